Background: an optimization exercise with open tools, aiming at small area. Do not read the settings as production practice.
RTL that was checked went through simulation tests only; none was proved equivalent to the original.
Order is by start time. A run may have started before the one above it ended, and the first run may already hold edits.
Not every run is shown, and edits may drop behaviour that the tests do not exercise.
Function not checked in run 5: the RTL went through the layout flow alone.
Power figures rest on the tool's default switching activity, not on a simulated workload.

`design/flow/config.mk`:
```
export PLATFORM = sky130hd
export DESIGN_NAME = top_level_pong
export DESIGN_NICKNAME = top_level_pong
export VERILOG_FILES = /design/flow/design.v
export SDC_FILE = /design/flow/constraint.sdc
export NUM_CORES = 4
export LEC_CHECK = 0
export CAP_MARGIN = 20
export CORE_MARGIN = 2
export CORE_UTILIZATION = 40
export SLEW_MARGIN = 20
```
`design/flow/constraint.sdc`:
```
create_clock -name core_clock -period 10.0 [get_ports {clk}]
set_input_delay 2.0000 -clock core_clock [delete_from_list [all_inputs] [get_ports {clk}]]
set_output_delay 2.0000 -clock core_clock [all_outputs]
set_load 0.01 [all_outputs]
```
`design/flow/design.v`:
```
module top_level_pong(
    input logic clk,
    input logic reset,
    input logic btnU,
    input logic btnL,
    input logic btnR,
    input logic btnD,
    input logic pong_en,
    input logic RsRx,
    output logic [3:0] vgaRed,
    output logic [3:0] vgaGreen,
    output logic [3:0] vgaBlue,
    output logic Vsync,
    output logic Hsync
);
logic [1:0] pc;
logic pz;
logic [9:0] h, v;
always_ff @(posedge clk) begin
    if (reset) begin
        pc <= 2'd0;
        pz <= 1'b0;
    end else begin
        pc <= pc + 2'd1;
        pz <= (pc == 2'd3);
    end
end
logic h_end, v_end;
assign h_end = h[9] & h[8] & (&h[4:0]);
assign v_end = v[9] & v[3] & v[2];
always_ff @(posedge clk) begin
    if (reset) begin
        h <= 10'd0;
        v <= 10'd0;
    end else if (pz) begin
        if (h_end) begin
            h <= 10'd0;
            v <= v_end ? 10'd0 : v + 10'd1;
        end else begin
            h <= h + 10'd1;
        end
    end
end
assign Hsync = ~(h >= 10'd656 && h <= 10'd751);
assign Vsync = ~(v[9:1] == 9'd245);
localparam logic [16:0] U_V1 = 17'd115365;
localparam logic [16:0] U_V2 = 17'd22196;
logic        busy;
logic [16:0] un;
logic        drdy;
assign drdy = ~busy & un[5];
always_ff @(posedge clk) begin
    if (reset | ~busy)
        un <= {16'd0, RsRx};
    else
        un <= {un[15:0], ~(un[16] ^ un[10])};
    if (reset)
        busy <= 1'b0;
    else if (busy)
        busy <= ~((un == U_V1 && RsRx) || un == U_V2);
    else
        busy <= un[0] & ~RsRx;
end
localparam logic [14:0] T = 15'd17894;
logic run, stp;
logic [14:0] bc, lc, rc;
logic [5:0] bx;
logic [4:0] by;
logic dx, dy;
logic [4:0] hl, hr;
logic bstep, lstep, rstep, lval, rval;
assign lval = btnU ^ btnL;
assign rval = btnR ^ btnD;
assign bstep = run & (bc == T);
assign lstep = run & lval & (lc == T);
assign rstep = run & rval & (rc == T);
always_ff @(posedge clk) begin
    bc <= (run & ~(bc == T)) ? {bc[13:0], ~(bc[14] ^ bc[13])} : 15'd0;
    lc <= (run & lval & ~(lc == T)) ? {lc[13:0], ~(lc[14] ^ lc[13])} : 15'd0;
    rc <= (run & rval & ~(rc == T)) ? {rc[13:0], ~(rc[14] ^ rc[13])} : 15'd0;
end
logic gox, goy;
assign gox = dx ? (bx != 6'd39) : (bx == 6'd0);    
assign goy = dy ? (by == 5'd0) : (by != 5'd29);    
always_ff @(posedge clk) begin
    if (reset | ~run) begin
        bx <= 6'd19;
        by <= 5'd14;
        dx <= 1'b0;
        dy <= 1'b0;
    end else if (bstep) begin
        bx <= gox ? bx + 6'd1 : bx - 6'd1;
        by <= goy ? by + 5'd1 : by - 5'd1;
        dx <= gox;
        dy <= ~goy;
    end
end
always_ff @(posedge clk) begin
    if (reset) begin
        hl <= 5'd0;
        hr <= 5'd0;
    end else begin
        if (lstep) begin
            if (btnL && hl != 5'd23) hl <= hl + 5'd1;
            if (btnU && hl != 5'd0)  hl <= hl - 5'd1;
        end
        if (rstep) begin
            if (btnD && hr != 5'd23) hr <= hr + 5'd1;
            if (btnR && hr != 5'd0)  hr <= hr - 5'd1;
        end
    end
end
logic miss_l, miss_r, miss;
assign miss_l = (hl < 5'd2) || (by < 5'd2) || ({1'b0, hl} > by + 6'd2) || ({1'b0, by} > hl + 6'd8);
assign miss_r = (hr < 5'd2) || (by < 5'd2) || ({1'b0, hr} > by + 6'd2) || ({1'b0, by} > hr + 6'd8);
assign miss = (bx == 6'd0 && miss_l) || (bx == 6'd39 && miss_r);
always_ff @(posedge clk) begin
    if (reset) begin
        run <= 1'b0;
        stp <= 1'b0;
    end else begin
        run <= run ? ~miss : (~stp & drdy);
        stp <= run & miss;
    end
end
logic [5:0] col;
logic [4:0] row;
logic valid, on_b, on_l, on_r;
logic [5:0] dl, dr;
assign col = h[9:4];
assign row = v[8:4];    
assign valid = (h < 10'd640) && (v < 10'd480);
assign dl = {1'b0, row} - {1'b0, hl};
assign dr = {1'b0, row} - {1'b0, hr};
assign on_b = (col == bx) && (row == by);
assign on_l = (col == 6'd0) && (dl <= 6'd6);
assign on_r = (col == 6'd39) && (dr <= 6'd6);
logic pix;
always_ff @(posedge clk)
    pix <= valid & ~(on_b | on_l | on_r);
assign vgaRed = {4{pix}};
assign vgaBlue = {4{pix}};
assign vgaGreen = 4'h0;
endmodule
```
`design/flow/run.sh`:
```
#!/bin/bash
# synth_recipe.tcl (not shown) runs the flow's synth.tcl, then flattens the netlist and writes it again
# the make line also repeats each setting of config.mk as NAME=value (left out here)
make -C /OpenROAD-flow-scripts/flow DESIGN_CONFIG=/design/flow/config.mk WORK_HOME=/design/flow/orfs CLKGATE_MAP_FILE= SYNTH_SCRIPT=/design/flow/synth_recipe.tcl finish
```
==> metrics.md, run 1 <==
| Metric | Value |
|---|---|
| Vias in the first global route | about 4300 |
| Crit path capture type | register |
| CP peak stage delay | ~0.47 ns |
| Gr usage total | 15.8% |
| Max cap viols | 0 |
| CP top delay family | buffers and inverters |
| Port Buffers | 16 |
| First-pass GRT wire length | 20300 um |
| Worst-Margin Slew | just under 0.8 ns |
| Reg2Reg Setup Slack | approximately 7.0 ns |
| Met3 WL | around 370 um |
| Setup Crit Path Kind | in2reg |
| Worst Hold Class | reg2reg |
| Std-Cell Core Area | about 14000 sq um |
| Clock root buffer | clkbuf_16 |
| Final Slew Violations | 0 |
| Hold Crit Depth | 1 |
| Clock slew at reported path FFs | around 0.070 ns |
| Prevailing post-synth register cell | dfxtp_1 |
| Cts hold-fix bufs | 0 |
| Resized Gates After CTS | 0 |
| Min-Delay Endpoint | pc[0] |
| Seq/Total Area, Yosys | approximately 38% |
| DP HPWL | around 8400 um |
| CP most frequent cell | o21ai_0 |
| DR WL/cell | approximately 14 um |
| Detailed Route WL | between 10000 and 15000 um |
| Average cell area after synthesis | around 9.2 sq um |
| Top-area cell type share of the netlist area | about two fifths |
| Inserted Diodes | 0 |
| GPL Wtd Cong | roughly 0.84 |
| Register Area | about 2200 sq um |
| Setup violations, final | 0 |
| Clock latency on the worst-skew pair | around 0.35 ns |
| Largest net degree at the start of global routing | 24 |
| Max frequency | between 200 and 300 MHz |
| Area Overhead vs Synth | 9.62% |
| Metal-1 WL | around 5400 um |
| Ranking of synthesized cells by area | dfxtp_1 38%, ha_1 12%, and2_1 5.6% |
| Synth Register Bits | ~110 |
| Top layer in use | met4 |
| Die Height | between 100 and 150 um |
| Fraction of registers with async set/reset | 0% |
| Relative slew slack | about half |
| Critical Path Source | btnR |
| Total grt overflow | 0 |
| Die Width | about 120 um |
| Reg2Reg Depth | 10 |
| Min Tclk post-route | slightly below 4 ns |
| CTS buffer count | 9 |
| Die ar. | ~16000 sq um |
| Wire length on met2 | ~5600 um |
| Worst r2r src | by[1] |
| CTS Sinks | 112 |
| Critical path buffers and inverters | 2 |
| Initial core utilization | between 40 and 50% |
| Via density per instance | between 5 and 6 |
| Post-CTS Setup Inserts | 0 |
| Vias | 4237 |
| Final Hold Fails | 0 |
| Final Skew | between 0.008 and 0.009 ns |
| Max Buffers Root-to-Sink | 2 |
| RR Endpoint | by[4] |
| Post-synthesis cell count | roughly 630 |
| Drt first-iter violations | 185 |
| Layout fillers | between 1000 and 1500 |
| Setup TNS | 0 ns |
| First-pass DRT Iterations | 4 |
| Outcome | finished clean |
| Initial antenna violation count | 0 |
| CP required | 10.24 ns |
| Boundary Pins | 22 |
| Netlist cell types | 55 |
| CP Max Fanout | 4 |
| Synthesized cell area | ~5800 sq um |
| Synth warnings | 1 |
| Unrepaired setup endpoints after global routing | false |
| CTS tree | built |
| Cell Rows | 44 |
| Multi-input logic area | between 3000 and 4000 sq um |
| CP Data Arrival Time | around 4.1 ns |
| Post-synth EDFFs | 0 |
| Cell at the slowest stage of the critical path | clkdlybuf4s50_1 |
| Cell taking the most area after synthesis | dfxtp_1 |
| Hold Crit Start | pc[0] |
| NumNets Final | 700 |
| CP Cell Sequence | clkdlybuf4s50_1 -> o21ai_0 -> inv_1 -> ha_1 -> nor2b_1 -> o21ai_0 -> and3_1 -> nor3_2 -> xnor2_1 -> nor2_1 |
| CP Launch Type | primary input |
| Antenna-violating nets left | 0 |
| Fin crit share | roughly 39% |
| DRC viols | 0 |
| CTS H-tree lvls | 3 |
| Layout cell share with drive strength beyond 1 | under 10% |
-- worst max path at each step --
stage                        to  slack, ns  depth (start not counted)
after floorplan           hr[4]       6.53                          9
after global placement    hr[4]       5.87                         10
after detailed placement  hr[4]       5.73                         10
after CTS                 hr[4]       6.11                         10
after global routing      hr[4]       5.87                         10
final                     hr[4]       6.11                         10
-- per-layer routing --
layer  track usage, %  vias to the layer above
met5                0                        -
met4             5.82                        0
met3             4.42                       18
met2             27.4                       48
met1             18.7                     2015
li1                 -                     2156
-- cells in the mapped netlist, types with 2 or more instances --
master and instances:
nand3_1 18, clkbuf_1 14, and3_1 17, nor3_1 11
o211ai_1 8, a21o_1 13, nand2b_1 2, ha_1 55
a21oi_1 30, buf_1 2, o31ai_1 3, inv_1 39
and4b_1 2, or3_1 6, nand3b_1 2, and2_1 52
xor2_1 27, buf_2 5, nand4_1 9, o21ai_0 17
a31oi_1 2, nor4_1 8, xnor2_1 23, dfxtp_1 112
mux2i_1 7, nor2b_1 11, buf_4 12, nor4bb_1 6
nor3b_1 3, fa_1 6, o21bai_1 5, nor2_1 48
nand4b_1 5, a211oi_1 6, nand2_1 24, a211o_1 2
or2_2 3
-- registers in the layout, indices dropped and copies added, names as in the netlist, 2 cells and up --
register,flops
lc,15
bc,15
un,17
pc,2
bx,6
hr,5
rc,15
h,10
hl,5
v,10
by,5
-- area by class of cell --
class	count	area share (%)
multi-input cells	451	51.1
flip-flops and latches	112	35.1
clock buffers	12	4.02
well taps	184	3.61
repair buffers	18	2.74
inverters	39	2.29
clock inverters	4	1.16
-- worst reg2reg max path: cells and delay by family (launching register included) --
family,cells,cell delay [ns]
DFF,1,0.48
adders and majority gates,1,0.33
AOI/OAI and AO/OA,3,0.57
and+or+nand+nor,5,1.38
xor gates and xnor gates,1,0.15
-- cell families after synthesis --
kind of cell | count (synthesis) | synth area share, %
xor gates and xnor gates | 50 | 7.52
muxes | 8 | 1.44
other | 1 | 0.0644
adders and majority gates | 61 | 13.9
AOI/OAI and AO/OA | 94 | 10.3
DFF | 112 | 38.5
buffers and inverters | 73 | 5.71
and+or+nand+nor | 234 | 22.6
-- per-stage QoR --
stage | instance area (sq um) | setup slack, ns | utilization [%] | instances | hold slack, ns
floorplan | 5840 | 6.53 | - | 636 | 0.399
global placement | 6060 | 5.87 | 42.1 | 804 | 0.407
detailed placement | 6060 | 5.73 | 42.1 | 804 | 0.414
CTS | 6390 | 6.11 | 44.4 | 820 | 0.424
global route | 6390 | 5.87 | 44.4 | 820 | 0.444
finish | 6390 | 6.11 | 44.4 | 820 | 0.419
-- cell usage in the layout, fill, tap and decap left out, types with 11 or more instances in the layout --
cell type	synthesis	final
a21o_1	13	13
nand2_1	24	24
nand3_1	18	18
xor2_1	27	27
and3_1	17	17
dfxtp_1	112	112
clkdlybuf4s50_1	0	16
inv_1	39	39
a21oi_1	30	30
and2_1	52	52
nor2_1	48	48
nor3_1	11	11
ha_1	55	55
xnor2_1	23	23
o21ai_0	17	17
nor2b_1	11	11
Power of run 1 is not shown: the default activity estimate is doubtful for this run.
==> inputs of run 2 (changes only) <==
==> design/flow/design.v (replaced) <==
module top_level_pong(
    input logic clk,
    input logic reset,
    input logic btnU,
    input logic btnL,
    input logic btnR,
    input logic btnD,
    input logic pong_en,
    input logic RsRx,
    output logic [3:0] vgaRed,
    output logic [3:0] vgaGreen,
    output logic [3:0] vgaBlue,
    output logic Vsync,
    output logic Hsync
);
logic [6:0] s;
logic [5:0] col, row;
logic [3:0] vl;
logic s_end, h_end, v_end;
assign s_end = &s[3:0];                             
assign h_end = s_end & col[5] & col[4] & col[0];    
assign v_end = row[5] & vl[3] & vl[2];              
always_ff @(posedge clk) begin
    if (reset)
        s <= 7'd0;
    else if (s_end)
        s <= 7'd1;
    else
        s <= {s[5:0], ~(s[6] ^ s[0])};
    col <= (reset | h_end) ? 6'd0 : col + {5'd0, s_end};
    {row, vl} <= (reset | (h_end & v_end)) ? 10'd0 : {row, vl} + {9'd0, h_end};
end
assign Hsync = ~(col[5] & ~col[4] & col[3] & (col[2:0] != 3'd0) & (col[2:0] != 3'd7));
assign Vsync = ~(row[4] & row[3] & row[2] & row[1] & ~row[0] & vl[3] & ~vl[2] & vl[1]);
localparam logic [16:0] U_V1 = 17'd115365;
localparam logic [16:0] U_V2 = 17'd22196;
localparam logic [16:0] UP = 17'h0AAAA;
logic        busy;
logic [16:0] us, un, un_next;
logic        drdy;
assign un = us ^ UP;
assign drdy = ~busy & un[5];
assign un_next = (reset | ~busy) ? {16'd0, RsRx} : {un[15:0], ~(un[16] ^ un[10])};
always_ff @(posedge clk) begin
    us <= un_next ^ UP;
    if (reset)
        busy <= 1'b0;
    else if (busy)
        busy <= ~((un == U_V1 && RsRx) || un == U_V2);
    else
        busy <= un[0] & ~RsRx;
end
localparam logic [14:0] T = 15'd13410;
localparam logic [14:0] CP = 15'h2AAA;
logic run, stp;
logic [14:0] bcs, lcs, rcs, bc, lc, rc;
logic ben, len, ren, bt, lt, rt, bstep, lstep, rstep;
assign bc = bcs ^ CP;
assign lc = lcs ^ CP;
assign rc = rcs ^ CP;
assign ben = run;
assign len = run & (btnU ^ btnL);
assign ren = run & (btnR ^ btnD);
assign bt = (bc == T);
assign lt = (lc == T);
assign rt = (rc == T);
assign bstep = ben & bt;
assign lstep = len & lt;
assign rstep = ren & rt;
always_ff @(posedge clk) begin
    bcs <= ((ben & ~bt) ? {bc[13:0], ~(bc[14] ^ bc[7])} : 15'd0) ^ CP;
    lcs <= ((len & ~lt) ? {lc[13:0], ~(lc[14] ^ lc[7])} : 15'd0) ^ CP;
    rcs <= ((ren & ~rt) ? {rc[13:0], ~(rc[14] ^ rc[7])} : 15'd0) ^ CP;
end
logic [5:0] bx;
logic [4:0] by;
logic [4:1] byh;
logic dx, dy;
logic bx0, bx39, gox, goy;
assign by = {byh, ~bx[0]};
assign bx0 = (bx == 6'd0);
assign bx39 = bx[5] & bx[2] & bx[1] & bx[0];
assign gox = dx ? ~bx39 : bx0;                                       
assign goy = dy ? (by == 5'd0) : ~(by[4] & by[3] & by[2] & by[0]);   
logic [5:0] tx;
logic [4:0] ty;
assign tx[0] = bstep;
assign ty[0] = bstep;
for (genvar i = 1; i < 6; i++) assign tx[i] = tx[i-1] & ~(bx[i-1] ^ gox);
for (genvar i = 1; i < 5; i++) assign ty[i] = ty[i-1] & ~(by[i-1] ^ goy);
always_ff @(posedge clk) begin
    if (reset | ~run) begin
        bx <= 6'd19;
        byh <= 4'd7;
        dx <= 1'b0;
        dy <= 1'b0;
    end else begin
        bx <= bx ^ tx;
        byh <= byh ^ ty[4:1];
        if (bstep) begin
            dx <= gox;
            dy <= ~goy;
        end
    end
end
logic [4:0] hl, hr, tl, tr;
assign tl[0] = lstep & (btnL ? ~(hl[4] & hl[2] & hl[1] & hl[0]) : (hl != 5'd0));
assign tr[0] = rstep & (btnD ? ~(hr[4] & hr[2] & hr[1] & hr[0]) : (hr != 5'd0));
for (genvar i = 1; i < 5; i++) assign tl[i] = tl[i-1] & (hl[i-1] ^ btnU);
for (genvar i = 1; i < 5; i++) assign tr[i] = tr[i-1] & (hr[i-1] ^ btnR);
always_ff @(posedge clk) begin
    hl <= reset ? 5'd0 : hl ^ tl;
    hr <= reset ? 5'd0 : hr ^ tr;
end
logic [4:0] hb;
logic [5:0] d;
logic hit, dok, miss;
assign hb = bx[5] ? hr : hl;
assign d = {1'b0, by} - {1'b0, hb};
assign dok = d[5] ? (&d[4:1]) : (~d[4] & (~d[3] | (d[2:0] == 3'd0)));
assign hit = (hb[4:1] != 4'd0) & (by[4:1] != 4'd0) & dok;
assign miss = (bx0 | bx39) & ~hit;
always_ff @(posedge clk) begin
    if (reset) begin
        run <= 1'b0;
        stp <= 1'b0;
    end else begin
        run <= run ? ~miss : (~stp & drdy);
        stp <= run & miss;
    end
end
logic valid, on_b, on_p;
logic [4:0] hp;
logic [5:0] dp;
assign valid = ~(col[5] & (col[4] | col[3])) & ~(row[5] | (row[4] & row[3] & row[2] & row[1]));
assign hp = col[5] ? hr : hl;
assign dp = {1'b0, row[4:0]} - {1'b0, hp};
assign on_b = (col == bx) && (row[4:0] == by);
assign on_p = ((col == 6'd0) | (col[5] & col[2] & col[1] & col[0])) & ~dp[5] & ~dp[4] & ~dp[3] & ~(&dp[2:0]);
logic pix;
always_ff @(posedge clk)
    pix <= valid & ~(on_b | on_p);
assign vgaRed = {4{pix}};
assign vgaBlue = {4{pix}};
assign vgaGreen = 4'h0;
endmodule
==> design/flow/flow/run.sh (new file) <==
#!/bin/bash
# Standard ORFS layout with three option changes: CTS without dummy loads
# and with clkbuf_8 buffers, buf_1 as the port buffer, and power recovery
# (downsizing of non-critical cells) after global routing.
set -euo pipefail
bash standard.sh \
  'CTS_ARGS=-sink_clustering_enable -repair_clock_nets -dont_use_dummy_load -buf_list sky130_fd_sc_hd__clkbuf_8' \
  'BUFFER_PORTS_ARGS=-buffer_cell sky130_fd_sc_hd__buf_1' \
  'RECOVER_POWER=100' \
  finish > orfs_flow.log 2>&1
==> design/flow/standard.sh (new file) <==
#!/bin/bash
# synth_recipe.tcl (not shown) runs the flow's synth.tcl, then flattens the netlist and writes it again
# the make line also repeats each setting of config.mk as NAME=value (left out here)
make -C /OpenROAD-flow-scripts/flow DESIGN_CONFIG=/design/flow/config.mk WORK_HOME=/design/flow/orfs CLKGATE_MAP_FILE= SYNTH_SCRIPT=/design/flow/synth_recipe.tcl "${@:-finish}"
--- a/design/flow/config.mk
+++ b/design/flow/config.mk
@@ -8,4 +8,5 @@
 export CAP_MARGIN = 20
 export CORE_MARGIN = 2
-export CORE_UTILIZATION = 40
+export CORE_UTILIZATION = 70
+export PLACE_DENSITY = 0.8
 export SLEW_MARGIN = 20
removed: design/flow/run.sh
==> metrics.md, run 2 <==
| Metric | Value |
|---|---|
| Clock root buffer | clkbuf_8 |
| Critical Path Source | row[1] |
| Port Buffers | 16 |
| Via density per instance | roughly 5.8 |
| Netlist cell types | 59 |
| Worst-Margin Slew | 1.29 ns |
| Detailed Route WL | 8890 um |
| Synth warnings | 1 |
| Setup Crit Path Kind | reg2out |
| Average cell area after synthesis | between 9 and 10 sq um |
| CTS tree | built |
| Antenna-violating nets left | 0 |
| Gr usage total | between 20% and 30% |
| Fin crit share | 37.8% |
| Final Slew Violations | 0 |
| CP required | 8.00 ns |
| Area Overhead vs Synth | 1.70% |
| Max FFs per register | 17 |
| GPL Wtd Cong | about 0.85 |
| Die ar. | around 8000 sq um |
| Reg with most FFs | us |
| Largest net degree at the start of global routing | 22 |
| Die Width | 88.6 um |
| Peak supply drop | 0.120 mV |
| Most common cell after layout, fill and taps aside | dfxtp_1 |
| Seq/Total Area, Yosys | between 40% and 50% |
| Pwr/cell area | 130 nW/um^2 |
| Max frequency | 265 MHz |
| Cell Rows | 30 |
| Std-Cell Core Area | 6870 sq um |
| Boundary Pins | 22 |
| Max Buffers Root-to-Sink | 2 |
| Post-synth EDFFs | 0 |
| Most numerous cell in the Yosys netlist | dfxtp_1 |
| CP Max Fanout | 7 |
| Drt first-iter violations | 161 |
| Final Hold Fails | 0 |
| Relative slew slack | 13.3% |
| CTS Sinks | ~110 |
| Fraction of registers with async set/reset | 0% |
| Initial antenna violation count | 0 |
| DRC viols | 0 |
| Post-route setup slack | 6.22 ns |
| Unrepaired setup endpoints after global routing | false |
| First-pass DRT Iterations | 4 |
| CTS buffer count | 9 |
| Worst Hold Class | reg2reg |
| CP Launch Type | register |
| Hold Crit Depth | 1 |
| Clock slew at reported path FFs | 0.08 ns |
| Outcome | finished clean |
| Setup TNS | 0 ns |
| Setup violations, final | 0 |
| Ranking of synthesized cells by area | dfxtp_1 44%, nor2_1 5.4%, xor2_1 4.9% |
| Vias | roughly 3600 |
| Layout cell share with drive strength beyond 1 | under 10% |
| Lkg Pwr | between 0.0015 and 0.002 uW |
| Post-CTS Setup Inserts | 0 |
| Resized Gates After CTS | 0 |
| Synthesized cell area | ~5000 sq um |
| Min Tclk post-route | about 3.8 ns |
| Vias in the first global route | 3295 |
| Initial core utilization | between 70% and 80% |
| CTS H-tree lvls | 3 |
| Post-Place Worst Slack | about 6.3 ns |
| CP Data Arrival Time | between 1.5 and 2 ns |
| Worst r2r src | bx[5] |
| Crit path capture type | primary output |
| Clock latency on the worst-skew pair | between 0.3 and 0.4 ns |
| DR WL/cell | between 10 and 15 um |
| Total grt overflow | 0 |
| Die Height | between 80 and 90 um |
| NumNets Final | ~560 |
| DP HPWL | 6450 um |
| Max cap viols | 0 |
| Post-synthesis cell count | ~550 |
| Final Skew | 0.0378 ns |
| Commonest non-fill, non-tap cells in the layout | 111 x dfxtp_1, 72 x nor2_1, 54 x nand2_1 |
| Synth Register Bits | 111 |
| Cell taking the most area after synthesis | dfxtp_1 |
| Reg2Reg Depth | 8 |
| Synth cell count leaders | 111 x dfxtp_1, 72 x nor2_1, 54 x nand2_1 |
| Inserted Diodes | 0 |
| First-pass GRT wire length | 15000 um |
| Top-area cell type share of the netlist area | about 44% |
| Hold Crit Start | lcs[6] |
| Prevailing post-synth register cell | dfxtp_1 |
| Cts hold-fix bufs | 0 |
-- run 2: cell families (layout without fill, tap and decap cells) --
kind of cell,count (synthesis),count (layout),synth area share (%)
other,1,4,0.0749
adders and majority gates,16,16,4.30
DFF,111,111,44.4
AOI/OAI and AO/OA,65,65,8.50
buffers and inverters,56,37,5.12
and+or+nand+nor,241,241,26.3
muxes,14,14,2.88
xor gates and xnor gates,48,48,8.40
-- run 2: cell type report --
cell class / instances / area (sq um)
flip-flops and latches: 111 / 2220
well taps: 96 / 120
multi-input cells: 388 / 2520
clock buffers: 9 / 124
fillers: 532 / 1780
inverters: 12 / 45.0
repair buffers: 16 / 60.1
-- run 2: power breakdown --
| group | total, uW | internal, uW | switching (uW) | leakage (uW) |
|---|---|---|---|---|
| registers | 445 | 444 | 1.35 | 0.000897 |
| logic | 11.6 | 3.77 | 7.79 | 0.000815 |
| clock network | 206 | 81.0 | 125 | 0.0000647 |
| total | 662 | 528 | 134 | 0.00178 |
-- run 2: metal layers --
layer  share of wire, %  track usage [%]  vias to the layer above
li1                   -                -                     1846
met1                 47             32.2                     1718
met2                 48             40.4                       64
met3                3.8             4.66                       11
met4                1.7             9.78                        0
met5                  0                0                        -
-- run 2: critical path: stages, from the launching register on --
cell and delay (ns):
dfxtp_1 0.53, nand4_1 0.24, or4_1 0.51, buf_1 0.14
-- run 2: final timing paths --
path             to  slack (ns)
min reg2reg  lcs[7]        0.37
max reg2reg     stp        6.91
max           Vsync        6.22
min          lcs[7]        0.37
-- run 2: metrics by stage --
| step | hold slack (ns) | power (uW) | area [sq um] | utilization (%) | std cells |
|---|---|---|---|---|---|
| 6_report | 0.372 | 662 | 5090 | 74.1 | 632 |
| 2_1_floorplan | 0.353 | 465 | 5020 | - | 555 |
| 5_1_grt | 0.389 | 684 | 5090 | 74.1 | 632 |
| 3_3_place_gp | 0.356 | 466 | 4980 | 72.6 | 623 |
| 3_5_place_dp | 0.359 | 467 | 4980 | 72.6 | 623 |
| 4_1_cts | 0.375 | 669 | 5110 | 74.4 | 632 |
==> inputs of run 3 (changes only) <==
==> design/flow/flow/run.sh (replaced) <==
#!/bin/bash
# Layout flow: the standard synthesis, then the gates between the
# registers are re-mapped for area with ABC (registers, their names and
# cell types are kept; a Yosys equivalence proof guards the swap), then the
# standard ORFS layout with three option changes: CTS without dummy loads
# and with clkbuf_8 buffers, buf_1 as the port buffer, and power recovery
# (downsizing of non-critical cells) after global routing.
set -euo pipefail
cd "$(dirname "$0")/.."
R=orfs/results/sky130hd/top_level_pong/base
YOSYS=yosys
if [ -x "$FLOW_HOME/../tools/install/yosys/bin/yosys" ]; then YOSYS="$FLOW_HOME/../tools/install/yosys/bin/yosys"; fi
cp "$FLOW_HOME/platforms/sky130hd/lib/sky130_fd_sc_hd__tt_025C_1v80.lib" lib.lib

bash standard.sh synth > log_1_synth.log 2>&1

cp $R/1_2_yosys.v resyn_in.v
RESYN_IN=resyn_in.v RESYN_OUT=resyn_out.v RESYN_LIB=lib.lib RESYN_SCRIPT=flow/area.abc \
  "$YOSYS" -c flow/resyn.tcl > log_2_resyn.log 2>&1
if "$YOSYS" -s flow/equiv.ys > log_3_equiv.log 2>&1; then
  cp resyn_out.v $R/1_2_yosys.v   # make rebuilds 1_synth.odb from it
  echo "re-mapped netlist used" > log_3_equiv.result
else
  echo "equivalence not proven: standard netlist kept" > log_3_equiv.result
fi

bash standard.sh \
  'CTS_ARGS=-sink_clustering_enable -repair_clock_nets -dont_use_dummy_load -buf_list sky130_fd_sc_hd__clkbuf_8' \
  'BUFFER_PORTS_ARGS=-buffer_cell sky130_fd_sc_hd__buf_1' \
  'RECOVER_POWER=100' \
  finish > log_4_layout.log 2>&1
==> design/flow/flow/area.abc (new file) <==
strash
dch
amap
strash
dch
amap
==> design/flow/flow/equiv.ys (new file) <==
# Proves that resyn_out.v computes the same register inputs and outputs as
# resyn_in.v (registers are matched by instance name).
read_liberty -ignore_miss_func lib.lib
read_verilog resyn_in.v
rename top_level_pong gold
read_verilog resyn_out.v
rename top_level_pong gate
hierarchy -check
flatten gold gate
delete t:$scopeinfo
rename -hide w:_*
opt_clean -purge
equiv_make gold gate eq
hierarchy -top eq
equiv_simple -seq 2
equiv_induct -seq 2
equiv_status -assert
==> design/flow/flow/resyn.tcl (new file) <==
# Re-maps the combinational logic of the standard synthesis netlist for
# area. Registers (sky130_fd_sc_hd__dfxtp_1 instances) are kept as they are,
# with their names; only the gates between them are re-mapped by ABC.
# usage: yosys -c resyn.tcl  (env: RESYN_IN, RESYN_OUT, RESYN_LIB, RESYN_SCRIPT)
yosys -import
set lib $::env(RESYN_LIB)
read_liberty -ignore_miss_func $lib
read_verilog $::env(RESYN_IN)
hierarchy -top top_level_pong
setattr -mod -set keep_hierarchy 1 sky130_fd_sc_hd__dfxtp_1
flatten
delete t:\$scopeinfo
opt -purge
select top_level_pong
abc -liberty $lib -script $::env(RESYN_SCRIPT) -dont_use sky130_fd_sc_hd__lpflow_bleeder_1 -dont_use sky130_fd_sc_hd__lpflow_clkbufkapwr_1 -dont_use sky130_fd_sc_hd__lpflow_clkbufkapwr_16 -dont_use sky130_fd_sc_hd__lpflow_clkbufkapwr_2 -dont_use sky130_fd_sc_hd__lpflow_clkbufkapwr_4 -dont_use sky130_fd_sc_hd__lpflow_clkbufkapwr_8 -dont_use sky130_fd_sc_hd__lpflow_clkinvkapwr_1 -dont_use sky130_fd_sc_hd__lpflow_clkinvkapwr_16 -dont_use sky130_fd_sc_hd__lpflow_clkinvkapwr_2 -dont_use sky130_fd_sc_hd__lpflow_clkinvkapwr_4 -dont_use sky130_fd_sc_hd__lpflow_clkinvkapwr_8 -dont_use sky130_fd_sc_hd__lpflow_decapkapwr_12 -dont_use sky130_fd_sc_hd__lpflow_decapkapwr_3 -dont_use sky130_fd_sc_hd__lpflow_decapkapwr_4 -dont_use sky130_fd_sc_hd__lpflow_decapkapwr_6 -dont_use sky130_fd_sc_hd__lpflow_decapkapwr_8 -dont_use sky130_fd_sc_hd__lpflow_inputiso0n_1 -dont_use sky130_fd_sc_hd__lpflow_inputiso0p_1 -dont_use sky130_fd_sc_hd__lpflow_inputiso1n_1 -dont_use sky130_fd_sc_hd__lpflow_inputiso1p_1 -dont_use sky130_fd_sc_hd__lpflow_inputisolatch_1 -dont_use sky130_fd_sc_hd__lpflow_isobufsrc_1 -dont_use sky130_fd_sc_hd__lpflow_isobufsrc_16 -dont_use sky130_fd_sc_hd__lpflow_isobufsrc_2 -dont_use sky130_fd_sc_hd__lpflow_isobufsrc_4 -dont_use sky130_fd_sc_hd__lpflow_isobufsrc_8 -dont_use sky130_fd_sc_hd__lpflow_isobufsrckapwr_16 -dont_use sky130_fd_sc_hd__lpflow_lsbuf_lh_hl_isowell_tap_1 -dont_use sky130_fd_sc_hd__lpflow_lsbuf_lh_hl_isowell_tap_2 -dont_use sky130_fd_sc_hd__lpflow_lsbuf_lh_hl_isowell_tap_4 -dont_use sky130_fd_sc_hd__lpflow_lsbuf_lh_isowell_4 -dont_use sky130_fd_sc_hd__lpflow_lsbuf_lh_isowell_tap_1 -dont_use sky130_fd_sc_hd__lpflow_lsbuf_lh_isowell_tap_2 -dont_use sky130_fd_sc_hd__lpflow_lsbuf_lh_isowell_tap_4 -dont_use sky130_fd_sc_hd__probe_p_8 -dont_use sky130_fd_sc_hd__probec_p_8 
select -clear
setundef -zero
splitnets
opt_clean -purge
hilomap -singleton -hicell sky130_fd_sc_hd__conb_1 HI -locell sky130_fd_sc_hd__conb_1 LO
insbuf -buf sky130_fd_sc_hd__buf_4 A X
select top_level_pong
write_verilog -noattr -nohex -nodec -selected $::env(RESYN_OUT)
tee -o $::env(RESYN_OUT).stat stat -liberty $lib
==> metrics.md, run 3 <==
| Metric | Value |
|---|---|
| Largest net degree at the start of global routing | 21 |
| GPL Wtd Cong | 0.870 |
| Max Buffers Root-to-Sink | 2 |
| Worst-Margin Slew | around 0.74 ns |
| Critical Path Source | reset |
| Layout cell share with drive strength beyond 1 | under 10% |
| Synthesized cell area | about 4400 sq um |
| Gr usage total | about a quarter |
| Multi-input logic area | between 1500 and 2000 sq um |
| Setup Crit Path Kind | in2reg |
| Clock slew at reported path FFs | roughly 0.10 ns |
| Post-CTS Setup Inserts | 0 |
| First-pass GRT wire length | 15100 um |
| CP Launch Type | primary input |
| Clock root buffer | clkbuf_8 |
| Unrepaired setup endpoints after global routing | false |
| Min Tclk post-route | between 3 and 4 ns |
| Via density per instance | slightly above 6 |
| Max frequency | between 200 and 300 MHz |
| Initial core utilization | approximately three quarters |
| Antenna-violating nets left | 0 |
| Commonest non-fill, non-tap cells in the layout | 111 x dfxtp_1, 107 x nor2_1, 59 x nand2_1 |
| Final Skew | roughly 0.03 ns |
| Detailed Route WL | approximately 9000 um |
| Max FFs per register | 17 |
| Drt first-iter violations | around 290 |
| CTS Sinks | ~110 |
| CP required | 10.27 ns |
| Layout fillers | 450 |
| Reg2Reg Setup Slack | a little over 7 ns |
| GR Util met2 | about 46% |
| Worst r2r src | lcs[4] |
| Cts hold-fix bufs | 0 |
| RR Endpoint | hl[4] |
| Max cap viols | 0 |
| Most used routing layer | met2 |
| Reg2Reg Depth | 11 |
| Post-synthesis cell count | approximately 530 |
| Outcome | finished clean |
| GR met1 Demand/Resource | 32.5% |
| Crit path capture type | register |
| Pwr/cell area | ~150 nW/um^2 |
| Register Area | between 2000 and 2500 sq um |
| Clock latency on the worst-skew pair | about 0.37 ns |
| Vias in the first global route | 3521 |
| DRC viols | 0 |
| Met3 Usage GRT | between 6 and 7% |
| Area Overhead vs Synth | 4.74% |
| Std-Cell Core Area | ~6000 sq um |
| Boundary Pins | 22 |
| CP Max Fanout | 15 |
| Fin crit share | approximately two fifths |
| NumNets Final | 559 |
| Total grt overflow | 0 |
| Final Slew Violations | 0 |
| Initial antenna violation count | 0 |
| Die Width | just over 80 um |
| Port Buffers | 16 |
| CP Data Arrival Time | 4.21 ns |
| Die ar. | ~6900 sq um |
| Resized Gates After CTS | 0 |
| Setup violations, final | 0 |
| Cell Rows | 28 |
| Power, Total | approximately 670 uW |
| Average cell area after synthesis | slightly above 8 sq um |
| Lkg Pwr | 0.00145 uW |
| Most common cell after layout, fill and taps aside | dfxtp_1 |
| Relative slew slack | 49.7% |
| DP HPWL | ~6600 um |
| Inserted Diodes | 0 |
| Worst Hold Class | reg2reg |
| Worst Setup EP | busy |
| Setup TNS | 0 ns |
| Peak supply drop | roughly 0.15 mV |
| CTS H-tree lvls | 3 |
| CTS buffer count | 9 |
| Synth warnings | 1 |
| Vias | approximately 3800 |
| Die Height | 82.9 um |
| First-pass DRT Iterations | 5 |
| Reg with most FFs | us |
| Final Hold Fails | 0 |
| DR WL/cell | 14.4 um |
| CTS tree | built |
[run 3: layout make-up]
type / count / share of cell area (%)
flip-flops and latches: 111 / 48.7
multi-input cells: 361 / 41.0
inverters: 50 / 4.11
clock buffers: 9 / 2.71
well taps: 75 / 2.06
repair buffers: 18 / 1.48
[run 3: how the worst min path moves through the flow]
stage            from     end  slack [ns]  depth (start not counted)
2_1_floorplan  bcs[4]  bcs[5]        0.35                          1
3_3_place_gp   rcs[8]  rcs[9]        0.36                          1
3_5_place_dp   bcs[4]  bcs[5]        0.36                          1
4_1_cts        lcs[4]  lcs[5]        0.37                          1
5_1_grt        lcs[4]  lcs[5]        0.38                          1
6_report       lcs[2]  lcs[3]        0.38                          1
[run 3: per-layer routing]
layer / wire [um] / share of wire [%]
met4: 184 / 2.0
met5: 0 / 0
met3: 470 / 5.2
met1: 4030 / 45
met2: 4320 / 48
[run 3: through the flow]
step	setup slack [ns]	utilization [%]	hold WS (ns)	cells	cell area [sq um]
6_report	6.07	76.6	0.376	624	4560
5_1_grt	5.89	76.6	0.383	624	4560
3_3_place_gp	6.09	74.7	0.360	615	4450
3_5_place_dp	5.88	74.7	0.360	615	4450
2_1_floorplan	6.49	-	0.353	534	4370
4_1_cts	6.25	76.8	0.375	624	4570
[run 3: power breakdown]
| part | switching [uW] | internal (uW) |
|---|---|---|
| Clock | 130 | 81.3 |
| Combinational | 7.36 | 2.82 |
| Sequential | 1.18 | 444 |
| Total | 138 | 528 |
[run 3: critical path, stage by stage]
cell      delay [ns]
buf_1           0.06
clkbuf_1        0.57
clkinv_1        0.52
nand2_1         0.42
clkinv_1        0.33
a32o_1          0.29
==> inputs of run 4 (changes only) <==
==> design/flow/flow/run.sh (replaced) <==
#!/bin/bash
# Layout flow: the standard synthesis, then the gates between the
# registers are re-mapped for area with ABC (registers, their names and
# cell types are kept). Several ABC scripts are tried; the smallest result
# that a Yosys equivalence proof accepts replaces the synthesis netlist.
# Then the standard ORFS layout with three option changes: CTS without
# dummy loads and with clkbuf_8 buffers, buf_1 as the port buffer, and
# power recovery (downsizing of non-critical cells) after global routing.
set -euo pipefail
cd "$(dirname "$0")/.."
R=orfs/results/sky130hd/top_level_pong/base
YOSYS=yosys
if [ -x "$FLOW_HOME/../tools/install/yosys/bin/yosys" ]; then YOSYS="$FLOW_HOME/../tools/install/yosys/bin/yosys"; fi
cp "$FLOW_HOME/platforms/sky130hd/lib/sky130_fd_sc_hd__tt_025C_1v80.lib" lib.lib

bash standard.sh synth > log_1_synth.log 2>&1
cp $R/1_2_yosys.v resyn_in.v

for f in flow/abc_*.abc; do
  n=$(basename $f .abc)
  ( RESYN_IN=resyn_in.v RESYN_OUT=resyn_$n.v RESYN_LIB=lib.lib RESYN_SCRIPT=$f \
      timeout 900 "$YOSYS" -c flow/resyn.tcl > log_2_resyn_$n.log 2>&1 || true ) &
done
wait

best=""; best_area=""
for f in flow/abc_*.abc; do
  n=$(basename $f .abc)
  [ -f resyn_$n.v.stat ] || continue
  a=$(grep -A400 "=== top_level_pong" resyn_$n.v.stat | grep "Chip area" | awk '{print $NF}')
  if grep -q '\$lut' resyn_$n.v; then continue; fi
  [ -n "$a" ] || continue
  echo "$n $a" >> log_2_resyn_areas.txt
  if [ -z "$best" ] || awk -v a="$a" -v b="$best_area" 'BEGIN{exit !(a < b)}'; then
    best=$n; best_area=$a
  fi
done

used=standard
if [ -n "$best" ]; then
  cp resyn_$best.v resyn_out.v
  if "$YOSYS" -s flow/equiv.ys > log_3_equiv.log 2>&1; then
    cp resyn_out.v $R/1_2_yosys.v   # make rebuilds 1_synth.odb from it
    used="$best ($best_area)"
  fi
fi
echo "netlist used: $used" > log_3_equiv.result

bash standard.sh \
  'CTS_ARGS=-sink_clustering_enable -repair_clock_nets -dont_use_dummy_load -buf_list sky130_fd_sc_hd__clkbuf_8' \
  'BUFFER_PORTS_ARGS=-buffer_cell sky130_fd_sc_hd__buf_1' \
  'RECOVER_POWER=100' \
  finish > log_4_layout.log 2>&1
==> design/flow/flow/abc_c1.abc (new file) <==
strash
dch -f
amap
strash
dch -f
amap
strash
dch -f
amap
==> design/flow/flow/abc_c5.abc (new file) <==
strash
dch
amap
strash
dch
amap
==> design/flow/flow/abc_c6.abc (new file) <==
strash
dch -f
amap
strash
dch -f
amap
strash
dch -f
amap
strash
dch -f
amap
==> design/flow/flow/abc_d1.abc (new file) <==
strash
dch
amap
strash
dch
amap
strash
dch
amap
==> design/flow/flow/abc_d2.abc (new file) <==
strash
dch
amap
strash
dch
amap
strash
dch
amap
strash
dch
amap
==> design/flow/flow/abc_d3.abc (new file) <==
strash
dch
amap
strash
dch -f
amap
strash
dch
amap
==> design/flow/flow/abc_e4.abc (new file) <==
strash
&get -n
&dch
&nf -a -R 1000
&put
strash
dch
amap
strash
dch
amap
removed: design/flow/flow/area.abc
==> metrics.md, run 4 <==
| Metric | Value |
|---|---|
| Post-layout util | 76.4% |
| Commonest non-fill, non-tap cells in the layout | 111 x dfxtp_1, 105 x nor2_1, 56 x clkinv_1 |
| Clock root buffer | clkbuf_8 |
| CTS tree | built |
| Antenna-violating nets left | 0 |
| Cell Count Post-Placement | between 600 and 700 |
| Average cell area after synthesis | roughly 8 sq um |
| Setup Crit Path Kind | reg2out |
| Max Buffers Root-to-Sink | 2 |
| Post-CTS Setup Inserts | 0 |
| Via density per instance | just over 6 |
| Drt first-iter violations | ~320 |
| Final Slew Violations | 0 |
| CTS H-tree lvls | 3 |
| Most common cell after layout, fill and taps aside | dfxtp_1 |
| GPL Wtd Cong | ~0.91 |
| CP Data Arrival Time | roughly 1.7 ns |
| Max cap viols | 0 |
| Port Buffers | 16 |
| Unrepaired setup endpoints after global routing | false |
| Max frequency | between 200 and 300 MHz |
| Cts hold-fix bufs | 0 |
| Max FFs per register | 17 |
| CP Launch Type | register |
| Die Width | 82.9 um |
| Clock slew at reported path FFs | about 0.1 ns |
| Clock latency on the worst-skew pair | about 0.37 ns |
| Crit path capture type | primary output |
| Die ar. | approximately 6900 sq um |
| Vias | 3757 |
| Inserted Diodes | 0 |
| Post-Layout Inst Area | around 4600 sq um |
| DR WL/cell | 13.6 um |
| Worst Hold Class | reg2reg |
| Synthesized cell area | 4350 sq um |
| Die Height | roughly 83 um |
| DRC viols | 0 |
| Worst-Margin Slew | just under 1 ns |
| Gr usage total | between 20% and 30% |
| CP required | approximately 8.0 ns |
| Lkg Pwr | 0.00147 uW |
| Placement Cell Area | approximately 4400 sq um |
| Largest net degree at the start of global routing | 19 |
| Outcome | finished clean |
| Cell Count, Final, Fillers Out | approximately 620 |
| CP Max Fanout | 9 |
| Setup TNS | 0 ns |
| Synth warnings | 1 |
| Setup violations, final | 0 |
| CTS Sinks | between 100 and 150 |
| DP HPWL | ~6300 um |
| CP Cell Sequence | clkinv_1 -> a31oi_1 -> nand2_1 -> buf_1 |
| Area Overhead vs Synth | 4.57% |
| Reg with most FFs | us |
| Vias in the first global route | around 3400 |
| Min Tclk post-route | between 3 and 4 ns |
| Initial core utilization | 73.1% |
| Final Hold Fails | 0 |
| Initial antenna violation count | 0 |
| Final Skew | between 0.03 and 0.04 ns |
| Post-synthesis cell count | 530 |
| Peak supply drop | approximately 0.14 mV |
| Fin crit share | between 30 and 40% |
| Total grt overflow | 0 |
| Cell Rows | 28 |
| Layout cell share with drive strength beyond 1 | roughly 1.6% |
| CTS buffer count | 9 |
| Relative slew slack | about a third |
| Std-Cell Core Area | around 6000 sq um |
| CP peak stage delay | approximately 0.52 ns |
| Detailed Route WL | 8440 um |
| NumNets Final | about 560 |
| Boundary Pins | 22 |
| Resized Gates After CTS | 0 |
| Post-Place Worst Slack | around 6 ns |
| First-pass GRT wire length | about 15000 um |
| Post-route setup slack | between 6 and 7 ns |
| Pwr/cell area | 146 nW/um^2 |
| First-pass DRT Iterations | 5 |
| Cell at the slowest stage of the critical path | dfxtp_1 |
-- run 4: cell count changes in the layout (fill, tap and decap cells not counted), sizes merged, moves of 3 or more --
| cell | previous run | this run |
|---|---|---|
| nor2b | 5 | 2 |
| a32oi | 0 | 4 |
| a211oi | 25 | 19 |
| a21oi | 11 | 14 |
| nand2 | 59 | 53 |
| clkinv | 50 | 56 |
| a31oi | 9 | 12 |
-- run 4: power breakdown --
group | leakage [uW] | internal, uW | switching (uW)
logic | 0.000506 | 3.11 | 7.27
clock network | 0.0000647 | 81.1 | 126
registers | 0.000897 | 444 | 1.26
total | 0.00147 | 528 | 135
-- run 4: path summary, 6_finish.rpt --
kind                from     end  slack [ns]  cells after the start
hold reg to reg   bcs[2]  bcs[3]        0.38                      1
setup reg to reg    s[0]  row[2]        7.13                     12
hold / removal    bcs[2]  bcs[3]        0.38                      1
setup / recovery  col[5]   Hsync        6.30                      4
-- run 4: layer usage --
layer | up-vias | share of wire (%) | track usage [%]
met4 | 0 | 1.5 | 6.41
met1 | 1717 | 45 | 33.1
met3 | 16 | 6.8 | 6.96
met2 | 132 | 46 | 42.1
li1 | 1892 | - | -
met5 | - | 0 | 0
-- run 4: through the flow --
stage                     total power, uW  hold WS, ns
after CTS                             667        0.384
final                                 663        0.382
after global routing                  683        0.388
after global placement                465        0.360
after floorplan                       462        0.353
after detailed placement              465        0.366
-- run 4: area by class of cell --
class	count	area [sq um]
clock buffers	9	124
multi-input cells	354	1840
well taps	75	93.8
flip-flops and latches	111	2220
inverters	56	210
repair buffers	16	60.1
fillers	447	1400
-- run 4: critical path, delay by kind of cell (launching register included) --
family | cells | cell delay, ns
buf+inv | 2 | 0.45
simple gates | 1 | 0.09
flops | 1 | 0.52
compound gates | 1 | 0.29
==> inputs of run 5 (changes only) <==
--- a/design/flow/design.v
+++ b/design/flow/design.v
@@ -53,5 +53,5 @@
 localparam logic [14:0] T = 15'd13410;
 localparam logic [14:0] CP = 15'h2AAA;
-logic run, stp;
+logic run;
 logic [14:0] bcs, lcs, rcs, bc, lc, rc;
 logic ben, len, ren, bt, lt, rt, bstep, lstep, rstep;
@@ -122,11 +122,8 @@
 assign miss = (bx0 | bx39) & ~hit;
 always_ff @(posedge clk) begin
-    if (reset) begin
+    if (reset)
         run <= 1'b0;
-        stp <= 1'b0;
-    end else begin
-        run <= run ? ~miss : (~stp & drdy);
-        stp <= run & miss;
-    end
+    else
+        run <= run ? ~miss : (bx[4] & drdy);
 end
 logic valid, on_b, on_p;
==> metrics.md, run 5 <==
| Metric | Value |
|---|---|
| Final Slew Violations | 0 |
| Synth warnings | 1 |
| Die ar. | slightly below 7000 sq um |
| Hold Crit Start | rcs[4] |
| Min Tclk post-route | 4.31 ns |
| Die Width | roughly 83 um |
| Unrepaired setup endpoints after global routing | false |
| Max Buffers Root-to-Sink | 2 |
| Die Height | between 80 and 90 um |
| CP Launch Type | primary input |
| CTS buffer count | 9 |
| NumNets Final | roughly 570 |
| Average cell area after synthesis | approximately 8.0 sq um |
| Reg with most FFs | us |
| Crit path capture type | register |
| Final Skew | between 0.02 and 0.025 ns |
| CP Cell Sequence | clkbuf_1 -> o221ai_1 -> a311oi_1 -> clkinv_1 -> a2111oi_0 -> o21ai_0 -> a211oi_1 -> nor2_1 -> a211oi_1 |
| Lkg Pwr | 0.00146 uW |
| Vias | 3865 |
| Worst Hold Class | reg2reg |
| Via density per instance | roughly 6.1 |
| Post-synthesis cell count | around 540 |
| Internal | 523 uW |
| Relative slew slack | between 40% and 50% |
| CTS tree | built |
| GPL Wtd Cong | ~0.89 |
| Resized Gates After CTS | 0 |
| Cell at the slowest stage of the critical path | a2111oi_0 |
| Combinational power share | between 1.5 and 2% |
| Clock root buffer | clkbuf_8 |
| CP Data Arrival Time | 4.57 ns |
| Initial antenna violation count | 0 |
| Fin crit share | 43.1% |
| Cts hold-fix bufs | 0 |
| Post-CTS Setup Inserts | 0 |
| Area Overhead vs Synth | 4.64% |
| Worst-Margin Slew | 0.816 ns |
| Port Buffers | 16 |
| Synthesized cell area | between 4000 and 5000 sq um |
| Critical Path Source | btnR |
| CP required | around 10 ns |
| Most common cell after layout, fill and taps aside | nor2_1 |
| Drt first-iter violations | roughly 290 |
| CP top delay family | compound AO/OA/AOI/OAI gates |
| Initial core utilization | about 73% |
| Gr usage total | approximately 27% |
| Max FFs per register | 17 |
| Power, Total | between 600 and 700 uW |
| DR WL/cell | between 10 and 15 um |
| Boundary Pins | 22 |
| CP Max Fanout | 6 |
| Setup TNS | 0 ns |
| Detailed Route WL | around 9000 um |
| Largest net degree at the start of global routing | 22 |
| Max cap viols | 0 |
| Layout cell share with drive strength beyond 1 | around 1.6% |
| Total grt overflow | 0 |
| Sw Pwr | 136 uW |
| Cell Count Post-Placement | around 630 |
| First-pass DRT Iterations | 5 |
| Commonest non-fill, non-tap cells in the layout | 115 x nor2_1, 110 x dfxtp_1, 60 x clkinv_1 |
| Clk pwr share | between 30% and 40% |
| Outcome | finished clean |
| Vias in the first global route | about 3500 |
| DP HPWL | slightly below 7000 um |
| Inserted Diodes | 0 |
| First-pass GRT wire length | 15500 um |
| Worst r2r src | rcs[4] |
| CTS H-tree lvls | 3 |
| CP most frequent cell | a211oi_1 |
| CP peak stage delay | 0.63 ns |
| Cell Rows | 28 |
| Critical path buffers and inverters | 2 |
| Layout fillers | between 400 and 500 |
| Final Hold Fails | 0 |
| Pwr/cell area | 144 nW/um^2 |
| DRC viols | 0 |
| Clock latency on the worst-skew pair | 0.38 ns |
| Max frequency | 232 MHz |
| CTS Sinks | 110 |
| Std-Cell Core Area | 5990 sq um |
| Setup violations, final | 0 |
| Peak supply drop | between 0.1 and 0.15 mV |
| Switching share of total power | between 20% and 30% |
| Cell Count, Final, Fillers Out | around 640 |
| Setup Crit Path Kind | in2reg |
| Antenna-violating nets left | 0 |
| Clock slew at reported path FFs | approximately 0.080 ns |
| Reg power frac | between 60% and 70% |
==> run 5: power by group through the flow <==
stage	registers, uW	logic, uW	clock network, uW
finish	441	10.4	208
global route	441	11.9	224
floorplan	451	7.29	0
global placement	451	10.1	0
detailed placement	451	10.5	0
CTS	441	10.6	211
==> run 5: stage by stage <==
step | utilization (%) | setup WS [ns] | hold WS, ns | area [sq um]
after floorplan | - | 6.11 | 0.353 | 4380
after global placement | 74.3 | 5.64 | 0.360 | 4450
after detailed placement | 74.3 | 5.43 | 0.362 | 4450
after CTS | 76.3 | 5.78 | 0.385 | 4570
after global routing | 76.3 | 5.50 | 0.394 | 4570
final | 76.3 | 5.69 | 0.379 | 4570
==> run 5: layout make-up <==
cell class | count | area, sq um | share of cell area [%]
Sequential cell | 110 | 2200 | 48.2
Timing Repair Buffer | 17 | 63.8 | 1.40
Inverter | 60 | 225 | 4.93
Tap cell | 75 | 93.8 | 2.05
Multi-Input combinational cell | 365 | 1860 | 40.7
Clock buffer | 9 | 124 | 2.71
==> run 5: path summary, 6_finish.rpt <==
path | endpoint | slack [ns] | cells after the start
worst min-delay path | rcs[5] | 0.38 | 1
worst min register to register | rcs[5] | 0.38 | 1
worst max register to register | hr[4] | 6.52 | 11
worst max-delay path | hr[4] | 5.69 | 9
==> run 5: per-layer routing <==
layer  up-vias  GRT usage, %  share of wire, %
li1       1927             -                 -
met1      1777          34.2                45
met2       129          45.4                47
met3        32          5.17               5.2
met4         0          10.6               2.5
met5         -             0                 0
==> inputs of run 6 (changes only) <==
--- a/design/flow/design.v
+++ b/design/flow/design.v
@@ -53,5 +53,5 @@
 localparam logic [14:0] T = 15'd13410;
 localparam logic [14:0] CP = 15'h2AAA;
-logic run;
+logic run, stp;
 logic [14:0] bcs, lcs, rcs, bc, lc, rc;
 logic ben, len, ren, bt, lt, rt, bstep, lstep, rstep;
@@ -122,8 +122,11 @@
 assign miss = (bx0 | bx39) & ~hit;
 always_ff @(posedge clk) begin
-    if (reset)
+    if (reset) begin
         run <= 1'b0;
-    else
-        run <= run ? ~miss : (bx[4] & drdy);
+        stp <= 1'b0;
+    end else begin
+        run <= run ? ~miss : (~stp & drdy);
+        stp <= run & miss;
+    end
 end
 logic valid, on_b, on_p;
--- a/design/flow/flow/run.sh
+++ b/design/flow/flow/run.sh
@@ -19,4 +19,5 @@
 for f in flow/abc_*.abc; do
   n=$(basename $f .abc)
+  while [ "$(jobs -rp | wc -l)" -ge "${NUM_CORES:-4}" ]; do sleep 1; done
   ( RESYN_IN=resyn_in.v RESYN_OUT=resyn_$n.v RESYN_LIB=lib.lib RESYN_SCRIPT=$f \
       timeout 900 "$YOSYS" -c flow/resyn.tcl > log_2_resyn_$n.log 2>&1 || true ) &
==> design/flow/flow/abc_f10.abc (new file) <==
strash
rewrite
refactor
dch
amap
strash
dch
amap
==> design/flow/flow/abc_f11.abc (new file) <==
strash
dch
amap
strash
dch -f
amap
==> design/flow/flow/abc_f2.abc (new file) <==
strash
dch
amap
strash
dch
amap
strash
dch
amap
strash
dch
amap
==> design/flow/flow/abc_f3.abc (new file) <==
strash
dch -f
amap
strash
dch
amap
==> design/flow/flow/abc_f4.abc (new file) <==
strash
balance
dch
amap
strash
dch
amap
==> design/flow/flow/abc_f5.abc (new file) <==
strash
drw
drf
dch
amap
strash
dch
amap
==> design/flow/flow/abc_f8.abc (new file) <==
strash
&get -n
&dch
&nf -a
&put
strash
dch
amap
strash
dch
amap
==> metrics.md, run 6 <==
| Metric | Value |
|---|---|
| Max Buffers Root-to-Sink | 2 |
| Cell Rows | 28 |
| Commonest non-fill, non-tap cells in the layout | 114 x nor2_1, 111 x dfxtp_1, 60 x nand2_1 |
| Final Hold Fails | 0 |
| Port Buffers | 16 |
| Die Height | a little over 80 um |
| NumNets Final | between 500 and 600 |
| Min Tclk post-route | between 4 and 5 ns |
| Via density per instance | 6.10 |
| Outcome | finished clean |
| Final Slew Violations | 0 |
| Clock root buffer | clkbuf_8 |
| Resized Gates After CTS | 0 |
| DR WL/cell | roughly 14 um |
| Register Area | 2220 sq um |
| Cell Count, Final, Fillers Out | between 600 and 700 |
| Synth warnings | 1 |
| Hold Crit Start | lcs[10] |
| Detailed Route WL | approximately 9000 um |
| Reg with most FFs | us |
| Max frequency | ~250 MHz |
| Antenna-violating nets left | 0 |
| Final Skew | around 0.039 ns |
| Gr usage total | 27.5% |
| Vias in the first global route | 3321 |
| Cell Count Post-Placement | about 610 |
| DP HPWL | 6540 um |
| Inserted Diodes | 0 |
| CTS Sinks | approximately 110 |
| Drt first-iter violations | approximately 250 |
| Crit path capture type | register |
| CTS H-tree lvls | 3 |
| CP Max Fanout | 15 |
| Setup TNS | 0 ns |
| Relative slew slack | between 40% and 50% |
| CP Launch Type | primary input |
| CP Data Arrival Time | approximately 4.3 ns |
| Multi-input logic area | 1850 sq um |
| Layout fillers | 455 |
| Layout cell share with drive strength beyond 1 | 1.65% |
| Post-layout util | approximately three quarters |
| First-pass DRT Iterations | 5 |
| Max cap viols | 0 |
| GPL Wtd Cong | 0.863 |
| Worst r2r src | s[0] |
| Initial core utilization | 73.0% |
| RR Endpoint | row[4] |
| Synthesized cell area | roughly 4300 sq um |
| Vias | 3789 |
| Average cell area after synthesis | 8.21 sq um |
| Initial antenna violation count | 0 |
| Unrepaired setup endpoints after global routing | false |
| Boundary Pins | 22 |
| CTS buffer count | 9 |
| Most common cell after layout, fill and taps aside | nor2_1 |
| Reg2Reg Depth | 13 |
| Largest net degree at the start of global routing | 21 |
| CTS tree | built |
| Die ar. | just under 7000 sq um |
| Post-CTS Setup Inserts | 0 |
| First-pass GRT wire length | 14400 um |
| Clock latency on the worst-skew pair | ~0.38 ns |
| Std-Cell Core Area | about 6000 sq um |
| Cts hold-fix bufs | 0 |
| DRC viols | 0 |
| Post-synthesis cell count | between 500 and 600 |
| Reg2Reg Setup Slack | 7.18 ns |
| Total grt overflow | 0 |
| Setup Crit Path Kind | in2reg |
| Setup violations, final | 0 |
| Peak supply drop | roughly 0.15 mV |
| Worst Hold Class | reg2reg |
| Fin crit share | between 40% and 50% |
| Hold Crit Depth | 1 |
| Area Overhead vs Synth | 4.66% |
| Worst-Margin Slew | about 0.86 ns |
| Die Width | 82.8 um |
| Lkg Pwr | 0.00146 uW |
| Pwr/cell area | roughly 150 nW/um^2 |
| CP required | around 10 ns |
| Min-Delay Endpoint | lcs[11] |
| Clock slew at reported path FFs | roughly 0.1 ns |
| Max FFs per register | 17 |
run 6: worst max-delay path by stage:
| stage | from | to |
|---|---|---|
| 5_1_grt | reset | us[0] |
| 6_report | reset | us[0] |
| 4_1_cts | btnR | hr[4] |
| 3_5_place_dp | btnR | hr[4] |
| 3_3_place_gp | btnR | hr[4] |
| 2_1_floorplan | btnR | hr[4] |
run 6: per-stage QoR:
step / worst slack [ns] / power (uW) / cell area [sq um] / hold slack [ns]
6_report: 6.00 / 663 / 4550 / 0.369
5_1_grt: 5.75 / 680 / 4550 / 0.382
4_1_cts: 6.44 / 664 / 4550 / 0.373
3_5_place_dp: 6.09 / 465 / 4430 / 0.362
3_3_place_gp: 6.09 / 464 / 4430 / 0.355
2_1_floorplan: 6.46 / 461 / 4360 / 0.353
run 6: final cells by class:
| class | instances | area share (%) |
|---|---|---|
| Multi-Input combinational cell | 357 | 40.7 |
| Sequential cell | 111 | 48.9 |
| Clock buffer | 9 | 2.72 |
| Tap cell | 75 | 2.06 |
| Timing Repair Buffer | 17 | 1.40 |
| Inverter | 52 | 4.29 |
run 6: metal layers:
layer	GRT usage [%]	vias to the layer above	part of all wire, %	routed length, um
met5	0	-	0	0
met4	12.5	0	2.1	187
met3	5.95	22	5.2	465
met2	45.6	129	47	4230
met1	34.5	1745	46	4080
li1	-	1893	-	-
run 6: report_power, final:
| group | switching (uW) | internal [uW] |
|---|---|---|
| logic | 7.15 | 2.38 |
| clock network | 127 | 81.1 |
| registers | 1.26 | 444 |
run 6: critical path, stage by stage:
cell and delay (ns):
buf_1 0.06, clkbuf_1 0.65, clkinv_1 0.51, nand2_1 0.43, clkinv_1 0.33, a32o_1 0.29
==> inputs of run 7 (changes only) <==
--- a/design/flow/flow/run.sh
+++ b/design/flow/flow/run.sh
@@ -21,28 +21,28 @@
   while [ "$(jobs -rp | wc -l)" -ge "${NUM_CORES:-4}" ]; do sleep 1; done
   ( RESYN_IN=resyn_in.v RESYN_OUT=resyn_$n.v RESYN_LIB=lib.lib RESYN_SCRIPT=$f \
-      timeout 900 "$YOSYS" -c flow/resyn.tcl > log_2_resyn_$n.log 2>&1 || true ) &
+      timeout 600 "$YOSYS" -c flow/resyn.tcl > log_2_resyn_$n.log 2>&1 || true ) &
 done
 wait
 
-best=""; best_area=""
 for f in flow/abc_*.abc; do
   n=$(basename $f .abc)
   [ -f resyn_$n.v.stat ] || continue
-  a=$(grep -A400 "=== top_level_pong" resyn_$n.v.stat | grep "Chip area" | awk '{print $NF}')
   if grep -q '\$lut' resyn_$n.v; then continue; fi
+  a=$(grep -A400 "=== top_level_pong" resyn_$n.v.stat | grep "Chip area" | awk '{print $NF}' || true)
   [ -n "$a" ] || continue
-  echo "$n $a" >> log_2_resyn_areas.txt
-  if [ -z "$best" ] || awk -v a="$a" -v b="$best_area" 'BEGIN{exit !(a < b)}'; then
-    best=$n; best_area=$a
-  fi
+  echo "$a $n" >> log_2_resyn_areas.txt
 done
 
+# smallest first; the first one proven equivalent is used
 used=standard
-if [ -n "$best" ]; then
-  cp resyn_$best.v resyn_out.v
-  if "$YOSYS" -s flow/equiv.ys > log_3_equiv.log 2>&1; then
-    cp resyn_out.v $R/1_2_yosys.v   # make rebuilds 1_synth.odb from it
-    used="$best ($best_area)"
-  fi
+if [ -f log_2_resyn_areas.txt ]; then
+  for n in $(sort -g log_2_resyn_areas.txt | awk '{print $2}'); do
+    cp resyn_$n.v resyn_out.v
+    if "$YOSYS" -s flow/equiv.ys > log_3_equiv_$n.log 2>&1; then
+      cp resyn_out.v $R/1_2_yosys.v   # make rebuilds 1_synth.odb from it
+      used=$n
+      break
+    fi
+  done
 fi
 echo "netlist used: $used" > log_3_equiv.result
==> design/flow/flow/abc_g1.abc (new file) <==
strash
&get -n
&deepsyn -T 60
&put
dch
amap
strash
dch
amap
==> design/flow/flow/abc_h1.abc (new file) <==
strash
dch
amap
strash
&get -n
&deepsyn -T 60 -S 1
&put
dch
amap
==> design/flow/flow/abc_h2.abc (new file) <==
strash
dch
amap
strash
&get -n
&deepsyn -T 60 -S 2
&put
dch
amap
==> design/flow/flow/abc_h3.abc (new file) <==
strash
dch
amap
strash
&get -n
&deepsyn -T 60 -S 3
&put
dch
amap
==> design/flow/flow/abc_h4.abc (new file) <==
strash
dch
amap
strash
&get -n
&deepsyn -T 60 -S 4
&put
dch
amap
==> metrics.md, run 7 <==
| Metric | Value |
|---|---|
| Max FFs per register | 17 |
| Die Width | 82.3 um |
| CP Max Fanout | 16 |
| Clock slew at reported path FFs | about 0.11 ns |
| CP top delay family | buffers and inverters |
| CP Data Arrival Time | roughly 4.2 ns |
| Initial antenna violation count | 0 |
| Wire length on met2 | between 3000 and 4000 um |
| Unrepaired setup endpoints after global routing | false |
| Hold Crit Depth | 1 |
| DR WL/cell | roughly 13 um |
| Area Overhead vs Synth | 4.72% |
| Max cap viols | 0 |
| CTS tree | built |
| Layout fillers | between 400 and 500 |
| Peak supply drop | 0.140 mV |
| Setup violations, final | 0 |
| Lkg Pwr | 0.00149 uW |
| Min Tclk post-route | 3.98 ns |
| Pwr/cell area | approximately 150 nW/um^2 |
| Switching share of total power | 20.2% |
| Final Skew | about 0.034 ns |
| Setup Crit Path Kind | in2reg |
| Die Height | between 80 and 90 um |
| Cell Rows | 28 |
| Top layer in use | met4 |
| Outcome | finished clean |
| Synth warnings | 1 |
| CTS H-tree lvls | 3 |
| Final Slew Violations | 0 |
| Vias in the first global route | 3203 |
| First-pass GRT wire length | around 14000 um |
| Initial core utilization | 72.5% |
| Metal-1 WL | approximately 4000 um |
| Inserted Diodes | 0 |
| Die ar. | a little under 7000 sq um |
| Max frequency | 251 MHz |
| Port Buffers | 16 |
| Sw Pwr | between 100 and 150 uW |
| Setup TNS | 0 ns |
| Largest net degree at the start of global routing | 22 |
| Power, Total | roughly 660 uW |
| Resized Gates After CTS | 0 |
| CP Launch Type | primary input |
| Final Hold Fails | 0 |
| Total grt overflow | 0 |
| Fin crit share | slightly below 40% |
| DRC viols | 0 |
| WP depth | 8 |
| Commonest non-fill, non-tap cells in the layout | 111 x nor2_1, 111 x dfxtp_1, 57 x clkinv_1 |
| Detailed Route WL | 8240 um |
| Boundary Pins | 22 |
| Layout cell share with drive strength beyond 1 | 1.66% |
| Reg2Reg Depth | 14 |
| Clk pwr share | between 30% and 40% |
| Worst-Margin Slew | 0.790 ns |
| Relative slew slack | between 40% and 50% |
| Std-Cell Core Area | 5920 sq um |
| Vias | ~3500 |
| Max Buffers Root-to-Sink | 2 |
| Synthesized cell area | 4300 sq um |
| Clock root buffer | clkbuf_8 |
| CP peak stage delay | approximately 0.59 ns |
| Gr usage total | 26.7% |
| Cts hold-fix bufs | 0 |
| Reg with most FFs | us |
| Combinational power share | under 10% |
| First-pass DRT Iterations | 4 |
| Cell at the slowest stage of the critical path | clkbuf_1 |
| Crit path capture type | register |
| Clock latency on the worst-skew pair | ~0.37 ns |
| Internal | 527 uW |
| CP required | 10.25 ns |
| Reg power frac | ~67% |
| Average cell area after synthesis | just over 8 sq um |
| Drt first-iter violations | 299 |
| Critical path buffers and inverters | 4 |
| Worst Hold Class | reg2reg |
| NumNets Final | around 550 |
| Post-synthesis cell count | around 520 |
| Antenna-violating nets left | 0 |
| Post-CTS Setup Inserts | 0 |
| Via density per instance | between 5 and 6 |
| CTS buffer count | 9 |
| CTS Sinks | about 110 |
| CP Cell Sequence | buf_1 -> clkbuf_1 -> clkinv_1 -> nand2_1 -> clkinv_1 -> nand2_1 -> o21a_1 -> o22ai_1 |
| Met3 WL | 359 um |
| DP HPWL | approximately 6000 um |
| GPL Wtd Cong | approximately 0.84 |
[run 7: changes by cell type in the layout (fill, tap and decap cells not counted), sizes merged, moves of 6 or more]
cell,delta
a211oi,-10
a22oi,+6
nand2,-11
nand2b,+8
nor3,-7
or2,+9
[run 7: area by class of cell]
cell class,count,area [sq um],area share (%)
Sequential cell,111,2220,49.4
Multi-Input combinational cell,347,1780,39.6
Inverter,57,214,4.76
Clock buffer,9,124,2.75
Tap cell,75,93.8,2.09
Timing Repair Buffer,17,63.8,1.42
[run 7: metal layers]
layer	track usage [%]	vias up
met5	0	-
met1	34.6	1609
met2	43.1	84
met3	5.76	12
li1	-	1818
met4	11.2	0
[run 7: metrics by stage]
stage                     instances  worst slack (ns)  hold WS, ns  instance area [sq um]  util (%)
after detailed placement        607              6.07        0.368                   4380      73.9
after global routing            616              5.79        0.410                   4500      76.0
final                           616              6.02        0.389                   4500      76.0
after global placement          607              6.17        0.360                   4380      73.9
after CTS                       616              6.27        0.394                   4500      76.0
after floorplan                 527              6.53        0.353                   4310         -
[run 7: worst paths after layout]
kind	start	to	slack, ns
min	us[8]	us[9]	0.39
max	reset	busy	6.02
min reg2reg	us[8]	us[9]	0.39
max reg2reg	s[0]	row[5]	6.87
[run 7: power groups by stage]
| stage | Clock, uW | Sequential [uW] | Combinational (uW) |
|---|---|---|---|
| global placement | 0 | 455 | 10.3 |
| floorplan | 0 | 455 | 7.48 |
| finish | 205 | 444 | 10.7 |
| detailed placement | 0 | 455 | 10.7 |
| CTS | 212 | 444 | 10.8 |
| global route | 224 | 445 | 12.3 |
==> inputs of run 8 (changes only) <==
--- a/design/flow/flow/run.sh
+++ b/design/flow/flow/run.sh
@@ -5,5 +5,5 @@
 # that a Yosys equivalence proof accepts replaces the synthesis netlist.
 # Then the standard ORFS layout with three option changes: CTS without
-# dummy loads and with clkbuf_8 buffers, buf_1 as the port buffer, and
+# dummy loads and with buf_6 buffers, buf_1 as the port buffer, and
 # power recovery (downsizing of non-critical cells) after global routing.
 set -euo pipefail
@@ -49,5 +49,5 @@
 
 bash standard.sh \
-  'CTS_ARGS=-sink_clustering_enable -repair_clock_nets -dont_use_dummy_load -buf_list sky130_fd_sc_hd__clkbuf_8' \
+  'CTS_ARGS=-sink_clustering_enable -repair_clock_nets -dont_use_dummy_load -buf_list sky130_fd_sc_hd__buf_6' \
   'BUFFER_PORTS_ARGS=-buffer_cell sky130_fd_sc_hd__buf_1' \
   'RECOVER_POWER=100' \
==> metrics.md, run 8 <==
| Metric | Value |
|---|---|
| Final Skew | roughly 0.038 ns |
| NumNets Final | 551 |
| Setup Crit Path Kind | in2reg |
| Peak supply drop | between 0.1 and 0.15 mV |
| Cts hold-fix bufs | 0 |
| Outcome | finished clean |
| Antenna-violating nets left | 0 |
| CP required | about 10 ns |
| Min Tclk post-route | between 4 and 5 ns |
| Worst-Margin Slew | about 0.8 ns |
| Max Buffers Root-to-Sink | 2 |
| Average cell area after synthesis | a little over 8 sq um |
| Drt first-iter violations | approximately 280 |
| Max FFs per register | 17 |
| Largest net degree at the start of global routing | 22 |
| Worst Hold Class | reg2reg |
| DRC viols | 0 |
| First-pass GRT wire length | between 10000 and 15000 um |
| Sw Pwr | 136 uW |
| Gr usage total | 26.3% |
| Vias in the first global route | around 3200 |
| Setup violations, final | 0 |
| Die Height | 82.3 um |
| Max frequency | ~250 MHz |
| CTS H-tree lvls | 3 |
| Relative slew slack | approximately 47% |
| Clock slew at reported path FFs | ~0.12 ns |
| Power, Total | 652 uW |
| Initial core utilization | between 70 and 80% |
| Port Buffers | 16 |
| Internal | a little over 500 uW |
| Initial antenna violation count | 0 |
| CTS buffer count | 9 |
| Worst r2r src | s[0] |
| CTS Sinks | approximately 110 |
| Post-synthesis cell count | about 520 |
| Total grt overflow | 0 |
| Cell Rows | 28 |
| Pwr/cell area | 146 nW/um^2 |
| CP Launch Type | primary input |
| Boundary Pins | 22 |
| Reg with most FFs | us |
| Final Hold Fails | 0 |
| Reg power frac | about 68% |
| Unrepaired setup endpoints after global routing | false |
| Synth warnings | 1 |
| Hold Crit Start | us[8] |
| Fin crit share | between 40% and 50% |
| DR WL/cell | 13.4 um |
| Via density per instance | approximately 5.7 |
| CTS tree | built |
| Std-Cell Core Area | a little under 6000 sq um |
| Switching share of total power | between 20% and 30% |
| Crit path capture type | register |
| Setup TNS | 0 ns |
| Inserted Diodes | 0 |
| CP Data Arrival Time | 4.23 ns |
| Combinational power share | between 1.5 and 2% |
| Post-CTS Setup Inserts | 0 |
| Vias | about 3500 |
| Layout cell share with drive strength beyond 1 | under 10% |
| GPL Wtd Cong | between 0.8 and 0.9 |
| Detailed Route WL | roughly 8300 um |
| Final Slew Violations | 0 |
| Lkg Pwr | between 0.001 and 0.0015 uW |
| First-pass DRT Iterations | 5 |
| Min-Delay Endpoint | us[9] |
| Commonest non-fill, non-tap cells in the layout | 111 x nor2_1, 111 x dfxtp_1, 57 x clkinv_1 |
| Synthesized cell area | roughly 4300 sq um |
| Reg2Reg Depth | 14 |
| Clk pwr share | 30.1% |
| RR Endpoint | row[5] |
| CP Max Fanout | 16 |
| DP HPWL | ~6000 um |
| Cell Count, Final, Fillers Out | 616 |
| Die Width | between 80 and 90 um |
| Cell Count Post-Placement | a little over 600 |
| Area Overhead vs Synth | 4.19% |
| Max cap viols | 0 |
| Clock latency on the worst-skew pair | 0.34 ns |
| Resized Gates After CTS | 0 |
| Reg2Reg Setup Slack | slightly below 7 ns |
| Die ar. | between 6000 and 7000 sq um |
| Clock root buffer | buf_6 |
| Hold Crit Depth | 1 |
==> run 8: cell types whose count changed in the layout (fill, tap and decap cells not counted), sizes merged <==
cell,before,now
clkbuf,10,1
buf,16,25
==> run 8: area by class of cell <==
| class | count | area, sq um |
|---|---|---|
| fillers | 452 | 1450 |
| inverters | 57 | 214 |
| well taps | 75 | 93.8 |
| clock buffers | 9 | 101 |
| flip-flops and latches | 111 | 2220 |
| repair buffers | 17 | 63.8 |
| multi-input cells | 347 | 1780 |
==> run 8: through the flow <==
step	hold WS [ns]	util (%)	setup WS (ns)	cell area (sq um)
after global routing	0.412	75.6	5.77	4480
final	0.392	75.6	6.00	4480
after floorplan	0.353	-	6.53	4310
after detailed placement	0.368	73.9	6.07	4380
after global placement	0.360	73.9	6.17	4380
after CTS	0.397	75.7	6.30	4480
==> run 8: power groups by stage <==
stage	clock network [uW]	logic [uW]	registers, uW
detailed placement	0	10.7	455
floorplan	0	7.48	455
finish	196	10.7	445
CTS	201	10.8	445
global route	214	12.3	445
global placement	0	10.3	455
==> run 8: worst max-delay path, cell delays in order <==
cell,delay [ns]
buf_1,0.06
clkbuf_1,0.59
clkinv_1,0.45
nand2_1,0.41
clkinv_1,0.33
nand2_1,0.17
o21a_1,0.14
o22ai_1,0.07
==> run 8: worst max-delay path by stage <==
stage	startpoint	to	slack (ns)	cells after the start
floorplan	btnU	hl[2]	6.53	11
global placement	btnL	hl[2]	6.17	11
detailed placement	btnL	hl[2]	6.07	11
CTS	col[5]	Hsync	6.30	4
global route	reset	busy	5.77	8
finish	reset	busy	6.00	8
==> run 8: per-layer routing <==
layer / share of wire (%) / GRT usage, % / vias up
li1: - / - / 1821
met5: 0 / 0 / -
met4: 1.4 / 9.17 / 0
met1: 48 / 34.6 / 1607
met2: 47 / 43.1 / 88
met3: 3.6 / 5.43 / 13
==> inputs of run 9 (changes only) <==
--- a/design/flow/flow/run.sh
+++ b/design/flow/flow/run.sh
@@ -4,7 +4,8 @@
 # cell types are kept). Several ABC scripts are tried; the smallest result
 # that a Yosys equivalence proof accepts replaces the synthesis netlist.
-# Then the standard ORFS layout with three option changes: CTS without
-# dummy loads and with buf_6 buffers, buf_1 as the port buffer, and
-# power recovery (downsizing of non-critical cells) after global routing.
+# Then the standard ORFS layout with these option changes: CTS without
+# dummy loads and with buf_6 buffers, buf_1 as the port buffer, one tie
+# cell for the constant outputs (no repair_tie_fanout), and power recovery
+# (downsizing of non-critical cells) after global routing.
 set -euo pipefail
 cd "$(dirname "$0")/.."
@@ -21,5 +22,5 @@
   while [ "$(jobs -rp | wc -l)" -ge "${NUM_CORES:-4}" ]; do sleep 1; done
   ( RESYN_IN=resyn_in.v RESYN_OUT=resyn_$n.v RESYN_LIB=lib.lib RESYN_SCRIPT=$f \
-      timeout 600 "$YOSYS" -c flow/resyn.tcl > log_2_resyn_$n.log 2>&1 || true ) &
+      timeout 900 "$YOSYS" -c flow/resyn.tcl > log_2_resyn_$n.log 2>&1 || true ) &
 done
 wait
@@ -52,3 +53,4 @@
   'BUFFER_PORTS_ARGS=-buffer_cell sky130_fd_sc_hd__buf_1' \
   'RECOVER_POWER=100' \
+  'SKIP_REPAIR_TIE_FANOUT=1' \
   finish > log_4_layout.log 2>&1
==> design/flow/flow/abc_0h1.abc (new file) <==
strash
dch
amap
strash
&get -n
&deepsyn -T 60 -S 1
&put
dch
amap
==> design/flow/flow/abc_0k1.abc (new file) <==
strash
dch
amap
strash
&get -n
&deepsyn -J 300 -T 400 -S 1
&put
dch
amap
==> design/flow/flow/abc_0k2.abc (new file) <==
strash
dch
amap
strash
&get -n
&deepsyn -J 300 -T 300 -S 2
&put
dch
amap
==> design/flow/flow/abc_0k4.abc (new file) <==
strash
dch
amap
strash
&get -n
&deepsyn -J 300 -T 400 -S 4
&put
dch
amap
==> design/flow/flow/abc_0k7.abc (new file) <==
strash
dch
amap
strash
&get -n
&deepsyn -J 300 -T 400 -S 7
&put
dch
amap
==> design/flow/flow/abc_0k8.abc (new file) <==
strash
dch
amap
strash
&get -n
&deepsyn -J 300 -T 400 -S 8
&put
dch
amap
removed: design/flow/flow/abc_c1.abc
removed: design/flow/flow/abc_d3.abc
removed: design/flow/flow/abc_e4.abc
removed: design/flow/flow/abc_f10.abc
removed: design/flow/flow/abc_f11.abc
removed: design/flow/flow/abc_f4.abc
removed: design/flow/flow/abc_f8.abc
removed: design/flow/flow/abc_g1.abc
removed: design/flow/flow/abc_h1.abc
removed: design/flow/flow/abc_h2.abc
removed: design/flow/flow/abc_h3.abc
removed: design/flow/flow/abc_h4.abc
==> metrics.md, run 9 <==
| Metric | Value |
|---|---|
| Clock latency on the worst-skew pair | 0.34 ns |
| CP Cell Sequence | clkbuf_1 -> clkinv_1 -> nand2_1 -> clkinv_1 -> nand2_1 -> o21a_1 -> o22ai_1 |
| CP required | approximately 10 ns |
| Cts hold-fix bufs | 0 |
| Largest net degree at the start of global routing | 21 |
| Reg2Reg Setup Slack | around 7.4 ns |
| Final Skew | about 0.044 ns |
| Reg with most FFs | us |
| Boundary Pins | 22 |
| Initial antenna violation count | 0 |
| Std-Cell Core Area | around 6000 sq um |
| Cell Count Post-Placement | between 500 and 600 |
| Max cap viols | 0 |
| Lkg Pwr | around 0.0015 uW |
| CP peak stage delay | 0.54 ns |
| Critical Path Source | reset |
| Drt first-iter violations | ~300 |
| Clock slew at reported path FFs | 0.12 ns |
| Gr usage total | about a quarter |
| Clock root buffer | buf_6 |
| Register Area | between 2000 and 2500 sq um |
| Outcome | finished clean |
| Cell at the slowest stage of the critical path | clkbuf_1 |
| Cell Count, Final, Fillers Out | about 600 |
| Max frequency | between 200 and 300 MHz |
| Initial core utilization | between 70 and 80% |
| Final Hold Fails | 0 |
| First-pass GRT wire length | ~14000 um |
| Die ar. | ~6700 sq um |
| Antenna-violating nets left | 0 |
| Relative slew slack | 51.1% |
| First-pass DRT Iterations | 5 |
| Synthesized cell area | 4270 sq um |
| Area Overhead vs Synth | 4.04% |
| Via density per instance | around 6 |
| Synth warnings | 1 |
| CTS tree | built |
| Setup TNS | 0 ns |
| RR Endpoint | hr[4] |
| DP HPWL | ~6000 um |
| Fin crit share | 39.4% |
| Worst r2r src | rcs[12] |
| Resized Gates After CTS | 0 |
| CP Max Fanout | 15 |
| Detailed Route WL | ~8200 um |
| Inserted Diodes | 0 |
| DRC viols | 0 |
| Max Buffers Root-to-Sink | 2 |
| Total grt overflow | 0 |
| Min-Delay Endpoint | rcs[7] |
| Commonest non-fill, non-tap cells in the layout | 111 x dfxtp_1, 103 x nor2_1, 52 x clkinv_1 |
| Hold Crit Start | rcs[6] |
| CP top delay family | buffers and inverters |
| Layout cell share with drive strength beyond 1 | ~1.9% |
| Die Width | 82.1 um |
| Hold Crit Depth | 1 |
| Final Slew Violations | 0 |
| Vias in the first global route | around 3100 |
| Max FFs per register | 17 |
| Reg2Reg Depth | 11 |
| CP Launch Type | primary input |
| DR WL/cell | between 10 and 15 um |
| CTS Sinks | approximately 110 |
| Die Height | a little over 80 um |
| GPL Wtd Cong | between 0.9 and 1 |
| Port Buffers | 16 |
| Critical path buffers and inverters | 3 |
| Peak supply drop | about 0.19 mV |
| CP Data Arrival Time | between 4 and 5 ns |
| Vias | roughly 3500 |
| Post-CTS Setup Inserts | 0 |
| Layout fillers | ~460 |
| Setup Crit Path Kind | in2reg |
| Worst-Margin Slew | roughly 0.73 ns |
| NumNets Final | 533 |
| Setup violations, final | 0 |
| Most common cell after layout, fill and taps aside | dfxtp_1 |
| Pwr/cell area | approximately 150 nW/um^2 |
| Unrepaired setup endpoints after global routing | false |
| CTS buffer count | 9 |
| Min Tclk post-route | just under 4 ns |
| Cell Rows | 28 |
| Worst Hold Class | reg2reg |
| Multi-input logic area | between 1500 and 2000 sq um |
| Post-synthesis cell count | between 500 and 600 |
| CTS H-tree lvls | 3 |
| Average cell area after synthesis | approximately 8.4 sq um |
| Crit path capture type | register |
run 9: worst max path at each step:
stage / cells past startpoint / endpoint
2_1_floorplan: 8 / hr[4]
3_3_place_gp: 7 / busy
3_5_place_dp: 7 / busy
4_1_cts: 7 / busy
5_1_grt: 7 / busy
6_report: 7 / busy
run 9: metrics by stage:
stage	hold WS, ns	utilization (%)	area (sq um)	setup WS, ns	power (uW)
floorplan	0.353	-	4270	6.57	462
global placement	0.364	73.4	4340	5.78	464
detailed placement	0.374	73.4	4340	5.76	465
CTS	0.397	75.1	4440	6.10	657
global route	0.416	75.1	4440	5.90	675
finish	0.391	75.1	4440	6.06	655
run 9: per-layer routing:
metal  share of wire [%]  GRT usage (%)  vias to the layer above  routed length [um]
li1                    -              -                     1795                   -
met5                   0              0                        -                   0
met4                 1.7           10.2                        0                 136
met2                  47           44.3                       96                3890
met3                 5.0           6.96                       17                 409
met1                  46           32.4                     1583                3800
run 9: area by class of cell:
cell class	instances	share of cell area, %
Clock buffer	9	2.28
Inverter	52	4.39
Multi-Input combinational cell	334	39.7
Sequential cell	111	50.0
Tap cell	75	2.11
Timing Repair Buffer	17	1.52
run 9: where the power goes:
group	leakage [uW]	switching (uW)	internal [uW]	total [uW]
registers	0.000897	1.13	444	445
logic	0.000534	7.15	2.68	9.84
clock network	0.0000545	130	70.0	200
total	0.00149	138	517	655
run 9: worst register-to-register path, delay by kind of cell, from the launching register on:
kind	cells	cell delay, ns
AOI/OAI and AO/OA	2	0.34
buffers and inverters	1	0.08
and+or+nand+nor	8	1.80
DFF	1	0.32
==> inputs of run 10 (changes only) <==
--- a/design/flow/config.mk
+++ b/design/flow/config.mk
@@ -8,5 +8,5 @@
 export CAP_MARGIN = 20
 export CORE_MARGIN = 2
-export CORE_UTILIZATION = 70
-export PLACE_DENSITY = 0.8
+export CORE_UTILIZATION = 80
+export PLACE_DENSITY = 0.9
 export SLEW_MARGIN = 20
==> metrics.md, run 10 <==
| Metric | Value |
|---|---|
| Initial core utilization | 83.1% |
| Vias in the first global route | roughly 3600 |
| Hold Crit Start | us[6] |
| Boundary Pins | 22 |
| Post-layout util | a little under nine tenths |
| Gr usage total | between 30% and 40% |
| Post-Place Worst Slack | between 5 and 6 ns |
| Detailed Route WL | between 9000 and 10000 um |
| Critical Path Source | reset |
| Commonest non-fill, non-tap cells in the layout | 111 x dfxtp_1, 103 x nor2_1, 52 x clkinv_1 |
| Min Tclk post-route | 3.89 ns |
| Setup Crit Path Kind | in2reg |
| Worst Hold Class | reg2reg |
| Antenna-violating nets left | 0 |
| DP HPWL | roughly 6700 um |
| Cell Rows | 26 |
| DR WL/cell | between 15 and 20 um |
| Clock latency on the worst-skew pair | 0.35 ns |
| Lkg Pwr | ~0.0015 uW |
| Worst r2r src | rcs[12] |
| Max Buffers Root-to-Sink | 2 |
| Post-CTS Setup Inserts | 0 |
| Setup TNS | 0 ns |
| Reg2Reg Setup Slack | about 7.3 ns |
| Area Overhead vs Synth | 3.90% |
| Initial antenna violation count | 0 |
| Post-synthesis cell count | between 500 and 600 |
| Port Buffers | 16 |
| CP required | just over 10 ns |
| Relative slew slack | between 40% and 50% |
| Unrepaired setup endpoints after global routing | false |
| Outcome | finished clean |
| Synth warnings | 1 |
| Worst-Margin Slew | about 0.78 ns |
| Reg with most FFs | us |
| Resized Gates After CTS | 0 |
| Pwr/cell area | roughly 150 nW/um^2 |
| NumNets Final | 533 |
| Post-route setup slack | between 6 and 7 ns |
| Cts hold-fix bufs | 0 |
| GPL Wtd Cong | between 0.9 and 1 |
| CP Data Arrival Time | slightly above 4 ns |
| CTS Sinks | about 110 |
| Die Height | ~77 um |
| Final Slew Violations | 0 |
| Max frequency | between 200 and 300 MHz |
| Largest net degree at the start of global routing | 20 |
| Most common cell after layout, fill and taps aside | dfxtp_1 |
| CTS H-tree lvls | 3 |
| DRC viols | 0 |
| Total grt overflow | 0 |
| Max cap viols | 0 |
| Die Width | approximately 77 um |
| Synthesized cell area | 4270 sq um |
| Clock slew at reported path FFs | around 0.11 ns |
| CP Max Fanout | 15 |
| Clock root buffer | buf_6 |
| CP Launch Type | primary input |
| Inserted Diodes | 0 |
| Die ar. | between 5000 and 6000 sq um |
| CTS tree | built |
| First-pass GRT wire length | 15700 um |
| Fin crit share | slightly below 40% |
| Vias | about 3700 |
| Setup violations, final | 0 |
| CTS buffer count | 9 |
| Max FFs per register | 17 |
| Post-Layout Inst Area | between 4000 and 5000 sq um |
| Final Hold Fails | 0 |
| Crit path capture type | register |
| Via density per instance | 6.21 |
| Layout cell share with drive strength beyond 1 | under 10% |
| Placement Cell Area | around 4300 sq um |
| Drt first-iter violations | 383 |
| Average cell area after synthesis | about 8.4 sq um |
| Final Skew | between 0.03 and 0.04 ns |
| Std-Cell Core Area | ~5100 sq um |
| Peak supply drop | approximately 0.19 mV |
| First-pass DRT Iterations | 8 |
==> run 10: final timing paths <==
check,end,depth (start not counted)
max,busy,7
min,us[7],1
max reg2reg,hr[4],11
min reg2reg,us[7],1
==> run 10: area by class of cell <==
cell class              instances  area [sq um]
clock buffers                   9           101
fillers                       305           702
inverters                      52           195
multi-input cells             334          1760
flip-flops and latches        111          2220
well taps                      70          87.6
repair buffers                 17          67.6
==> run 10: power breakdown <==
group | internal (uW) | switching [uW] | total (uW)
combinational | 2.68 | 7.67 | 10.3
sequential | 444 | 1.26 | 445
clock | 69.9 | 131 | 201
==> run 10: metal layers <==
metal	up-vias	part of all wire [%]	wire length, um	GRT usage [%]
met2	184	49	4510	57.3
li1	1780	-	-	-
met3	47	7.6	698	10.0
met4	0	4.2	385	15.4
met1	1673	39	3650	37.7
met5	-	0	0	0
==> run 10: per-stage QoR <==
| step | hold slack [ns] | power (uW) | cells |
|---|---|---|---|
| 3_3_place_gp | 0.359 | 464 | 584 |
| 6_report | 0.379 | 656 | 593 |
| 5_1_grt | 0.395 | 675 | 593 |
| 4_1_cts | 0.372 | 655 | 593 |
| 2_1_floorplan | 0.353 | 462 | 509 |
| 3_5_place_dp | 0.367 | 465 | 584 |
==> run 10: critical path, stage by stage <==
cell and delay, ns:
clkbuf_1 0.53, clkinv_1 0.45, nand2_1 0.43, clkinv_1 0.33, nand2_1 0.16, o21a_1 0.12
o22ai_1 0.07

[afterwards: timing with drivers on the ports]
No port has a modelled driver above. Below, the same layouts with a new extraction and two added sets of constraints.
Step 1: set_driving_cell puts a clkbuf_16 on clk and a buf_2 on each other input, an assumption about the parent block.
Step 2 also shifts input and output timing later by t, the mid clock arrival at the registers, as if the neighbouring blocks saw the same clock.
Three values: ideal, step 1, step 2; two values: the first two.
| run | shift t [ns] | setup WS [ns] | hold slack, ns |
|---|---|---|---|
| run 1 | 0.392 | 6.111 / 6.130 / 5.739 | 0.419 / 0.419 / 0.419 |
| run 2 | 0.396 | 6.222 / 6.187 / 6.306 | 0.372 / 0.372 / 0.372 |
| run 3 | 0.386 | 6.066 / 6.072 / 5.686 | 0.376 / 0.376 / 0.376 |
| run 4 | 0.385 | 6.304 / 6.272 / 5.988 | 0.382 / 0.382 / 0.382 |
| run 5 | 0.389 | 5.687 / 5.692 / 5.303 | 0.379 / 0.379 / 0.379 |
| run 6 | 0.391 | 6.000 / 6.007 / 5.616 | 0.369 / 0.369 / 0.369 |
| run 7 | 0.389 | 6.021 / 6.031 / 5.642 | 0.389 / 0.389 / 0.389 |
| run 8 | 0.354 | 5.998 / 6.005 / 5.651 | 0.392 / 0.392 / 0.392 |
| run 9 | 0.354 | 6.064 / 6.070 / 5.717 | 0.391 / 0.391 / 0.391 |
| run 10 | 0.363 | 6.108 / 6.113 / 5.750 | 0.379 / 0.379 / 0.379 |
After both steps setup and hold are still met in every run listed.
